Context: an optimization exercise on an open-source flow, tuned for small area. The choices shown serve that exercise and are no tape-out recipe.
The RTL was checked by simulation tests, not by an equivalence proof against the original design.
The runs stand in the order in which they began. Some may have run side by side, so a run need not build on the results above it, and the first need not be the original design.
Not every run is shown, and edits may drop behaviour that the tests do not exercise.
In runs 5 to 11 and 13 to 16 the design's own scripts or RTL, not TritonCTS, make the clock network.
No driver is modelled on the clock port, so clock power and skew are understated where the tree is cut down; a real chip needs a root buffer or a tree.
Power is estimated from default activity; no workload was simulated.

===== design.v =====
module Decoder_7_segment(
    input [3:0] in,
    output reg [6:0] seg
    );
    always @(in)
    begin
        case(in)
            4'b0000: seg = 7'b0000001;  
            4'b0001: seg = 7'b1001111;  
            4'b0010: seg = 7'b0010010;  
            4'b0011: seg = 7'b0000110;  
            4'b0100: seg = 7'b1001100;  
            4'b0101: seg = 7'b0100100;  
            4'b0110: seg = 7'b0100000;  
            4'b0111: seg = 7'b0001111;  
            4'b1000: seg = 7'b0000000;  
            4'b1001: seg = 7'b0000100;  
            default: seg = 7'b1111111;  
        endcase
    end
endmodule
module binarytoBCD(
    input [11:0] binary,
    output reg [3:0] thos,
    output reg [3:0] hund,
    output reg [3:0] tens,
    output reg [3:0] ones
    );
    reg [11:0] bcd_data;
    always @(binary)
    begin
    bcd_data=binary;
    thos=bcd_data/1000;
    bcd_data=bcd_data%1000;
    hund=bcd_data/100;
    bcd_data=bcd_data%100;
    tens=bcd_data/10;
    ones=bcd_data%10;
    end
endmodule
module debounce(
    input clk_in, pb,    
    output reg pb_out,   
    input rst            
);
    reg [19:0] count;
    reg pb_sync_0, pb_sync_1, pb_stable;
    always @(posedge clk_in) begin
        if (rst) begin
        pb_sync_0 <= 1'b0;
        pb_sync_1 <= 1'b0;
        pb_stable <= 1'b0;
        count <= 0;
        end else begin
        pb_sync_0 <= pb;  
        pb_sync_1 <= pb_sync_0;
        if (pb_sync_1 == pb_stable)
            count <= 0;   
        else begin
            count <= count + 1;
            if (count > 100)  
                pb_stable <= pb_sync_1;
        end
        end
    end
    always @(posedge clk_in) begin
        if (rst)
        pb_out <= 1'b0;
        else
        pb_out <= (pb_sync_1 & ~pb_stable);  
    end
endmodule
 module sevenseg_driver(
        input clk,
        input clr,
        input [3:0] in1,
        input [3:0] in2,
        input [3:0] in3,
        input [3:0] in4,
        output reg [6:0] seg,
        output reg [3:0] an
        );
        wire[6:0] seg1,seg2,seg3,seg4;
        reg [9:0] segclk;  
        localparam LEFT=2'b00,MIDLEFT=2'b01,MIDRIGHT=2'b10,RIGHT=2'b11;
        reg [1:0] state;
        always @(posedge clk)
        begin
        if (clr==1)
        segclk<=0;
        else
        segclk<=segclk+1'b1;
        end
        always @(posedge clk)
        begin
        if (clr==1)
        begin
        seg<=7'b0000000;
        an<=4'b0000;
        state<=LEFT;
        end
        else if (segclk==10'h1FF)
        begin
        case(state)
        LEFT:
        begin
        seg<=seg1;
        an<=4'b0111;
        state<=MIDLEFT;
        end
        MIDLEFT:
        begin
        seg<=seg2;
        an<=4'b1011;
        state<=MIDRIGHT;
        end
        MIDRIGHT:
        begin
        seg<=seg3;
        an<=4'b1101;
        state<=RIGHT;
        end
        RIGHT:
        begin
        seg<=seg4;
        an<=4'b1110;
        state<=LEFT;
        end
        endcase
        end
        end
        Decoder_7_segment disp1(in1,seg1);
        Decoder_7_segment disp2(in2,seg2);
        Decoder_7_segment disp3(in3,seg3);
        Decoder_7_segment disp4(in4,seg4);
    endmodule
module digital_clock(
    input clk,
    input en,
    input rst,
    input srst,
    input hrup,
    input minup,
    output [3:0] s1,
    output [3:0] s2,
    output [3:0] m1,
    output [3:0] m2,
    output [3:0] h1,
    output [3:0] h2
    );
    reg [5:0] hour,min,sec;  
    integer clkc;
    localparam onesec=1_000;  
     always @(posedge clk)
     begin
     if (srst==1'b1)
     begin
     hour<=0;
     min<=0;
     sec<=0;
     clkc<=0;
     end
     else if (rst==1'b1)
     begin
     hour<=0;
     min<=0;
     sec<=0;
     end
     else if (minup==1'b1)
     begin
     if (min==6'd59)
     begin
     min<=0;
     end
     else
     begin
     min<=min+1'd1;
     end
     end
     else if (hrup==1'b1)
     begin
     if (hour==23)
     begin
     hour<=0;
     end
     else
     begin
     hour<=hour+1'd1;
     end
     end
     else if (en==1'b1)
        if (clkc==onesec)
        begin 
        clkc<=0;
        if (sec==6'd59)
        begin
    sec<=0;
    if (min==6'd59)
    begin min<=0;
    if (hour==6'd23)
    hour<=0;
     else
        hour<=hour+1'd1;
    end
    else
    min<=min+1'd1;
    end
    else
    sec<=sec+1'd1;
    end
    else
    clkc<=clkc+1;
    end
binarytoBCD secs(.binary(sec),.thos(),.hund(),.tens(s2),.ones(s1));
binarytoBCD mins(.binary(min),.thos(),.hund(),.tens(m2),.ones(m1));
binarytoBCD hours(.binary(hour),.thos(),.hund(),.tens(h2),.ones(h1));
endmodule
module Top_Module(
    input clk,  
    input rst,  
    input sw,  
    input btnC,  
    input btnU,  
    input btnR,  
    output [6:0] seg,
    output [3:0] an,
    output [7:0] led  
);
wire [3:0] s1, s2, m1, m2, h1, h2;
reg hrup, minup;
wire btnCclr, btnUclr, btnRclr;
reg btnCclr_prev, btnUclr_prev, btnRclr_prev;
debounce dbC(clk, btnC, btnCclr, rst);
debounce dbU(clk, btnU, btnUclr, rst);  
debounce dbR(clk, btnR, btnRclr, rst);  
sevenseg_driver seg7(clk, rst, h2, h1, m2, m1, seg, an);  
digital_clock clock(clk, sw, btnCclr, rst, hrup, minup, s1, s2, m1, m2, h1, h2);
always @(posedge clk)
begin
if (rst) begin
    btnUclr_prev <= 1'b0;
    btnRclr_prev <= 1'b0;
    hrup <= 1'b0;
    minup <= 1'b0;
end else begin
    btnUclr_prev <= btnUclr;  
    btnRclr_prev <= btnRclr;  
    if (btnUclr_prev == 1'b0 && btnUclr == 1'b1) 
        hrup <= 1'b1; 
    else 
        hrup <= 1'b0;
    if (btnRclr_prev == 1'b0 && btnRclr == 1'b1) 
        minup <= 1'b1; 
    else 
        minup <= 1'b0;
end
end
assign led[7:0] = {s2, s1};
endmodule

===== run.sh =====
#!/bin/bash
# synth_recipe.tcl (not shown) runs the flow's synth.tcl, then flattens the netlist and writes it again
# the make line also repeats each setting of config.mk as NAME=value (left out here)
make -C /OpenROAD-flow-scripts/flow DESIGN_CONFIG=/design/flow/config.mk WORK_HOME=/design/flow/orfs CLKGATE_MAP_FILE= SYNTH_SCRIPT=/design/flow/synth_recipe.tcl finish

===== config.mk =====
export PLATFORM = sky130hd
export DESIGN_NAME = Top_Module
export DESIGN_NICKNAME = Top_Module
export VERILOG_FILES = /design/flow/design.v
export SDC_FILE = /design/flow/constraint.sdc
export NUM_CORES = 4
export LEC_CHECK = 0
export CAP_MARGIN = 20
export CORE_MARGIN = 2
export CORE_UTILIZATION = 40
export SLEW_MARGIN = 20

===== constraint.sdc =====
create_clock -name core_clock -period 10.0 [get_ports {clk}]
set_input_delay 2.0000 -clock core_clock [delete_from_list [all_inputs] [get_ports {clk}]]
set_output_delay 2.0000 -clock core_clock [all_outputs]
set_load 0.01 [all_outputs]

==> results.cfg, run 1 <==
[yosys]
async_flop_share = 0
netlist_area_mm2 = 0.00880
yosysSeqAreaShare = 0.339
synth_top_area_frac = 0.339
ys_types = 90
syn_avg_cell_area_um2 = 8.24
yosys_warnings = 9
synth_edf_count = 0
ys.flop_type = dfxtp_1
syn-num-nets = 1133
synth_common_cells = 150 x nor2_1, 149 x dfxtp_1, 66 x nand2_1, 63 x inv_1, 59 x ha_1
synth_cells = 1068
ys_seq_elements = 149
yosysMostFrequentCell = nor2_1
ys_top_cells_by_area = dfxtp_1 34%, ha_1 8.4%, nor2_1 6.4%
yosys.area.top_type = dfxtp_1

[floorplanning]
die_x_um = 152
coreArea_mm2 = 0.0217
dieArea_mm2 = 0.0232
rows = 54
start_util = 0.406
fp.dieH_um = 152
io_pins = 25

[route]
ant_nets = 0
drt_pass1_iterations = 5
drc_errors = 0
vias = 7111
drt-vias-per-instance = 5.23
first_iter_violations = 327
routedWlPerCell_um = 12.9
finalWirelength_um = 17600

[power]
switchingPower_mw = 0.272
intPower_mw = 1.01
leakagePower_nw = 3.51
ir_drop_uv = 105
clkPwrFrac = 0.512
power_density_mw_per_mm2 = 131
power_frac_comb = 0.018
p_seq_frac = 0.470
sw_frac_of_total = 0.213

[worst_setup_path]
r2r_start = clock.min[4]
criticalPathCategory = reg2out
cp_data_arrival_time_ns = 4.07
startpoint = clock.sec[4]
cp_common_cell = ha_1
path_max_fanout = 8
cp_cell_sequence = inv_1 > ha_1 > or2_2 > ha_1 > and3b_1 > o21ai_0 > o311ai_1 > o21a_1 > xnor2_1 > ha_1 > o311a_1 > a22oi_1 > clkdlybuf4s50_1
cpPeakStageDelay_ns = 0.57
start_kind = flip-flop
slowest_stage = clkdlybuf4s50_1
cp.required_ns = 8.00
crit_path_end_kind = primary output

[sta]
timing.final.crit_period_ns = 6.07
drv_slew = 0
fin_worst_skew_ns = 0.0110
timing.setup.tns_ns = 0
hold_violations = 0
final-setup-viol-count = 0
worst_pin_slew_ns = 0.985
finalCritPeriodShare = 0.607
rsz0062_at_grt = false
maxSlewHeadroom = 0.343
fmax_mhz = 165

[clocking]
clockBufferDepth = 2
cts_sinks = 149
cts_buffers = 17
htreeDepth = 4
ctsResizeCount = 0
hold_buffers = 0
cts_setup_buffers = 0
root_buffer = clkbuf_16
path_clk_slew_ns = 0.06
clk_latency_ns = 0.42
cts_tree = yes

[hold_path]
hp-class = reg2reg
hp-start = btnUclr_prev

[flow_run]
maxCapViolations = 0

[global_routing]
antenna_found_initial = 0
grt_max_degree = 46
grt_pass1_vias = 6511
grt_pass1_wl_um = 30200
overflow = 0
grt.total_usage = 0.151

[final_layout]
num_antenna_cells = 0
fin_area_mm2 = 0.00977
area_growth_pct = 11.1
drive_gt1_frac = 0.0547
fin_nets = 1131

[placed_design]
place_congestion = 0.795
io_buffers = 23
place_area_mm2 = 0.00917
place_hpwl_um = 12200

[status]
status = timing/DRC/antenna clean
kinds of logic (layout without fill, tap and decap cells):
logic type                 count (synthesis)  count (layout)  share of synthesized area
AOI/OAI and AO/OA                        189             189                      0.148
xor gates and xnor gates                  93              93                     0.0947
adders and majority gates                 62              62                     0.0875
buffers and inverters                    113             124                     0.0530
DFF                                      149             149                      0.339
muxes                                     15              15                     0.0178
other                                      1               1                   0.000426
and+or+nand+nor                          446             446                      0.260
per-layer routing:
layer	GRT usage	wire (um)	up-vias
met1	0.213	9210	3295
met2	0.236	7740	75
met3	0.0282	426	20
met4	0.0432	221	0
met5	0	0	-
li1	-	-	3721
worst paths after layout:
check / end / cells after the start / slack [ns]
worst min register to register: hrup / 1 / 0.39
worst max-delay path: led[3] / 13 / 3.93
worst max register to register: seg7.seg[2] / 14 / 5.66
worst min-delay path: hrup / 1 / 0.39
power by group through the flow:
stage	Combinational (mW)	Clock [mW]	Sequential, mW
after floorplan	0.0178	0	0.613
after global placement	0.0237	0	0.614
after detailed placement	0.0237	0	0.614
after CTS	0.0239	0.669	0.601
after global routing	0.0268	0.693	0.601
final	0.0233	0.654	0.601
worst max-delay path: cells and delay by family, from the launching register on:
family                   cells  cell delay (ns)
buffers and inverters        2             0.70
adder cells (fa/ha/maj)      3             0.81
flip-flops                   1             0.44
XOR/XNOR                     1             0.16
AND/OR/NAND/NOR              2             0.46
AO/OA/AOI/OAI                5             1.07
area by class of cell:
type                            count  area [um2]
Timing Repair Buffer               25         240
Clock buffer                       21         450
Tap cell                          280         350
Multi-Input combinational cell    806        5350
Clock inverter                     11         149
Sequential cell                   149        2980
Fill cell                        2149       11900
Inverter                           67         251
layout by cell type, fill, tap and decap left out, drive strengths merged, types with 4 or more instances in the layout:
cell / n
a211oi: 8
a21o: 5
a21oi: 46
a221oi: 8
a22oi: 4
a311oi: 7
a31oi: 8
a41oi: 5
and2: 7
and3: 25
and4: 7
clkbuf: 21
clkdlybuf4s50: 22
dfxtp: 149
ha: 59
inv: 70
mux2i: 13
nand2: 66
nand2b: 11
nand3: 43
nand4: 26
nor2: 152
nor2b: 28
nor3: 16
nor4: 12
nor4b: 4
o211ai: 4
o21a: 6
o21ai: 43
o311ai: 7
or2: 11
or3: 19
or4: 8
xnor2: 42
xor2: 51
flip-flops by register name, indices dropped and copies added, names as in the netlist, 2 cells and up:
name and cells:
clock.clkc 32, clock.hour 6, clock.min 6, clock.sec 6
dbC.count 20, dbR.count 20, dbU.count 20, seg7.an 4
seg7.seg 7, seg7.segclk 10, seg7.state 2
metrics by stage:
stage          worst slack (ns)  instances  hold slack [ns]  utilization  power [mW]
3_3_place_gp               4.49       1327            0.373        0.423       0.638
2_1_floorplan              5.11       1068            0.367            -       0.631
3_5_place_dp               4.40       1327            0.376        0.423       0.638
5_1_grt                    3.67       1359            0.403        0.451        1.32
6_report                   3.93       1359            0.385        0.451        1.28
4_1_cts                    3.94       1359            0.384        0.451        1.29
==> inputs of run 2 (changes only) <==
==> design.v (replaced) <==
module Decoder_7_segment(
    input [3:0] in,
    output [6:0] seg
    );
    wire d3 = in[3], d2 = in[2], d1 = in[1], d0 = in[0];
    assign seg[6] = (~d3 & ~d2 & ~d1 & d0) | (d2 & ~d1 & ~d0);
    assign seg[5] = d2 & (d1 ^ d0);
    assign seg[4] = ~d2 & d1 & ~d0;
    assign seg[3] = (~d3 & ~d2 & ~d1 & d0) | (d2 & ~(d1 ^ d0));
    assign seg[2] = d0 | (d2 & ~d1);
    assign seg[1] = (~d2 & d1) | (d1 & d0) | (~d3 & ~d2 & d0);
    assign seg[0] = (~d3 & ~d2 & ~d1) | (d2 & d1 & d0);
endmodule
module debounce(
    input clk_in, pb,
    output reg pb_out,
    input rst
);
    reg [19:0] count;
    reg pb_sync_0, pb_sync_1, pb_stable;
    wire eq = (pb_sync_1 == pb_stable);
    wire gt = (|count[19:7]) |
              (count[6] & count[5] & (count[4] | count[3] | (count[2] & (count[1] | count[0]))));
    always @(posedge clk_in) begin
        count <= eq ? 20'd0 : count + 20'd1;
        if (rst) begin
            pb_sync_0 <= 1'b0;
            pb_sync_1 <= 1'b0;
            pb_stable <= 1'b0;
            pb_out <= 1'b0;
        end else begin
            pb_sync_0 <= pb;
            pb_sync_1 <= pb_sync_0;
            if (!eq && gt)
                pb_stable <= pb_sync_1;
            pb_out <= pb_sync_1 & ~pb_stable;
        end
    end
endmodule
module sevenseg_driver(
        input clk,
        input clr,
        input [3:0] in1,
        input [3:0] in2,
        input [3:0] in3,
        input [3:0] in4,
        output [6:0] seg,
        output [3:0] an
        );
        reg [11:0] cnt;
        reg started;
        reg [3:0] digit;
        wire load = &cnt[9:0];
        wire [1:0] st = cnt[11:10];
        reg [3:0] sel;
        always @(*) begin
            case (st)
                2'd0: sel = in1;
                2'd1: sel = in2;
                2'd2: sel = in3;
                default: sel = in4;
            endcase
        end
        always @(posedge clk) begin
            if (clr) begin
                cnt <= 12'h200;
                started <= 1'b0;
                digit <= 4'd8;
            end else begin
                cnt <= cnt + 12'd1;
                if (load) begin
                    started <= 1'b1;
                    digit <= sel;
                end
            end
        end
        assign an[3] = started & (st != 2'd1);
        assign an[2] = started & (st != 2'd2);
        assign an[1] = started & (st != 2'd3);
        assign an[0] = started & (st != 2'd0);
        Decoder_7_segment dec(digit, seg);
endmodule
module digital_clock(
    input clk,
    input en,         
    input srst,       
    input clr,        
    input hrup,
    input minup,
    output reg [3:0] s1,
    output reg [2:0] s2,
    output reg [3:0] m1,
    output reg [2:0] m2,
    output reg [3:0] h1,
    output reg [1:0] h2
    );
    reg [9:0] clkc;
    wire pre_end = &{clkc[9:5], clkc[3]};
    wire adv  = en & ~clr & ~minup & ~hrup;
    wire tick = adv & pre_end;
    wire s1_9 = s1[3] & s1[0];
    wire s2_5 = s2[2] & s2[0];
    wire m1_9 = m1[3] & m1[0];
    wire m2_5 = m2[2] & m2[0];
    wire h1_9 = h1[3] & h1[0];
    wire h_23 = h2[1] & h1[1] & h1[0];
    wire inc_s1 = tick;
    wire inc_s2 = tick & s1_9;
    wire inc_m1 = minup | (inc_s2 & s2_5);
    wire inc_m2 = inc_m1 & m1_9;
    wire inc_h  = (hrup & ~minup) | (inc_s2 & s2_5 & m1_9 & m2_5);
    wire clear = srst | clr;
    always @(posedge clk) begin
        if (srst)
            clkc <= 10'd0;
        else if (adv)
            clkc <= pre_end ? 10'd0 : clkc + 10'd1;
        if (clear) begin
            s1 <= 0; s2 <= 0; m1 <= 0; m2 <= 0; h1 <= 0; h2 <= 0;
        end else begin
            if (inc_s1) s1 <= s1_9 ? 4'd0 : s1 + 4'd1;
            if (inc_s2) s2 <= s2_5 ? 3'd0 : s2 + 3'd1;
            if (inc_m1) m1 <= m1_9 ? 4'd0 : m1 + 4'd1;
            if (inc_m2) m2 <= m2_5 ? 3'd0 : m2 + 3'd1;
            if (inc_h) begin
                if (h_23) begin
                    h1 <= 4'd0; h2 <= 2'd0;
                end else if (h1_9) begin
                    h1 <= 4'd0; h2 <= h2 + 2'd1;
                end else
                    h1 <= h1 + 4'd1;
            end
        end
    end
endmodule
module Top_Module(
    input clk,  
    input rst,  
    input sw,  
    input btnC,  
    input btnU,  
    input btnR,  
    output [6:0] seg,
    output [3:0] an,
    output [7:0] led  
);
wire [3:0] s1, m1, h1;
wire [2:0] s2, m2;
wire [1:0] h2;
reg hrup, minup;
wire btnCclr, btnUclr, btnRclr;
reg btnUclr_prev, btnRclr_prev;
debounce dbC(clk, btnC, btnCclr, rst);
debounce dbU(clk, btnU, btnUclr, rst);  
debounce dbR(clk, btnR, btnRclr, rst);  
sevenseg_driver seg7(clk, rst, {2'b00, h2}, h1, {1'b0, m2}, m1, seg, an);
digital_clock clock(clk, sw, rst, btnCclr, hrup, minup, s1, s2, m1, m2, h1, h2);
always @(posedge clk) begin
    btnUclr_prev <= btnUclr;
    btnRclr_prev <= btnRclr;
    if (rst) begin
        hrup <= 1'b0;
        minup <= 1'b0;
    end else begin
        hrup <= btnUclr & ~btnUclr_prev;
        minup <= btnRclr & ~btnRclr_prev;
    end
end
assign led[7:0] = {1'b0, s2, s1};
endmodule
==> run 2 against run 1 <==
  * Cell area fell by 31%
  * Register-to-register slack improved by 2.1 ns
  * Synthesized area fell by 34%
  * Synthesized cell count fell by 39%
  * First-iteration DRC count fell by 8.9%
  * Non-clock buffer count did not move
  * Critical path type unchanged
  * Critical endpoint is now seg[6]
  * Largest cell class unchanged
==> results.cfg, run 2 <==
[status]
status = timing/DRC/antenna clean

[route]
drc_errors = 0
drt-vias-per-instance = 5.40
routedWlPerCell_um = 12.8
ant_nets = 0
vias = 4636
drt_pass1_iterations = 6
first_iter_violations = 298
finalWirelength_um = 11000

[sta]
drv_slew = 0
worst_pin_slew_ns = 0.878
rsz0062_at_grt = false
hold_ws_ns = 0.343
maxSlewHeadroom = 0.413
final-setup-viol-count = 0
timing.final.crit_period_ns = 3.92
hold_violations = 0
fmax_mhz = 255
finalCritPeriodShare = 0.392
fin_worst_skew_ns = 0.00404
timing.setup.tns_ns = 0

[hold_path]
hp-class = reg2reg

[global_routing]
grt_max_degree = 41
overflow = 0
grt_pass1_vias = 4243
grt.busiest_layer = met2
use_met1 = 0.195
grt_pass1_wl_um = 19100
antenna_found_initial = 0
use_met3 = 0.0472
grt.total_usage = 0.157
gr-usage-met2 = 0.244

[floorplanning]
rows = 43
start_util = 0.413
die_x_um = 124
coreArea_mm2 = 0.0140
dieArea_mm2 = 0.0154
io_pins = 25
fp.dieH_um = 124

[placed_design]
place_hpwl_um = 7460
io_buffers = 23
dp.cells = 827
place_congestion = 0.816

[yosys]
yosys.area.top_type = dfxtp_1
netlist_area_mm2 = 0.00578
syn_avg_cell_area_um2 = 8.90
synth_edf_count = 0
yosysSeqAreaShare = 0.426
syn-num-nets = 672
synth_common_cells = 123 x dfxtp_1, 70 x nor2_1, 46 x nand2_1, 35 x nand3_1, 34 x xor2_1
async_flop_share = 0
synth_cells = 649
yosysMostFrequentCell = dfxtp_1
ys_seq_elements = 123
ys.flop_type = dfxtp_1
synth_top_area_frac = 0.426
ys_top_cells_by_area = dfxtp_1 43%, xor2_1 5.2%, nor2_1 4.5%
ys_types = 63
yosys_warnings = 4

[clocking]
root_buffer = clkbuf_16
path_clk_slew_ns = 0.05
cts_setup_buffers = 0
hold_buffers = 0
ctsResizeCount = 0
htreeDepth = 4
cts_buffers = 17
clockBufferDepth = 2
cts_tree = yes
clk_latency_ns = 0.41
cts_sinks = 123

[power]
ir_drop_uv = 121
leakagePower_nw = 2.19
power_density_mw_per_mm2 = 165

[worst_setup_path]
cp.required_ns = 8.00
path_max_fanout = 10
cp_data_arrival_time_ns = 1.92
critical_path_buf_inv_count = 1
criticalPathCategory = reg2out
cp_cell_sequence = mux2_2 > nor2_1 > clkdlybuf4s50_1
crit_family = buffers and inverters
crit_path_end_kind = primary output
slowest_stage = clkdlybuf4s50_1
cpPeakStageDelay_ns = 0.55
start_kind = flip-flop

[final_layout]
fin_nets = 689
drive_gt1_frac = 0.0692
final_cell_mix = 123 x dfxtp_1, 70 x nor2_1, 46 x nand2_1
largest_registers = dbC.count x20, dbR.count x20, dbU.count x20
fin_cells = 859
num_antenna_cells = 0
area_growth_pct = 15.9
finalCoreUtilization = 0.479
layout_commonest_cell = dfxtp_1

[flow_run]
maxCapViolations = 0
-- run 2: cell types whose count changed after synthesis, sizes merged, moves of 13 or more --
cell / previous run / this run
dfxtp: 149 / 123
a21oi: 46 / 33
inv: 67 / 17
ha: 59 / 17
xnor2: 42 / 19
nor2: 152 / 70
o21ai: 43 / 16
xor2: 51 / 34
nand2: 66 / 46
buf: 19 / 4
and3: 25 / 4
-- run 2: cells by family (layout without fill, tap and decap cells) --
group | Yosys count | in the layout | share of synthesized area
xor+xnor | 53 | 53 | 0.0804
flops | 123 | 123 | 0.426
buf+inv | 44 | 74 | 0.0308
other cells | 1 | 1 | 0.000649
mux | 14 | 14 | 0.0292
compound gates | 93 | 93 | 0.107
simple gates | 304 | 304 | 0.289
fa+ha+maj | 17 | 17 | 0.0368
-- run 2: final cells by class --
class,count,area (um2)
tap,180,225
multi-input combinational,482,3140
timing repair buffer,25,245
inverter,17,63.8
clock buffer,23,468
sequential,123,2460
clock inverter,9,95.1
fill,1315,7290
-- run 2: power breakdown --
part	internal [mW]	switching [mW]	total (mW)
clock	0.376	0.208	0.584
combinational	0.00881	0.0137	0.0225
sequential	0.495	0.00372	0.499
total	0.880	0.225	1.11
-- run 2: path summary, 6_finish.rpt --
check,from,endpoint,slack [ns],depth (start not counted)
worst min register to register,dbR.pb_out,btnRclr_prev,0.34,0
worst max-delay path,seg7.digit[2],seg[6],6.08,3
worst min-delay path,dbR.pb_out,btnRclr_prev,0.34,0
worst max register to register,minup,clock.h1[2],7.81,4
-- run 2: metrics by stage --
step | cell area, um2 | power [mW] | setup WS, ns
global placement | 6130 | 0.531 | 5.87
floorplan | 5780 | 0.526 | 6.42
detailed placement | 6130 | 0.532 | 5.84
CTS | 6700 | 1.12 | 6.06
global route | 6700 | 1.15 | 5.98
finish | 6700 | 1.11 | 6.08
-- run 2: layer usage --
metal  vias to the layer above  part of all wire
met5                         -                 0
met4                         0             0.018
met3                        22             0.044
met2                        96              0.45
met1                      2140              0.49
li1                       2378                 -
==> inputs of run 3 (changes only) <==
--- a/config.mk
+++ b/config.mk
@@ -9,3 +9,6 @@
 export CORE_MARGIN = 2
-export CORE_UTILIZATION = 40
+export CORE_UTILIZATION = 60
+export CTS_BUF_LIST = sky130_fd_sc_hd__clkbuf_8
+export CTS_CLUSTER_DIAMETER = 200
+export CTS_CLUSTER_SIZE = 40
 export SLEW_MARGIN = 20
==> run 3 against run 2 <==
  * Still clean
  * Synthesized cell count unchanged
  * Synthesized area unchanged
  * Register-to-register slack got worse by 0.02 ns
  * Sequential share of layout area is 1.6 points higher
  * Worst hold slack improved by 0.0033 ns
  * Via count about the same
  * Count of clock-buffer cells in the layout down 5
  * Largest cell class unchanged
  * Largest power group is now sequential cells
==> results.cfg, run 3 <==
[sta]
final-setup-viol-count = 0
timing.final.crit_period_ns = 3.93
hold_violations = 0
maxSlewHeadroom = 0.389
rsz0062_at_grt = false
worst_pin_slew_ns = 0.913
fmax_mhz = 254
fin_worst_skew_ns = 0.00916
drv_slew = 0
finalCritPeriodShare = 0.393
timing.setup.tns_ns = 0

[power]
leakagePower_nw = 2.08
ir_drop_uv = 112
power_density_mw_per_mm2 = 140

[global_routing]
grt_max_degree = 41
overflow = 0
grt_pass1_wl_um = 18300
antenna_found_initial = 0
grt_pass1_vias = 4099
grt.total_usage = 0.219

[clocking]
clockBufferDepth = 2
path_clk_slew_ns = 0.07
cts_setup_buffers = 0
clk_latency_ns = 0.43
cts_sinks = 123
root_buffer = clkbuf_8
ctsResizeCount = 0
hold_buffers = 0
cts_tree = yes
cts_buffers = 17
htreeDepth = 4

[worst_setup_path]
cp.required_ns = 8.00
timing.rr.end = clock.h1[2]
r2r_start = minup
path_max_fanout = 7
cpPeakStageDelay_ns = 0.57
slowest_stage = clkdlybuf4s50_1
critical_path_buf_inv_count = 1
rr_worst_depth = 4
criticalPathCategory = reg2out
r2r_slack_ns = 7.79
cp_cell_sequence = ha_1 > nand2b_1 > o31ai_1 > clkdlybuf4s50_1
start_kind = flip-flop
crit_family = buffers and inverters
crit_path_end_kind = primary output
cp_data_arrival_time_ns = 1.93

[final_layout]
drive_gt1_frac = 0.0722
fin_nets = 689
fill_cells = 792
final_cell_mix = 123 x dfxtp_1, 70 x nor2_1, 46 x nand2_1
fin_cells = 808
area_growth_pct = 11.1
layout_commonest_cell = dfxtp_1
largest_registers = dbC.count x20, dbR.count x20, dbU.count x20
num_antenna_cells = 0

[yosys]
ys_seq_elements = 123
synth_cells = 649
synth_top_area_frac = 0.426
yosys.area.top_type = dfxtp_1
syn_avg_cell_area_um2 = 8.90
synth_common_cells = 123 x dfxtp_1, 70 x nor2_1, 46 x nand2_1, 35 x nand3_1, 34 x xor2_1
synth_edf_count = 0
ys.flop_type = dfxtp_1
yosysMostFrequentCell = dfxtp_1
syn-num-nets = 672
yosysSeqAreaShare = 0.426
ys_types = 63
ys_top_cells_by_area = dfxtp_1 43%, xor2_1 5.2%, nor2_1 4.5%
netlist_area_mm2 = 0.00578
yosys_warnings = 4
async_flop_share = 0

[floorplanning]
coreArea_mm2 = 0.00928
fp.dieH_um = 102
io_pins = 25
rows = 35
start_util = 0.622
die_x_um = 102
dieArea_mm2 = 0.0104

[route]
vias = 4640
routedWlPerCell_um = 13.3
first_iter_violations = 181
ant_nets = 0
drc_errors = 0
finalWirelength_um = 10700
drt-vias-per-instance = 5.74
drt_pass1_iterations = 5

[placed_design]
place_congestion = 0.855
dp.cells = 776
io_buffers = 23
place_hpwl_um = 7270

[status]
status = timing/DRC/antenna clean

[hold_path]
hp-class = reg2reg
hp-start = dbU.pb_out
holdPathEnd = btnUclr_prev
worstHoldPathCells = 0

[flow_run]
maxCapViolations = 0
run 3: through the flow:
stage / hold slack [ns] / power, mW / instance area (um2) / worst slack, ns / util
6_report: 0.346 / 0.898 / 6420 / 6.07 / 0.691
5_1_grt: 0.353 / 0.934 / 6420 / 5.93 / 0.691
4_1_cts: 0.348 / 0.907 / 6420 / 6.04 / 0.691
3_5_place_dp: 0.328 / 0.532 / 6070 / 5.83 / 0.654
3_3_place_gp: 0.329 / 0.531 / 6070 / 5.87 / 0.654
2_1_floorplan: 0.323 / 0.526 / 5780 / 6.42 / -
run 3: cells by family (layout without fill, tap and decap cells):
group           count (synthesis)  in the layout  share of synthesized area
compound gates                 93             93                      0.107
fa+ha+maj                      17             17                     0.0368
buf+inv                        44             74                     0.0308
other cells                     1              1                   0.000649
flops                         123            123                      0.426
mux                            14             14                     0.0292
xor+xnor                       53             53                     0.0804
simple gates                  304            304                      0.289
run 3: worst max-delay path by stage:
| stage | from | endpoint | slack, ns | depth (start not counted) |
|---|---|---|---|---|
| final | seg7.digit[0] | seg[3] | 6.07 | 4 |
| after detailed placement | sw | clock.h1[2] | 5.83 | 5 |
| after global routing | seg7.digit[1] | seg[3] | 5.93 | 4 |
| after CTS | seg7.digit[1] | seg[3] | 6.04 | 4 |
| after floorplan | sw | clock.h1[3] | 6.42 | 5 |
| after global placement | sw | clock.h1[2] | 5.87 | 5 |
run 3: per-layer routing:
metal	part of all wire	global-route usage	wire length, um
met1	0.47	0.276	5050
met2	0.48	0.365	5120
met3	0.042	0.0581	448
met4	0.011	0.0759	116
met5	0	0	0
run 3: cell type report:
class | count | area, um2 | share of cell area
multi-input cells | 482 | 3140 | 0.489
clock inverters | 14 | 101 | 0.0158
flip-flops and latches | 123 | 2460 | 0.384
repair buffers | 25 | 245 | 0.0382
clock buffers | 18 | 248 | 0.0386
inverters | 17 | 63.8 | 0.00994
well taps | 129 | 161 | 0.0252
run 3: worst register-to-register path, cell delays in order, from the launching register on:
cell	delay (ns)
dfxtp_1	0.43
or4b_4	0.63
o41ai_1	0.57
a41oi_1	0.18
o221a_2	0.29
run 3: report_power, final:
group          internal, mW  switching [mW]  total (mW)
combinational       0.00879          0.0134      0.0222
clock                 0.177           0.200       0.378
sequential            0.494         0.00373       0.498
==> inputs of run 4 (changes only) <==
--- a/design.v
+++ b/design.v
@@ -18,9 +18,14 @@
 );
+    localparam [19:0] P = 20'hAAAAA;
     reg [19:0] count;
+    reg past;
     reg pb_sync_0, pb_sync_1, pb_stable;
     wire eq = (pb_sync_1 == pb_stable);
-    wire gt = (|count[19:7]) |
-              (count[6] & count[5] & (count[4] | count[3] | (count[2] & (count[1] | count[0]))));
+    wire [19:0] s = count ^ P;
+    wire z = ~|s[18:0];
+    wire fb = s[19] ^ s[16] ^ z;
+    wire hit = s[19] & s[14];
     always @(posedge clk_in) begin
-        count <= eq ? 20'd0 : count + 20'd1;
+        count <= eq ? P : ({s[18:0], fb} ^ P);
+        past <= ~eq & (past ? ~z : hit);
         if (rst) begin
@@ -33,3 +38,3 @@
             pb_sync_1 <= pb_sync_0;
-            if (!eq && gt)
+            if (!eq && past)
                 pb_stable <= pb_sync_1;
--- a/config.mk
+++ b/config.mk
@@ -9,6 +9,3 @@
 export CORE_MARGIN = 2
-export CORE_UTILIZATION = 60
-export CTS_BUF_LIST = sky130_fd_sc_hd__clkbuf_8
-export CTS_CLUSTER_DIAMETER = 200
-export CTS_CLUSTER_SIZE = 40
+export CORE_UTILIZATION = 40
 export SLEW_MARGIN = 20
==> run 4 against run 3 <==
  * Critical endpoint is now clock.m1[3]
  * Utilization is 20 points lower
  * Final cell count down 18%
  * Sequential share of layout area up 6.5 points
  * Synthesized area is 19% lower
  * Clock power grew 72%
  * Critical path depth is 1 higher
  * Clock skew decreased by 0.0038 ns
  * Non-clock buffer count is 1 lower
  * Worst setup slack lost 0.048 ns
  * Sequential cell count increased by 3
==> results.cfg, run 4 <==
[status]
status = timing/DRC/antenna clean

[route]
drt_pass1_iterations = 5
first_iter_violations = 188
drc_errors = 0
vias = 3396
routedWlPerCell_um = 12.2
ant_nets = 0
finalWirelength_um = 8160
drt-vias-per-instance = 5.10

[yosys]
ys_types = 52
ys.flop_type = dfxtp_1
synth_edf_count = 0
yosysMostFrequentCell = dfxtp_1
syn_avg_cell_area_um2 = 9.46
synth_top_area_frac = 0.541
netlist_area_mm2 = 0.00466
synth_cells = 493
ys_top_cells_by_area = dfxtp_1 54%, nor2_1 4.7%, nand2_1 4.0%
ys_seq_elements = 126
async_flop_share = 0
yosys.area.top_type = dfxtp_1
syn-num-nets = 510
synth_common_cells = 126 x dfxtp_1, 58 x nor2_1, 50 x nand2_1, 29 x a21oi_1, 19 x clkbuf_1
yosysSeqAreaShare = 0.541
yosys_warnings = 4

[sta]
worst_pin_slew_ns = 0.753
final-setup-viol-count = 0
fmax_mhz = 251
finalCritPeriodShare = 0.398
timing.setup.tns_ns = 0
timing.final.crit_period_ns = 3.98
rsz0062_at_grt = false
fin_worst_skew_ns = 0.00537
drv_slew = 0
hold_violations = 0
maxSlewHeadroom = 0.491

[placed_design]
io_buffers = 23
place_hpwl_um = 5550
place_congestion = 0.821

[global_routing]
antenna_found_initial = 0
grt_pass1_vias = 3137
grt_pass1_wl_um = 14100
grt_max_degree = 36
grt.total_usage = 0.139
overflow = 0

[clocking]
clockBufferDepth = 2
cts_buffers = 17
htreeDepth = 4
clk_latency_ns = 0.40
path_clk_slew_ns = 0.05
cts_tree = yes
ctsResizeCount = 0
cts_sinks = 126
cts_setup_buffers = 0
hold_buffers = 0
root_buffer = clkbuf_16

[worst_setup_path]
cpPeakStageDelay_ns = 0.60
path_max_fanout = 10
cp.required_ns = 10.33
slowest_stage = or4b_1
start_kind = input port
critical_path_buf_inv_count = 1
crit_path_end_kind = flip-flop
cp_cell_sequence = clkdlybuf4s50_1 > or4b_1 > o41a_1 > or4_1 > a21oi_1
crit_family = simple AND/OR/NAND/NOR gates
criticalPathCategory = in2reg
cp_data_arrival_time_ns = 4.30

[power]
power_frac_comb = 0.020
p_seq_frac = 0.432
switchingPower_mw = 0.213
power.total_mw = 1.18
leakagePower_nw = 2.11
sw_frac_of_total = 0.180
clkPwrFrac = 0.548
intPower_mw = 0.971
power_density_mw_per_mm2 = 211
ir_drop_uv = 151

[final_layout]
largest_registers = dbC.count x20, dbR.count x20, dbU.count x20
fin_nets = 532
layout_commonest_cell = dfxtp_1
drive_gt1_frac = 0.0765
final_cell_mix = 126 x dfxtp_1, 58 x nor2_1, 50 x nand2_1
multiInputGateArea_mm2 = 0.00200
num_antenna_cells = 0
area_growth_pct = 20.6
final-seq-area_mm2 = 0.00252
fill_cells = 1082

[floorplanning]
coreArea_mm2 = 0.0114
fp.dieH_um = 112
start_util = 0.408
dieArea_mm2 = 0.0125
rows = 39
die_x_um = 112
io_pins = 25

[hold_path]
hp-class = reg2reg

[flow_run]
maxCapViolations = 0
run 4: changes by cell type after synthesis, sizes merged, moves of 7 or more:
| cell | change |
|---|---|
| nand4 | -12 |
| nand3 | -20 |
| xor2 | -25 |
| nor4 | -8 |
| nor2 | -12 |
| nor2b | -7 |
| xnor2 | -8 |
| and4 | -11 |
| o31ai | -11 |
run 4: through the flow:
step                      instance area (um2)  setup WS [ns]  hold WS [ns]   util  cells
final                                    5630           6.02         0.343  0.493    666
after global routing                     5630           5.96         0.358  0.493    666
after CTS                                5630           6.04         0.347  0.493    666
after detailed placement                 5000           5.61         0.333  0.438    639
after global placement                   5000           5.65         0.329  0.438    639
after floorplan                          4660           6.27         0.323      -    493
run 4: logic make-up after synthesis:
family,share of synthesized area
xor gates and xnor gates,0.0376
other,0.000804
adders and majority gates,0.0295
and+or+nand+nor,0.238
muxes,0.0292
DFF,0.541
AOI/OAI and AO/OA,0.0939
buffers and inverters,0.0301
run 4: power by group through the flow:
stage,sequential (mW),clock (mW),combinational [mW]
2_1_floorplan,0.521,0,0.0181
3_3_place_gp,0.522,0,0.0232
3_5_place_dp,0.522,0,0.0233
4_1_cts,0.512,0.665,0.0235
5_1_grt,0.512,0.687,0.0266
6_report,0.512,0.649,0.0232
run 4: cell type report:
| cell class | instances | share of cell area |
|---|---|---|
| repair buffers | 24 | 0.0423 |
| flip-flops and latches | 126 | 0.448 |
| clock buffers | 20 | 0.0830 |
| clock inverters | 7 | 0.0289 |
| multi-input cells | 331 | 0.356 |
| inverters | 15 | 0.0100 |
| well taps | 143 | 0.0318 |
run 4: metal layers:
metal / vias to the layer above / share of wire / wire (um) / GRT usage
met5: - / 0 / 0 / 0
met4: 0 / 0.014 / 115 / 0.0610
li1: 1756 / - / - / -
met2: 49 / 0.46 / 3710 / 0.215
met3: 10 / 0.036 / 291 / 0.0533
met1: 1581 / 0.49 / 4040 / 0.174
run 4: path summary, 6_finish.rpt:
kind	start	end	slack [ns]	depth (start not counted)
setup / recovery	sw	clock.m1[3]	6.02	5
hold / removal	dbU.pb_out	btnUclr_prev	0.34	0
setup reg to reg	minup	clock.m1[3]	7.68	4
hold reg to reg	dbU.pb_out	btnUclr_prev	0.34	0
==> inputs of run 5 (changes only) <==
==> flow/run.sh (new file) <==
#!/bin/bash
# Own layout flow:
#  1. the standard synthesis (kept as std_1_2_yosys.v for reference);
#  3. the standard ORFS layout from floorplan to finish, with a smaller clock
#     tree built by manual_cts.tcl and the smallest buffer on the ports.
# Each tool's output goes to a log file in this folder.
set -euo pipefail
W=$PWD
F=$W/flow
R=$W/orfs/results/$FLOW_PLATFORM/Top_Module/base
L=$W/orfs/logs/$FLOW_PLATFORM/Top_Module/base

bash standard.sh synth > $W/log_std_synth.txt 2>&1
cp $R/1_2_yosys.v $W/std_1_2_yosys.v
cp $L/1_2_yosys.log $W/log_std_yosys.txt

export OWN_ABC_SCRIPT=$F/area.abc
bash standard.sh SYNTH_SCRIPT=$F/own_synth.tcl ADDER_MAP_FILE= do-yosys > $W/log_own_synth.txt 2>&1 || true
cp $L/1_2_yosys.log $W/log_own_yosys.txt || true

regs() { grep -oE '^\s*sky130_fd_sc_hd__(df|sdf|edf)[a-z0-9_]* +[^ ]+' "$1" | sed -E 's/_[0-9]+ / /; s/^\s*//' | sort; }
if [[ -s $R/1_2_yosys.v ]] && diff <(regs $W/std_1_2_yosys.v) <(regs $R/1_2_yosys.v) > $W/log_reg_diff.txt; then
  echo "own synthesis: registers match ($(regs $R/1_2_yosys.v | wc -l))"
else
  echo "own synthesis: registers differ or synthesis failed; using the standard netlist"
  cp $W/std_1_2_yosys.v $R/1_2_yosys.v
fi
touch $R/1_2_yosys.v

export OWN_CTS_CELL=${OWN_CTS_CELL:-sky130_fd_sc_hd__clkbuf_8}
export OWN_CTS_ROOT=${OWN_CTS_ROOT:-sky130_fd_sc_hd__clkbuf_8}
export OWN_RESULTS=$R
export PLATFORM_DIR=$FLOW_HOME/platforms/$FLOW_PLATFORM
LIMIT=${OWN_SLEW_LIMIT_PS:-115}
ok=0
bash standard.sh "BUFFER_PORTS_ARGS=-buffer_cell sky130_fd_sc_hd__buf_1" place > $W/log_orfs_place.txt 2>&1
for fan in ${OWN_CTS_FANS:-18 14 11 8}; do
  export OWN_CTS_MAXFAN=$fan
  bash standard.sh clean_cts clean_route clean_finish > /dev/null 2>&1 || true
  bash standard.sh \
    "PRE_CTS_TCL=$F/manual_cts.tcl" \
    "BUFFER_PORTS_ARGS=-buffer_cell sky130_fd_sc_hd__buf_1" \
    finish > $W/log_orfs_layout_fan$fan.txt 2>&1 || continue
  openroad -no_init -exit $F/clk_slew.tcl > $W/log_clk_slew_fan$fan.txt 2>&1 || continue
  slew=$(awk '/^OWN_CLK_SLEW_PS/ {print $2}' $W/log_clk_slew_fan$fan.txt)
  echo "manual clock tree, at most $fan sinks per buffer: worst clock-pin slew $slew ps"
  if awk -v s="$slew" -v l="$LIMIT" 'BEGIN { exit !(s > 0 && s <= l) }'; then ok=1; break; fi
done
if [[ $ok == 0 ]]; then
  echo "manual clock trees too slow; using TritonCTS"
  bash standard.sh clean_cts clean_route clean_finish > /dev/null 2>&1 || true
  bash standard.sh \
    "BUFFER_PORTS_ARGS=-buffer_cell sky130_fd_sc_hd__buf_1" \
    finish > $W/log_orfs_layout_tritoncts.txt 2>&1
fi
==> flow/area.abc (new file) <==
strash
&get -n
&fraig -x
&put
scorr
dc2
strash
&get -n
&dch -f
&nf -R 1000
&put
==> flow/clk_slew.tcl (new file) <==
set P $::env(PLATFORM_DIR)
set R $::env(OWN_RESULTS)
read_lef $P/lef/sky130_fd_sc_hd.tlef
read_lef $P/lef/sky130_fd_sc_hd_merged.lef
read_liberty $P/lib/sky130_fd_sc_hd__tt_025C_1v80.lib
read_db $R/6_final.odb
read_sdc $R/6_final.sdc
source $P/setRC.tcl
read_spef $R/6_final.spef
set_propagated_clock [all_clocks]
set worst 0
foreach pin [all_registers -clock_pins -edge_triggered] {
  foreach edge {rise fall} {
    foreach a {min max} {
      set worst [expr { max($worst, [sta::time_ui_sta [get_property $pin slew_${a}_$edge]] * 1e12) }]
    }
  }
}
puts "OWN_CLK_SLEW_PS $worst"
puts "OWN_SETUP_WS [worst_slack -max]"
puts "OWN_HOLD_WS [worst_slack -min]"
==> flow/manual_cts.tcl (new file) <==
# Clock tree for a small design, used instead of TritonCTS (ORFS's PRE_CTS_TCL
# hook): the flip-flops are split into groups of at most OWN_CTS_MAXFAN by
# position (k-means with a size cap),
# each group is driven by one clock buffer of type OWN_CTS_CELL placed at the
# group's centre, and the clock port drives only those buffers. ORFS's own
# clock_tree_synthesis call is then skipped; the rest of its CTS step (detailed
# placement, timing repair) runs as usual.
set maxfan [expr { [info exists ::env(OWN_CTS_MAXFAN)] ? $::env(OWN_CTS_MAXFAN) : 16 }]
set cell [expr { [info exists ::env(OWN_CTS_CELL)] ? $::env(OWN_CTS_CELL) : "sky130_fd_sc_hd__clkbuf_8" }]

set block [ord::get_db_block]
set clknet [[$block findBTerm clk] getNet]

# sinks: every instance pin on the clock net
set sinks {}
foreach it [$clknet getITerms] {
  set inst [$it getInst]
  set bb [$inst getBBox]
  lappend sinks [list $it [expr { ([$bb xMin] + [$bb xMax]) / 2.0 }] [expr { ([$bb yMin] + [$bb yMax]) / 2.0 }]]
}
set n [llength $sinks]
set k [expr { ($n + $maxfan - 1) / $maxfan }]
set cap [expr { ($n + $k - 1) / $k }]
puts "manual CTS: $n sinks, $k buffers of $cell, at most $cap sinks each"

# k-means, started from sinks spread along x
set sorted [lsort -real -index 1 $sinks]
set cx {}; set cy {}
for { set j 0 } { $j < $k } { incr j } {
  set s [lindex $sorted [expr { int(($j + 0.5) * $n / $k) }]]
  lappend cx [lindex $s 1]; lappend cy [lindex $s 2]
}
for { set iter 0 } { $iter < 50 } { incr iter } {
  # nearest centre with room left, sinks with the most to lose placed first
  set order {}
  set idx 0
  foreach s $sinks {
    set ds {}
    for { set j 0 } { $j < $k } { incr j } {
      lappend ds [list $j [expr { abs([lindex $s 1] - [lindex $cx $j]) + abs([lindex $s 2] - [lindex $cy $j]) }]]
    }
    set ds [lsort -real -index 1 $ds]
    set regret [expr { $k > 1 ? [lindex $ds 1 1] - [lindex $ds 0 1] : 0 }]
    lappend order [list $idx $regret $ds]
    incr idx
  }
  set order [lsort -real -decreasing -index 1 $order]
  set assign [lrepeat $n 0]
  set load [lrepeat $k 0]
  foreach o $order {
    foreach d [lindex $o 2] {
      set j [lindex $d 0]
      if { [lindex $load $j] < $cap } {
        lset assign [lindex $o 0] $j
        lset load $j [expr { [lindex $load $j] + 1 }]
        break
      }
    }
  }
  set nx {}; set ny {}
  for { set j 0 } { $j < $k } { incr j } {
    set sx 0.0; set sy 0.0; set c 0
    foreach s $sinks a $assign {
      if { $a == $j } { set sx [expr { $sx + [lindex $s 1] }]; set sy [expr { $sy + [lindex $s 2] }]; incr c }
    }
    if { $c > 0 } { lappend nx [expr { $sx / $c }]; lappend ny [expr { $sy / $c }] } else { lappend nx [lindex $cx $j]; lappend ny [lindex $cy $j] }
  }
  set cx $nx; set cy $ny
}

set master [[ord::get_db] findMaster $cell]
set drv $clknet
if { $k > 4 } {
  set rcell [expr { [info exists ::env(OWN_CTS_ROOT)] ? $::env(OWN_CTS_ROOT) : "sky130_fd_sc_hd__clkbuf_8" }]
  set root [odb::dbInst_create $block [[ord::get_db] findMaster $rcell] "clkbuf_own_root"]
  set drv [odb::dbNet_create $block "clknet_own_root"]
  $drv setSigType CLOCK
  [$root findITerm A] connect $clknet
  [$root findITerm X] connect $drv
  set sx 0.0; set sy 0.0
  foreach x $cx y $cy { set sx [expr { $sx + $x }]; set sy [expr { $sy + $y }] }
  $root setLocation [expr { int($sx / $k) }] [expr { int($sy / $k) }]
  $root setPlacementStatus PLACED
}
for { set j 0 } { $j < $k } { incr j } {
  set buf [odb::dbInst_create $block $master "clkbuf_own_$j"]
  set net [odb::dbNet_create $block "clknet_own_$j"]
  $net setSigType CLOCK
  [$buf findITerm A] connect $drv
  [$buf findITerm X] connect $net
  set c 0
  foreach s $sinks a $assign {
    if { $a == $j } {
      set it [lindex $s 0]
      $it disconnect
      $it connect $net
      incr c
    }
  }
  $buf setLocation [expr { int([lindex $cx $j]) }] [expr { int([lindex $cy $j]) }]
  $buf setPlacementStatus PLACED
  puts "manual CTS: buffer $j drives $c sinks at [expr { int([lindex $cx $j]) }] [expr { int([lindex $cy $j]) }]"
}
$clknet setSigType CLOCK

set_propagated_clock [all_clocks]
proc clock_tree_synthesis { args } {
  puts "manual CTS: clock_tree_synthesis skipped"
}
proc repair_clock_inverters { args } {}
==> flow/own_synth.tcl (new file) <==
# The standard synthesis (synth_recipe.tcl, ORFS's synth.tcl) with only the ABC
# script of the combinational mapping replaced by an area-oriented one. The
# registers are mapped before ABC runs, so they keep the standard names and cells.
proc abc {args} {
  set i [lsearch -exact $args -script]
  if { $i >= 0 } {
    lset args [expr { $i + 1 }] $::env(OWN_ABC_SCRIPT)
  }
  yosys abc {*}$args
}
source [file join [file dirname [file dirname [file normalize [info script]]]] synth_recipe.tcl]
==> standard.sh (new file) <==
#!/bin/bash
# synth_recipe.tcl (not shown) runs the flow's synth.tcl, then flattens the netlist and writes it again
# the make line also repeats each setting of config.mk as NAME=value (left out here)
make -C /OpenROAD-flow-scripts/flow DESIGN_CONFIG=/design/flow/config.mk WORK_HOME=/design/flow/orfs CLKGATE_MAP_FILE= SYNTH_SCRIPT=/design/flow/synth_recipe.tcl "${@:-finish}"
--- a/config.mk
+++ b/config.mk
@@ -9,3 +9,3 @@
 export CORE_MARGIN = 2
-export CORE_UTILIZATION = 40
+export CORE_UTILIZATION = 70
 export SLEW_MARGIN = 20
removed: run.sh
==> run 5 against run 4 <==
  * Critical endpoint is now clock.m2[1]
  * Maximum frequency is 9.1% higher
  * Clock skew is 0.0021 ns higher
  * Combinational power is 24% lower
  * Critical path type unchanged
  * Clock power is 68% lower
  * Sequential cell count stayed put
==> results.cfg, run 5 <==
[floorplanning]
dieArea_mm2 = 0.00651
fp.dieH_um = 80.7
die_x_um = 80.7
rows = 27
coreArea_mm2 = 0.00561
start_util = 0.734
io_pins = 25

[worst_setup_path]
cp.required_ns = 10.25
crit_path_end_kind = flip-flop
criticalPathCategory = in2reg
start_kind = input port
path_max_fanout = 7
cp_data_arrival_time_ns = 3.90

[power]
switchingPower_mw = 0.148
power_density_mw_per_mm2 = 167
intPower_mw = 0.584
sw_frac_of_total = 0.203
p_seq_frac = 0.694
leakagePower_nw = 1.65
power_frac_comb = 0.024
clkPwrFrac = 0.281
ir_drop_uv = 142

[yosys]
netlist_area_mm2 = 0.00412
async_flop_share = 0
syn-num-nets = 434
yosys_warnings = 4
ys_seq_elements = 126
synth_edf_count = 0
yosysMostFrequentCell = dfxtp_1
yosys.area.top_type = dfxtp_1
ys_types = 34
synth_cells = 428
yosysSeqAreaShare = 0.613
ys.flop_type = dfxtp_1
syn_avg_cell_area_um2 = 9.61
synth_common_cells = 126 x dfxtp_1, 65 x nor2_1, 51 x nand2_1, 42 x a21oi_1, 28 x nor3_1
ys_top_cells_by_area = dfxtp_1 61%, nor2_1 5.9%, a21oi_1 5.1%
synth_top_area_frac = 0.613

[route]
routedWlPerCell_um = 12.8
drc_errors = 0
drt-vias-per-instance = 5.59
finalWirelength_um = 6810
ant_nets = 0
vias = 2969
first_iter_violations = 117
drt_pass1_iterations = 4

[final_layout]
fill_cells = 405
layout_commonest_cell = dfxtp_1
area_growth_pct = 6.96
fin_area_mm2 = 0.00440
drive_gt1_frac = 0.0218
num_antenna_cells = 0
fin_nets = 467
final-seq-area_mm2 = 0.00252
final_cell_mix = 126 x dfxtp_1, 65 x nor2_1, 51 x nand2_1
largest_registers = dbC.count x20, dbR.count x20, dbU.count x20
multiInputGateArea_mm2 = 0.00157

[clocking]
clk_latency_ns = 0.36
hold_buffers = 0
cts_setup_buffers = 0
ctsResizeCount = 0
path_clk_slew_ns = 0.10

[sta]
finalCritPeriodShare = 0.365
timing.final.ws_setup_ns = 6.35
drv_slew = 0
rsz0062_at_grt = false
timing.final.crit_period_ns = 3.65
timing.setup.tns_ns = 0
fmax_mhz = 274
final-setup-viol-count = 0
fin_worst_skew_ns = 0.00747
hold_violations = 0
worst_pin_slew_ns = 0.811
maxSlewHeadroom = 0.457

[global_routing]
overflow = 0
antenna_found_initial = 0
grt.total_usage = 0.213
grt_pass1_vias = 2725
grt_pass1_wl_um = 11500
grt_max_degree = 39

[placed_design]
pre_cts_ws_ns = 6.01
io_buffers = 23
place_area_mm2 = 0.00429
place_hpwl_um = 4790
place_congestion = 0.833

[hold_path]
hp-class = reg2reg

[status]
status = timing/DRC/antenna clean

[flow_run]
maxCapViolations = 0
run 5: cell types whose count changed in the layout (fill, tap and decap cells not counted), sizes merged, moves of 10 or more:
cell	previous run	this run
a21oi	29	42
and3	3	16
buf	1	24
clkbuf	20	8
clkdlybuf4s50	23	0
ha	11	0
inv	15	0
nor3	12	28
o21ai	17	7
run 5: worst max-delay path: stages:
cell and delay, ns:
buf_1 0.09, and3_1 0.23, and3_1 0.31, and3_1 0.29
a21oi_1 0.12, nor2b_1 0.38, and3_1 0.28, xnor2_1 0.13
nor2_1 0.06
run 5: worst paths after layout:
check | start | end | slack [ns] | cells past startpoint
worst max register to register | clock.clkc[3] | clock.m2[1] | 7.52 | 9
worst max-delay path | sw | clock.m2[1] | 6.35 | 9
worst min register to register | dbR.pb_out | btnRclr_prev | 0.36 | 0
worst min-delay path | dbR.pb_out | btnRclr_prev | 0.36 | 0
run 5: cell type report:
cell class              instances  area share
inverters                       4     0.00341
flip-flops and latches        126       0.573
multi-input cells             297       0.357
plain buffers                   8      0.0250
well taps                      72      0.0205
repair buffers                 24      0.0213
run 5: routing by layer:
layer / GRT usage / share of wire / vias up
met5: 0 / 0 / -
met4: 0.0305 / 0.010 / 0
met3: 0.0247 / 0.047 / 10
met2: 0.375 / 0.46 / 62
met1: 0.289 / 0.48 / 1365
li1: - / - / 1532
run 5: per-stage QoR:
step            util  hold slack, ns  total power [mW]  std cells
3_3_place_gp   0.765           0.335             0.537        523
4_1_cts        0.785           0.355             0.739        531
6_report       0.785           0.356             0.733        531
5_1_grt        0.785           0.369             0.762        531
3_5_place_dp   0.765           0.339             0.538        523
2_1_floorplan      -           0.323             0.532        428
run 5: cell families after synthesis:
family | Yosys count | synth area share
multiplexers | 4 | 0.0128
buffers and inverters | 5 | 0.00547
other | 1 | 0.000911
AO/OA/AOI/OAI | 69 | 0.0967
AND/OR/NAND/NOR | 206 | 0.235
flip-flops | 126 | 0.613
XOR/XNOR | 17 | 0.0362
run 5: power by group through the flow:
stage / Clock [mW] / Sequential, mW / Combinational (mW)
final: 0.206 / 0.509 / 0.0177
after global routing: 0.232 / 0.510 / 0.0202
after CTS: 0.213 / 0.509 / 0.0178
after detailed placement: 0 / 0.520 / 0.0178
after global placement: 0 / 0.520 / 0.0173
after floorplan: 0 / 0.520 / 0.0120
==> inputs of run 6 (changes only) <==
--- a/flow/run.sh
+++ b/flow/run.sh
@@ -33,6 +33,6 @@
 export PLATFORM_DIR=$FLOW_HOME/platforms/$FLOW_PLATFORM
-LIMIT=${OWN_SLEW_LIMIT_PS:-115}
+LIMIT=${OWN_SLEW_LIMIT_PS:-120}
 ok=0
 bash standard.sh "BUFFER_PORTS_ARGS=-buffer_cell sky130_fd_sc_hd__buf_1" place > $W/log_orfs_place.txt 2>&1
-for fan in ${OWN_CTS_FANS:-18 14 11 8}; do
+for fan in ${OWN_CTS_FANS:-20 18 16 14 12 10}; do
   export OWN_CTS_MAXFAN=$fan
==> flow/area.abc (replaced) <==
strash
&get -n
&fraig -x
&put
scorr
dc2
strash
&get -n
&deepsyn -T 60
&put
strash
&get -n
&dch -f
&nf -R 1000
&put
strash
&get -n
&dch -f
&nf -R 1000
&put
--- a/config.mk
+++ b/config.mk
@@ -9,3 +9,3 @@
 export CORE_MARGIN = 2
-export CORE_UTILIZATION = 70
+export CORE_UTILIZATION = 75
 export SLEW_MARGIN = 20
==> run 6 against run 5 <==
  * Still clean on timing, DRC and antenna
  * Synthesized cell count fell by 5.6%
  * Worst setup slack got worse by 1.4 ns
  * Power barely moved
  * Via count fell by 3.2%
  * Die area fell by 8.5%
  * Final cell count fell by 4.9%
  * Combinational power barely moved
  * Worst hold slack got worse by 0.0049 ns
  * Maximum frequency fell by 28%
  * Routed wire length fell by 1.0%
  * Highest routed layer unchanged
==> results.cfg, run 6 <==
[status]
status = timing/DRC/antenna clean

[clocking]
cts_setup_buffers = 0
clk_latency_ns = 0.36
ctsResizeCount = 0
hold_buffers = 0
path_clk_slew_ns = 0.11

[yosys]
ys_top_cells_by_area = dfxtp_1 63%, nor2_1 6.4%, a21oi_1 4.6%
yosys.area_share.adder = 0
synth-simple-area-share = 0.233
muxShareOfSynthArea = 0.0215
synth_compound_area_frac = 0.0960
synth_common_cells = 126 x dfxtp_1, 68 x nor2_1, 42 x nand2_1, 37 x a21oi_1, 24 x nor3_1
ys_seq_elements = 126
async_flop_share = 0
synth_cells = 404
yosys_warnings = 4
synthXorXnorAreaFrac = 0.0174
yosysSeqAreaShare = 0.628
syn-num-nets = 410
netlist_area_mm2 = 0.00402
yosysMostFrequentCell = dfxtp_1
synth_top_area_frac = 0.628
synth_edf_count = 0
synth_top_family_by_area = simple AND/OR/NAND/NOR gates
syn_avg_cell_area_um2 = 9.94
ys.flop_type = dfxtp_1
ys_types = 34
yosys.area.top_type = dfxtp_1

[power]
ir_drop_uv = 157
leakagePower_nw = 1.64
power.total_mw = 0.734
power_density_mw_per_mm2 = 171

[route]
drc_errors = 0
routedWlPerCell_um = 13.3
drt_pass1_iterations = 4
vias = 2873
first_iter_violations = 123
finalWirelength_um = 6740
ant_nets = 0
drt-vias-per-instance = 5.69

[final_layout]
final-seq-area_mm2 = 0.00252
largest_registers = dbC.count x20, dbR.count x20, dbU.count x20
final_cell_mix = 126 x dfxtp_1, 68 x nor2_1, 42 x nand2_1
layout_commonest_cell = dfxtp_1
fill_cells = 323
area_growth_pct = 7.07
num_antenna_cells = 0
drive_gt1_frac = 0.0253
fin_nets = 443
multiInputGateArea_mm2 = 0.00148

[worst_setup_path]
r2r_slack_ns = 6.27
crit_path_end_kind = flip-flop
slowest_stage = nor4b_1
cp.required_ns = 10.30
critical_path_buf_inv_count = 1
criticalPathCategory = in2reg
path_max_fanout = 7
cp.depth = 15
rr_worst_depth = 14
start_kind = input port
cp_cell_sequence = buf_1 > nor4b_1 > nand2_1 > nor2_1 > and3_1 > a21oi_1 > nor2b_1 > and3_1 > a21oi_1 > nor2_1 > and2_0 > nand2_1 > nor4_1 > nor2_1 > a21oi_1
timing.rr.end = clock.h1[2]
cpPeakStageDelay_ns = 0.64
cp_data_arrival_time_ns = 5.35
crit_family = simple AND/OR/NAND/NOR gates
r2r_start = minup

[floorplanning]
start_util = 0.781
coreArea_mm2 = 0.00514
dieArea_mm2 = 0.00596
die_x_um = 77.2
rows = 26
io_pins = 25
fp.dieH_um = 77.2

[hold_path]
holdPathEnd = btnRclr_prev
hp-start = dbR.pb_out
worstHoldPathCells = 0
hp-class = reg2reg

[sta]
timing.final.ws_setup_ns = 4.96
final-setup-viol-count = 0
fin_worst_skew_ns = 0.0101
fmax_mhz = 198
worst_pin_slew_ns = 0.842
timing.setup.tns_ns = 0
rsz0062_at_grt = false
drv_slew = 0
finalCritPeriodShare = 0.504
maxSlewHeadroom = 0.437
timing.final.crit_period_ns = 5.04
hold_violations = 0

[global_routing]
antenna_found_initial = 0
grt_pass1_vias = 2677
grt.total_usage = 0.225
grt_max_degree = 31
grt_pass1_wl_um = 11500
overflow = 0

[flow_run]
maxCapViolations = 0

[placed_design]
io_buffers = 23
place_hpwl_um = 4730
pre_cts_ws_ns = 4.65
place_congestion = 0.817
==> run 6: logic make-up after synthesis <==
group                     count (synthesis)
other                                     1
muxes                                     6
buffers and inverters                     2
DFF                                     126
xor gates and xnor gates                  8
and+or+nand+nor                         197
AOI/OAI and AO/OA                        64
==> run 6: stage by stage <==
| stage | hold WS [ns] | area, um2 | util | std cells |
|---|---|---|---|---|
| 2_1_floorplan | 0.323 | 4020 | - | 404 |
| 3_3_place_gp | 0.329 | 4190 | 0.815 | 497 |
| 3_5_place_dp | 0.328 | 4190 | 0.815 | 497 |
| 4_1_cts | 0.352 | 4300 | 0.837 | 505 |
| 5_1_grt | 0.365 | 4300 | 0.837 | 505 |
| 6_report | 0.351 | 4300 | 0.837 | 505 |
==> run 6: worst max-delay path by stage <==
stage	start	to	slack, ns
floorplan	sw	clock.h1[3]	5.22
global placement	sw	clock.h1[3]	4.89
detailed placement	sw	clock.h1[2]	4.65
CTS	sw	clock.h1[2]	5.03
global route	sw	clock.h1[3]	4.57
finish	sw	clock.h1[2]	4.96
==> run 6: final cells by class <==
class | count | share of cell area
Buffer | 8 | 0.0256
Inverter | 1 | 0.000873
Multi-Input combinational cell | 276 | 0.345
Sequential cell | 126 | 0.587
Tap cell | 70 | 0.0204
Timing Repair Buffer | 24 | 0.0218
==> run 6: report_power, final <==
part           total, mW  switching [mW]  internal (mW)
clock              0.207           0.134         0.0729
sequential         0.509         0.00299          0.506
combinational     0.0178          0.0115        0.00628
==> run 6: routing by layer <==
metal  GRT usage  vias up  wire, um
met1       0.298     1346      3060
met2       0.409       61      3380
met4      0.0304        0        64
li1            -     1458         -
met5           0        -         0
met3      0.0259        8       236
==> inputs of run 7 (changes only) <==
--- a/flow/run.sh
+++ b/flow/run.sh
@@ -29,4 +29,4 @@
 
-export OWN_CTS_CELL=${OWN_CTS_CELL:-sky130_fd_sc_hd__clkbuf_8}
-export OWN_CTS_ROOT=${OWN_CTS_ROOT:-sky130_fd_sc_hd__clkbuf_8}
+export OWN_CTS_CELL=${OWN_CTS_CELL:-sky130_fd_sc_hd__inv_8}
+export OWN_CTS_ROOT=${OWN_CTS_ROOT:-sky130_fd_sc_hd__inv_8}
 export OWN_RESULTS=$R
@@ -36,3 +36,3 @@
 bash standard.sh "BUFFER_PORTS_ARGS=-buffer_cell sky130_fd_sc_hd__buf_1" place > $W/log_orfs_place.txt 2>&1
-for fan in ${OWN_CTS_FANS:-20 18 16 14 12 10}; do
+for fan in ${OWN_CTS_FANS:-23 20 18 16 14 12}; do
   export OWN_CTS_MAXFAN=$fan
--- a/flow/manual_cts.tcl
+++ b/flow/manual_cts.tcl
@@ -71,4 +71,16 @@
 set master [[ord::get_db] findMaster $cell]
+# input and output pin of a buffer or inverter cell
+proc io_iterms { inst } {
+  set in ""; set out ""
+  foreach it [$inst getITerms] {
+    if { [$it getSigType] ne "SIGNAL" } { continue }
+    if { [$it getIoType] eq "INPUT" } { set in $it }
+    if { [$it getIoType] eq "OUTPUT" } { set out $it }
+  }
+  return [list $in $out]
+}
 set drv $clknet
-if { $k > 4 } {
+# (an inverting group cell always gets an inverting root, so the flip-flops see
+# the clock's own polarity)
+if { $k > 4 || [string match "*inv*" $cell] } {
   set rcell [expr { [info exists ::env(OWN_CTS_ROOT)] ? $::env(OWN_CTS_ROOT) : "sky130_fd_sc_hd__clkbuf_8" }]
@@ -77,4 +89,5 @@
   $drv setSigType CLOCK
-  [$root findITerm A] connect $clknet
-  [$root findITerm X] connect $drv
+  lassign [io_iterms $root] rin rout
+  $rin connect $clknet
+  $rout connect $drv
   set sx 0.0; set sy 0.0
@@ -88,4 +101,5 @@
   $net setSigType CLOCK
-  [$buf findITerm A] connect $drv
-  [$buf findITerm X] connect $net
+  lassign [io_iterms $buf] bin bout
+  $bin connect $drv
+  $bout connect $net
   set c 0
==> run 7 against run 6 <==
  * Worst hold slack about the same
  * Critical path depth stayed put
  * Sequential cell count did not move
  * Synthesized area is the same
  * Final cell count fell by 0.20%
  * Global-route usage fell by 0.23 points
  * Routed wire length fell by 1.8%
  * First-iteration DRC count is 15% higher
  * Clock skew grew 0.0044 ns
==> results.cfg, run 7 <==
[power]
sw_frac_of_total = 0.245
ir_drop_uv = 138
power_density_mw_per_mm2 = 167
intPower_mw = 0.538
p_seq_frac = 0.713
clkPwrFrac = 0.262
power_frac_comb = 0.025
switchingPower_mw = 0.175
leakagePower_nw = 1.62

[route]
dr_wl_met3_um = 157
top_layer_used = met4
wl_met1_um = 3120
drc_errors = 0
finalWirelength_um = 6620
vias = 2834
ant_nets = 0
first_iter_violations = 142
met2_wirelength_um = 3220
drt_pass1_iterations = 4
routedWlPerCell_um = 13.1
drt-vias-per-instance = 5.62

[sta]
fmax_mhz = 191
final-setup-viol-count = 0
drv_slew = 0
finalCritPeriodShare = 0.522
timing.setup.tns_ns = 0
rsz0062_at_grt = false
fin_worst_skew_ns = 0.0145
hold_violations = 0
worst_pin_slew_ns = 0.858
timing.final.ws_setup_ns = 4.78
timing.final.crit_period_ns = 5.22
maxSlewHeadroom = 0.426

[yosys]
yosysMostFrequentCell = dfxtp_1
ys_types = 34
synth_compound_area_frac = 0.0960
synthXorXnorAreaFrac = 0.0174
muxShareOfSynthArea = 0.0215
ys.flop_type = dfxtp_1
syn-num-nets = 410
synth_cells = 404
yosysSeqAreaShare = 0.628
async_flop_share = 0
synth_edf_count = 0
synth-simple-area-share = 0.233
netlist_area_mm2 = 0.00402
ys_seq_elements = 126
yosys.area.top_type = dfxtp_1
synth_top_area_frac = 0.628
synth_top_family_by_area = simple AND/OR/NAND/NOR gates
yosys.area_share.adder = 0
ys_top_cells_by_area = dfxtp_1 63%, nor2_1 6.4%, a21oi_1 4.6%
synth_common_cells = 126 x dfxtp_1, 68 x nor2_1, 42 x nand2_1, 37 x a21oi_1, 24 x nor3_1
yosys_warnings = 4
syn_avg_cell_area_um2 = 9.94

[final_layout]
largest_registers = dbC.count x20, dbR.count x20, dbU.count x20
drive_gt1_frac = 0.0230
fill_cells = 331
final_cell_mix = 126 x dfxtp_1, 68 x nor2_1, 42 x nand2_1
num_antenna_cells = 0
fin_nets = 442
area_growth_pct = 6.29
layout_commonest_cell = dfxtp_1

[status]
status = timing/DRC/antenna clean

[global_routing]
grt_pass1_vias = 2687
grt_max_degree = 31
grt_pass1_wl_um = 11400
overflow = 0
grt.total_usage = 0.223
antenna_found_initial = 0

[worst_setup_path]
criticalPathCategory = in2reg
crit_path_end_kind = flip-flop
r2r_start = hrup
worstSetupEndpoint = clock.h1[2]
r2r_slack_ns = 6.26
cp_data_arrival_time_ns = 5.34
timing.rr.end = clock.h1[2]
path_max_fanout = 7
startpoint = sw
cp.required_ns = 10.12
start_kind = input port
rr_worst_depth = 14

[floorplanning]
fp.dieH_um = 77.2
dieArea_mm2 = 0.00596
rows = 26
die_x_um = 77.2
coreArea_mm2 = 0.00514
start_util = 0.781
io_pins = 25

[placed_design]
pre_cts_ws_ns = 4.65
place_hpwl_um = 4730
place_congestion = 0.817
io_buffers = 23

[clocking]
cts_setup_buffers = 0
path_clk_slew_ns = 0.10
clk_latency_ns = 0.19
ctsResizeCount = 0
hold_buffers = 0

[hold_path]
hp-class = reg2reg

[flow_run]
maxCapViolations = 0
==> run 7: cell counts after synthesis <==
Identical to the previous run, type by type.
==> run 7: cells by family after synthesis <==
| logic type | Yosys count |
|---|---|
| DFF | 126 |
| buffers and inverters | 2 |
| xor gates and xnor gates | 8 |
| other | 1 |
| muxes | 6 |
| and+or+nand+nor | 197 |
| AOI/OAI and AO/OA | 64 |
==> run 7: how the worst min path moves through the flow <==
stage,from,end,slack (ns),cells past startpoint
final,dbR.pb_out,btnRclr_prev,0.35,0
after global routing,dbR.pb_out,btnRclr_prev,0.37,0
after CTS,dbR.pb_out,btnRclr_prev,0.35,0
after detailed placement,dbR.pb_out,btnRclr_prev,0.33,0
after global placement,dbR.pb_out,btnRclr_prev,0.33,0
after floorplan,dbR.pb_out,btnRclr_prev,0.32,0
==> run 7: power by group through the flow <==
stage | registers (mW) | clock network, mW | logic, mW
after floorplan | 0.520 | 0 | 0.0126
after global placement | 0.520 | 0 | 0.0169
after detailed placement | 0.520 | 0 | 0.0178
after CTS | 0.509 | 0.191 | 0.0178
after global routing | 0.510 | 0.208 | 0.0198
final | 0.509 | 0.187 | 0.0178
==> run 7: through the flow <==
step                power, mW   util  hold slack, ns  area [um2]  cells
floorplan               0.532      -           0.323        4020    404
global placement        0.537  0.815           0.329        4190    497
detailed placement      0.538  0.815           0.328        4190    497
CTS                     0.717  0.831           0.351        4270    504
global route            0.737  0.831           0.366        4270    504
finish                  0.713  0.831           0.352        4270    504
==> run 7: critical path: stages <==
cell and delay, ns:
buf_1 0.07, nor4b_1 0.64, nand2_1 0.15, nor2_1 0.36, and3_1 0.27, a21oi_1 0.09
nor2b_1 0.34, and3_1 0.31, a21oi_1 0.09, nor2_1 0.13, and2_0 0.30, nand2_1 0.12
nor4_1 0.26, nor2_1 0.08, a21oi_1 0.12
==> run 7: cell type report <==
type,count,area (um2),share of cell area
tap,70,87.6,0.0205
multi-input combinational,276,1480,0.347
sequential,126,2520,0.591
inverter,8,82.6,0.0193
timing repair buffer,24,93.8,0.0220
==> run 7: per-layer routing <==
layer / global-route usage / vias up
li1: - / 1459
met1: 0.293 / 1319
met2: 0.409 / 47
met3: 0.0153 / 9
met4: 0.0411 / 0
met5: 0 / -
==> inputs of run 8 (changes only) <==
--- a/design.v
+++ b/design.v
@@ -52,35 +52,24 @@
         output [6:0] seg,
-        output [3:0] an
+        output reg [3:0] an
         );
-        reg [11:0] cnt;
-        reg started;
+        localparam [9:0] P = 10'h2AA;
+        reg [9:0] segclk;
         reg [3:0] digit;
-        wire load = &cnt[9:0];
-        wire [1:0] st = cnt[11:10];
-        reg [3:0] sel;
-        always @(*) begin
-            case (st)
-                2'd0: sel = in1;
-                2'd1: sel = in2;
-                2'd2: sel = in3;
-                default: sel = in4;
-            endcase
-        end
+        wire [9:0] s = segclk ^ P;
+        wire z = ~|s[8:0];
+        wire fb = s[9] ^ s[6] ^ z;
+        wire load = (s == 10'h084);
+        wire first = ~(an[3] | an[2]);
+        wire [3:0] sel = ({4{~an[0] | first}} & in1) | ({4{~an[3] & ~first}} & in2) |
+                         ({4{~an[2] & ~first}} & in3) | ({4{~an[1] & ~first}} & in4);
         always @(posedge clk) begin
+            segclk <= clr ? P : ({s[8:0], fb} ^ P);
             if (clr) begin
-                cnt <= 12'h200;
-                started <= 1'b0;
+                an <= 4'b0000;
                 digit <= 4'd8;
-            end else begin
-                cnt <= cnt + 12'd1;
-                if (load) begin
-                    started <= 1'b1;
-                    digit <= sel;
-                end
+            end else if (load) begin
+                an <= first ? 4'b0111 : {an[0], an[3:1]};
+                digit <= sel;
             end
         end
-        assign an[3] = started & (st != 2'd1);
-        assign an[2] = started & (st != 2'd2);
-        assign an[1] = started & (st != 2'd3);
-        assign an[0] = started & (st != 2'd0);
         Decoder_7_segment dec(digit, seg);
--- a/flow/run.sh
+++ b/flow/run.sh
@@ -3,2 +3,6 @@
 #  1. the standard synthesis (kept as std_1_2_yosys.v for reference);
+#  2. the same synthesis again with an area-oriented ABC script for the
+#     combinational logic (own_synth.tcl, area.abc), once per ABC seed; the
+#     smallest netlist whose registers match the standard synthesis (names and
+#     cells) is used, or the standard netlist if none does;
 #  3. the standard ORFS layout from floorplan to finish, with a smaller clock
@@ -16,11 +20,33 @@
 
-export OWN_ABC_SCRIPT=$F/area.abc
-bash standard.sh SYNTH_SCRIPT=$F/own_synth.tcl ADDER_MAP_FILE= do-yosys > $W/log_own_synth.txt 2>&1 || true
-cp $L/1_2_yosys.log $W/log_own_yosys.txt || true
-
+# Own synthesis, once per ABC random seed (in parallel, each in its own ORFS
+# work folder); the smallest netlist whose registers match the standard
+# synthesis is used.
 regs() { grep -oE '^\s*sky130_fd_sc_hd__(df|sdf|edf)[a-z0-9_]* +[^ ]+' "$1" | sed -E 's/_[0-9]+ / /; s/^\s*//' | sort; }
-if [[ -s $R/1_2_yosys.v ]] && diff <(regs $W/std_1_2_yosys.v) <(regs $R/1_2_yosys.v) > $W/log_reg_diff.txt; then
-  echo "own synthesis: registers match ($(regs $R/1_2_yosys.v | wc -l))"
+for S in ${OWN_SYNTH_SEEDS:-1 2 3 4}; do
+  H=$W/syn_s$S
+  mkdir -p $H
+  sed "s/&deepsyn -T 60/\&deepsyn -T 60 -S $S/" $F/area.abc > $H/area.abc
+  OWN_ABC_SCRIPT=$H/area.abc bash standard.sh WORK_HOME=$H SYNTH_SCRIPT=$F/own_synth.tcl ADDER_MAP_FILE= \
+    $H/results/$FLOW_PLATFORM/Top_Module/base/1_2_yosys.v > $W/log_own_synth_s$S.txt 2>&1 &
+done
+wait || true
+best=""; best_area=""
+for S in ${OWN_SYNTH_SEEDS:-1 2 3 4}; do
+  H=$W/syn_s$S
+  v=$H/results/$FLOW_PLATFORM/Top_Module/base/1_2_yosys.v
+  st=$H/reports/$FLOW_PLATFORM/Top_Module/base/synth_stat.txt
+  cp $H/logs/$FLOW_PLATFORM/Top_Module/base/1_2_yosys.log $W/log_own_yosys_s$S.txt 2>/dev/null || true
+  [[ -s $v && -s $st ]] || { echo "own synthesis seed $S: failed"; continue; }
+  if ! diff <(regs $W/std_1_2_yosys.v) <(regs $v) > $W/log_reg_diff_s$S.txt; then
+    echo "own synthesis seed $S: registers differ from the standard synthesis"; continue
+  fi
+  a=$(awk '/Chip area for module/ {print $NF}' $st | tail -1)
+  echo "own synthesis seed $S: area $a, registers match ($(regs $v | wc -l))"
+  if [[ -z $best_area ]] || awk -v a="$a" -v b="$best_area" 'BEGIN { exit !(a < b) }'; then best=$v; best_area=$a; fi
+done
+if [[ -n $best ]]; then
+  echo "using $best ($best_area)"
+  cp $best $R/1_2_yosys.v
 else
-  echo "own synthesis: registers differ or synthesis failed; using the standard netlist"
+  echo "no own synthesis usable; using the standard netlist"
   cp $W/std_1_2_yosys.v $R/1_2_yosys.v
@@ -36,3 +62,3 @@
 bash standard.sh "BUFFER_PORTS_ARGS=-buffer_cell sky130_fd_sc_hd__buf_1" place > $W/log_orfs_place.txt 2>&1
-for fan in ${OWN_CTS_FANS:-23 20 18 16 14 12}; do
+for fan in ${OWN_CTS_FANS:-26 23 20 18 16 14}; do
   export OWN_CTS_MAXFAN=$fan
==> run 8 against run 7 <==
  * Still clean on timing, DRC and antenna
  * Sequential share of layout area up 0.98 points
  * Routed wire length down 2.0%
  * Worst setup slack improved by 0.033 ns
  * Sequential power rose by 0.8%
  * Sequential cell count up 1
  * Critical endpoint unchanged
==> results.cfg, run 8 <==
[status]
status = timing/DRC/antenna clean

[clocking]
hold_buffers = 0
ctsResizeCount = 0
cts_setup_buffers = 0
clk_latency_ns = 0.19
path_clk_slew_ns = 0.11

[floorplanning]
fp.dieH_um = 76.8
start_util = 0.779
die_x_um = 76.8
dieArea_mm2 = 0.00591
rows = 26
coreArea_mm2 = 0.00511
io_pins = 25

[sta]
timing.setup.tns_ns = 0
worst_pin_slew_ns = 0.833
hold_violations = 0
drv_slew = 0
fmax_mhz = 193
finalCritPeriodShare = 0.519
final-setup-viol-count = 0
fin_worst_skew_ns = 0.0146
timing.final.crit_period_ns = 5.19
maxSlewHeadroom = 0.443
rsz0062_at_grt = false

[worst_setup_path]
start_kind = input port
cp.required_ns = 10.09
path_max_fanout = 7
crit_family = simple AND/OR/NAND/NOR gates
cpPeakStageDelay_ns = 0.56
r2r_start = hrup
startpoint = sw
slowest_stage = nor4b_1
cp_data_arrival_time_ns = 5.28
criticalPathCategory = in2reg
critical_path_buf_inv_count = 1
cp_common_cell = nor2_1
crit_path_end_kind = flip-flop
cp_cell_sequence = buf_1 > nor4b_1 > nand3_1 > nor2_1 > nand3_1 > nor2_1 > a21oi_1 > nor2b_1 > and3_1 > a21oi_1 > nor2_1 > and2_0 > nand2_1 > nand2_1 > nor3_1

[hold_path]
hp-start = dbU.pb_out
hp-class = reg2reg

[route]
ant_nets = 0
drt-vias-per-instance = 5.46
finalWirelength_um = 6490
drc_errors = 0
first_iter_violations = 103
drt_pass1_iterations = 5
routedWlPerCell_um = 12.7
vias = 2784

[placed_design]
io_buffers = 23
dp.cells = 503
place_area_mm2 = 0.00415
place_hpwl_um = 4690
place_congestion = 0.802

[final_layout]
fin_nets = 448
num_antenna_cells = 0
finalCoreUtilization = 0.829
drive_gt1_frac = 0.0182
fin_cells = 510
fin_area_mm2 = 0.00423
final_cell_mix = 127 x dfxtp_1, 75 x nor2_1, 53 x nand2_1
area_growth_pct = 6.35
largest_registers = dbC.count x20, dbR.count x20, dbU.count x20
layout_commonest_cell = dfxtp_1
fill_cells = 320

[global_routing]
antenna_found_initial = 0
grt_pass1_wl_um = 11300
overflow = 0
grt_max_degree = 30
grt.total_usage = 0.221
grt_pass1_vias = 2654

[power]
leakagePower_nw = 1.57
ir_drop_uv = 153
power.total_mw = 0.718
power_density_mw_per_mm2 = 170

[yosys]
netlist_area_mm2 = 0.00398
syn-num-nets = 416
yosys_warnings = 4
syn_avg_cell_area_um2 = 9.71
synth_cells = 410

[flow_run]
maxCapViolations = 0
## run 8: worst register-to-register path: stages, from the launching register on
cell and delay [ns]:
dfxtp_1 0.33, nor4b_1 0.62, nand3_1 0.14, nor2_1 0.31, nand3_1 0.14, nor2_1 0.28
a21oi_1 0.14, nor2b_1 0.39, and3_1 0.34, a21oi_1 0.10, nor2_1 0.10, and2_0 0.34
nand2_1 0.16, nand2_1 0.14, nor3_1 0.07
## run 8: final timing paths
kind              depth (start not counted)  slack, ns      endpoint
setup / recovery                         15       4.81   clock.h1[2]
hold / removal                            0       0.36  btnUclr_prev
setup reg to reg                         14       6.31   clock.h1[2]
hold reg to reg                           0       0.36  btnUclr_prev
## run 8: report_power, final
part	total, mW	leakage [nW]	switching [mW]	internal, mW
Sequential	0.513	1.03	0.00291	0.510
Clock	0.186	0.0424	0.160	0.0260
Combinational	0.0181	0.502	0.0116	0.00649
## run 8: through the flow
step | setup WS [ns] | hold WS (ns)
after global routing | 4.22 | 0.364
after CTS | 4.85 | 0.356
after floorplan | 5.20 | 0.323
final | 4.81 | 0.357
after global placement | 4.86 | 0.332
after detailed placement | 4.66 | 0.335
## run 8: cell type report
cell class	count	area, um2	share of cell area
Sequential cell	127	2540	0.601
Timing Repair Buffer	24	93.8	0.0222
Multi-Input combinational cell	274	1400	0.331
Tap cell	70	87.6	0.0207
Inverter	15	109	0.0257
## run 8: per-layer routing
metal | part of all wire | GRT usage
met2 | 0.49 | 0.412
met5 | 0 | 0
met4 | 0.012 | 0.0218
met3 | 0.038 | 0.0212
met1 | 0.46 | 0.289
==> inputs of run 9 (changes only) <==
--- a/design.v
+++ b/design.v
@@ -91,3 +91,4 @@
     reg [9:0] clkc;
-    wire pre_end = &{clkc[9:5], clkc[3]};
+    localparam [9:0] OFS = 10'd23;
+    wire pre_end = &clkc;
     wire adv  = en & ~clr & ~minup & ~hrup;
@@ -108,5 +109,5 @@
         if (srst)
-            clkc <= 10'd0;
+            clkc <= OFS;
         else if (adv)
-            clkc <= pre_end ? 10'd0 : clkc + 10'd1;
+            clkc <= pre_end ? OFS : clkc + 10'd1;
         if (clear) begin
==> run 9 against run 8 <==
  * Power is 0.75% higher
  * Clock skew is 0.0086 ns lower
  * Utilization is 0.61 points lower
  * Synthesized cell count is 2.0% lower
  * Sequential cell count stayed put
  * Critical endpoint is now clock.h1[3]
  * Sequential power is 1% higher
  * Register-to-register slack worse by 1.2 ns
  * Global-route usage is 0.51 points lower
  * Die area is 0.47% lower
  * Critical path depth is 4 higher
  * Still clean on timing, DRC and antenna
==> results.cfg, run 9 <==
[worst_setup_path]
slowest_stage = a2111oi_0
critical_path_buf_inv_count = 1
start_kind = input port
cp.required_ns = 10.12
crit_family = simple AND/OR/NAND/NOR gates
cp_cell_sequence = buf_1 > and3_1 > and4_1 > and3_1 > and3_1 > and3_1 > and2_0 > and3_1 > a21oi_1 > nor2b_1 > and3_1 > a21oi_1 > nor2_1 > and2_0 > nand2b_1 > o31ai_1 > a2111oi_0 > nand2_1 > o21ai_0
cpPeakStageDelay_ns = 0.59
path_max_fanout = 7
cp_data_arrival_time_ns = 6.23
crit_path_end_kind = flip-flop
criticalPathCategory = in2reg
cp_common_cell = and3_1

[final_layout]
area_growth_pct = 6.10
largest_registers = dbC.count x20, dbR.count x20, dbU.count x20
fill_cells = 313
finalCoreUtilization = 0.823
final_cell_mix = 127 x dfxtp_1, 63 x nor2_1, 56 x nand2_1
fin_area_mm2 = 0.00420
layout_commonest_cell = dfxtp_1
fin_nets = 439
drive_gt1_frac = 0.0162
num_antenna_cells = 0

[yosys]
syn-num-nets = 408
yosys_warnings = 4
syn_avg_cell_area_um2 = 9.85
synth_cells = 402
netlist_area_mm2 = 0.00396

[route]
drc_errors = 0
ant_nets = 0
first_iter_violations = 161
routedWlPerCell_um = 12.7
drt_pass1_iterations = 4
finalWirelength_um = 6360
vias = 2779
drt-vias-per-instance = 5.55

[sta]
final-setup-viol-count = 0
finalCritPeriodShare = 0.611
drv_slew = 0
fmax_mhz = 164
rsz0062_at_grt = false
timing.final.crit_period_ns = 6.11
timing.setup.tns_ns = 0
hold_violations = 0
maxSlewHeadroom = 0.446
worst_pin_slew_ns = 0.828
timing.final.ws_setup_ns = 3.89
fin_worst_skew_ns = 0.00598

[floorplanning]
rows = 26
dieArea_mm2 = 0.00588
coreArea_mm2 = 0.00511
start_util = 0.775
fp.dieH_um = 76.7
die_x_um = 76.7
io_pins = 25

[flow_run]
maxCapViolations = 0

[hold_path]
hp-class = reg2reg

[placed_design]
place_hpwl_um = 4570
place_congestion = 0.810
io_buffers = 23
place_area_mm2 = 0.00413
pre_cts_ws_ns = 3.76

[status]
status = timing/DRC/antenna clean

[clocking]
ctsResizeCount = 0
path_clk_slew_ns = 0.11
cts_setup_buffers = 0
hold_buffers = 0
clk_latency_ns = 0.18

[power]
power_density_mw_per_mm2 = 172
ir_drop_uv = 155
power.total_mw = 0.723
leakagePower_nw = 1.57

[global_routing]
grt_pass1_vias = 2555
grt.total_usage = 0.216
grt_max_degree = 35
overflow = 0
antenna_found_initial = 0
grt_pass1_wl_um = 10900
==> run 9: cell types whose count changed in the layout (fill, tap and decap cells not counted), moves of 3 or more <==
cell	before	now
a21oi_1	25	28
and3_1	5	9
nand2_1	53	56
nand3_1	6	0
nor2_1	75	63
o21a_1	0	4
o21ai_0	11	14
==> run 9: area by class of cell <==
cell class | count | area, um2 | share of cell area
multi-input combinational | 267 | 1380 | 0.329
inverter | 13 | 93.8 | 0.0223
sequential | 127 | 2540 | 0.605
timing repair buffer | 24 | 93.8 | 0.0223
tap | 70 | 87.6 | 0.0208
==> run 9: final timing paths <==
check / start / endpoint / slack, ns / cells past startpoint
worst max-delay path: sw / clock.h1[3] / 3.89 / 19
worst min-delay path: dbR.pb_out / btnRclr_prev / 0.36 / 0
worst max register to register: minup / clock.h1[3] / 5.14 / 19
worst min register to register: dbR.pb_out / btnRclr_prev / 0.36 / 0
==> run 9: routing by layer <==
| metal | vias to the layer above | global-route usage | wire length [um] |
|---|---|---|---|
| li1 | 1428 | - | - |
| met1 | 1265 | 0.292 | 2950 |
| met2 | 69 | 0.378 | 2960 |
| met3 | 17 | 0.0165 | 254 |
| met4 | 0 | 0.0600 | 197 |
| met5 | - | 0 | 0 |
==> run 9: where the power goes <==
| group | switching, mW | internal (mW) |
|---|---|---|
| logic | 0.0154 | 0.0104 |
| clock network | 0.154 | 0.0232 |
| registers | 0.00602 | 0.514 |
==> run 9: worst register-to-register path, cell delays in order, from the launching register on <==
cell and delay, ns:
dfxtp_1 0.35, nor3_1 0.26, and3_1 0.29, and4_1 0.29, and3_1 0.25, and3_1 0.22
and3_1 0.21, and2_0 0.25, and3_1 0.28, a21oi_1 0.12, nor2b_1 0.36, and3_1 0.32
a21oi_1 0.09, nor2_1 0.11, and2_0 0.23, nand2b_1 0.22, o31ai_1 0.14, a2111oi_0 0.59
nand2_1 0.13, o21ai_0 0.09
==> run 9: stage by stage <==
stage                     hold WS [ns]  cells
after floorplan                  0.323    402
after global placement           0.330    495
after detailed placement         0.348    495
after CTS                        0.361    501
after global routing             0.364    501
final                            0.362    501
==> inputs of run 10 (changes only) <==
--- a/flow/run.sh
+++ b/flow/run.sh
@@ -24,3 +24,5 @@
 regs() { grep -oE '^\s*sky130_fd_sc_hd__(df|sdf|edf)[a-z0-9_]* +[^ ]+' "$1" | sed -E 's/_[0-9]+ / /; s/^\s*//' | sort; }
-for S in ${OWN_SYNTH_SEEDS:-1 2 3 4}; do
+SEEDS=${OWN_SYNTH_SEEDS:-1 2 3 4 5 6 7 8}
+n=0
+for S in $SEEDS; do
   H=$W/syn_s$S
@@ -30,2 +32,4 @@
     $H/results/$FLOW_PLATFORM/Top_Module/base/1_2_yosys.v > $W/log_own_synth_s$S.txt 2>&1 &
+  n=$((n + 1))
+  if (( n % ${NUM_CORES:-4} == 0 )); then wait || true; fi
 done
@@ -33,3 +37,3 @@
 best=""; best_area=""
-for S in ${OWN_SYNTH_SEEDS:-1 2 3 4}; do
+for S in $SEEDS; do
   H=$W/syn_s$S
==> run 10 against run 9 <==
  * Still clean
  * Sequential power shrank 0.8%
  * Worst setup slack improved by 0.37 ns
  * Combinational power is 15% lower
  * Cell area about the same
  * Clock skew increased by 0.0025 ns
  * Worst hold slack got worse by 0.0069 ns
  * Clock power is 3% lower
  * Power shrank 1.9%
  * Routed wire length fell by 1.5%
  * Utilization barely moved
  * Largest cell class unchanged
  * Highest routed layer unchanged
==> results.cfg, run 10 <==
[status]
status = timing/DRC/antenna clean

[yosys]
syn_avg_cell_area_um2 = 9.87
yosys_warnings = 4
netlist_area_mm2 = 0.00396
syn-num-nets = 407
synth_cells = 401

[floorplanning]
die_x_um = 76.7
io_pins = 25
start_util = 0.775
rows = 26
dieArea_mm2 = 0.00588
fp.dieH_um = 76.7
coreArea_mm2 = 0.00511

[sta]
finalCritPeriodShare = 0.574
final-setup-viol-count = 0
timing.final.ws_setup_ns = 4.26
fmax_mhz = 174
rsz0062_at_grt = false
worst_pin_slew_ns = 0.877
maxSlewHeadroom = 0.413
timing.setup.tns_ns = 0
fin_worst_skew_ns = 0.00848
hold_violations = 0
hold_ws_ns = 0.355
drv_slew = 0
timing.final.crit_period_ns = 5.74

[worst_setup_path]
crit_path_end_kind = flip-flop
path_max_fanout = 7
cpPeakStageDelay_ns = 0.34
criticalPathCategory = in2reg
start_kind = input port
slowest_stage = nor2b_1
crit_family = simple AND/OR/NAND/NOR gates
cp_common_cell = and3_1
critical_path_buf_inv_count = 1
cp_cell_sequence = buf_1 > and3_1 > and4_1 > and3_1 > and3_1 > and3_1 > and2_0 > and3_1 > a21oi_1 > nor2b_1 > and3_1 > a21oi_1 > nor2_1 > nand2_1 > nor2_1 > and2_0 > o21ai_0 > o21ai_0 > nor2_1
cp_data_arrival_time_ns = 5.80
cp.required_ns = 10.05

[power]
switchingPower_mw = 0.165
ir_drop_uv = 148
sw_frac_of_total = 0.233
power_density_mw_per_mm2 = 169
power_frac_comb = 0.031
leakagePower_nw = 1.58
clkPwrFrac = 0.241
p_seq_frac = 0.728
intPower_mw = 0.544

[clocking]
path_clk_slew_ns = 0.11
ctsResizeCount = 0
clk_latency_ns = 0.18
hold_buffers = 0
cts_setup_buffers = 0

[global_routing]
grt.total_usage = 0.218
grt_pass1_wl_um = 11000
overflow = 0
antenna_found_initial = 0
grt_max_degree = 34
grt_pass1_vias = 2662

[route]
finalWirelength_um = 6260
drc_errors = 0
ant_nets = 0
first_iter_violations = 121
vias = 2775
drt_pass1_iterations = 4
routedWlPerCell_um = 12.5
drt-vias-per-instance = 5.55

[final_layout]
num_antenna_cells = 0
area_growth_pct = 6.10
fin_nets = 438
drive_gt1_frac = 0.0163
largest_registers = dbC.count x20, dbR.count x20, dbU.count x20
layout_commonest_cell = dfxtp_1
final_cell_mix = 127 x dfxtp_1, 67 x nor2_1, 48 x nand2_1
fin_cells = 500

[flow_run]
maxCapViolations = 0

[placed_design]
place_hpwl_um = 4510
place_congestion = 0.848
pre_cts_ws_ns = 4.15
io_buffers = 23
dp.cells = 494

[hold_path]
hp-class = reg2reg
-- run 10: power by group through the flow --
stage	registers, mW	logic (mW)	clock network (mW)
final	0.516	0.0220	0.171
after global routing	0.517	0.0250	0.195
after CTS	0.516	0.0221	0.178
after detailed placement	0.528	0.0220	0
after global placement	0.528	0.0212	0
after floorplan	0.527	0.0162	0
-- run 10: per-layer routing --
layer,track usage,vias up,routed length [um]
li1,-,1419,-
met1,0.279,1294,2860
met2,0.412,52,3110
met3,0.0129,10,181
met4,0.0382,0,114
met5,0,-,0
-- run 10: cell type report --
| type | count | area (um2) |
|---|---|---|
| Timing Repair Buffer | 24 | 93.8 |
| Multi-Input combinational cell | 267 | 1390 |
| Tap cell | 70 | 87.6 |
| Fill cell | 328 | 907 |
| Inverter | 12 | 90.1 |
| Sequential cell | 127 | 2540 |
-- run 10: worst paths after layout --
check,end,slack [ns],from,cells after the start
max,clock.h2[1],4.26,sw,19
min,btnUclr_prev,0.36,dbU.pb_out,0
max reg2reg,clock.h2[1],5.51,minup,19
min reg2reg,btnUclr_prev,0.36,dbU.pb_out,0
-- run 10: per-stage QoR --
stage	power [mW]	instance area, um2	util
3_3_place_gp	0.549	4130	0.809
3_5_place_dp	0.550	4130	0.809
6_report	0.709	4200	0.822
5_1_grt	0.737	4200	0.822
2_1_floorplan	0.543	3960	-
4_1_cts	0.717	4200	0.822
==> inputs of run 11 (changes only) <==
--- a/flow/run.sh
+++ b/flow/run.sh
@@ -60,3 +60,3 @@
 export OWN_CTS_CELL=${OWN_CTS_CELL:-sky130_fd_sc_hd__inv_8}
-export OWN_CTS_ROOT=${OWN_CTS_ROOT:-sky130_fd_sc_hd__inv_8}
+export OWN_CTS_ROOT=${OWN_CTS_ROOT:-sky130_fd_sc_hd__inv_4}
 export OWN_RESULTS=$R
==> run 11 against run 10 <==
  * Clock power decreased by 2%
  * Sequential power about the same
  * Sequential share of layout area increased by 0.072 points
  * Final cell count unchanged
  * Utilization decreased by 0.098 points
  * Still clean on timing, DRC and antenna
  * Clock skew about the same
  * Cell area decreased by 0.12%
  * Combinational power about the same
  * Worst hold slack improved by 0.0011 ns
==> results.cfg, run 11 <==
[flow_run]
maxCapViolations = 0

[final_layout]
layout_commonest_cell = dfxtp_1
largest_registers = dbC.count x20, dbR.count x20, dbU.count x20
finalCoreUtilization = 0.821
num_antenna_cells = 0
final_cell_mix = 127 x dfxtp_1, 67 x nor2_1, 48 x nand2_1
fin_nets = 438
area_growth_pct = 5.97
fin_cells = 500
fin_area_mm2 = 0.00420
drive_gt1_frac = 0.0163
fill_cells = 329

[route]
finalWirelength_um = 6280
vias = 2777
routedWlPerCell_um = 12.6
first_iter_violations = 159
drc_errors = 0
ant_nets = 0
drt_pass1_iterations = 4
drt-vias-per-instance = 5.55

[power]
power_density_mw_per_mm2 = 168
leakagePower_nw = 1.58
ir_drop_uv = 147

[sta]
maxSlewHeadroom = 0.432
worst_pin_slew_ns = 0.849
rsz0062_at_grt = false
final-setup-viol-count = 0
finalCritPeriodShare = 0.567
fin_worst_skew_ns = 0.00880
timing.final.crit_period_ns = 5.67
drv_slew = 0
hold_violations = 0
timing.setup.tns_ns = 0
timing.final.ws_setup_ns = 4.33
fmax_mhz = 176

[floorplanning]
start_util = 0.775
dieArea_mm2 = 0.00588
coreArea_mm2 = 0.00511
fp.dieH_um = 76.7
die_x_um = 76.7
rows = 26
io_pins = 25

[placed_design]
dp.cells = 494
place_area_mm2 = 0.00413
io_buffers = 23
place_hpwl_um = 4510
pre_cts_ws_ns = 4.15
place_congestion = 0.848

[yosys]
netlist_area_mm2 = 0.00396
synth_cells = 401
syn-num-nets = 407
yosys_warnings = 4
syn_avg_cell_area_um2 = 9.87

[global_routing]
grt_max_degree = 34
overflow = 0
antenna_found_initial = 0
grt.total_usage = 0.218
grt_pass1_vias = 2661
grt_pass1_wl_um = 11000

[worst_setup_path]
crit_path_end_kind = flip-flop
cpPeakStageDelay_ns = 0.35
start_kind = input port
cp_data_arrival_time_ns = 5.79
cp_common_cell = and3_1
cp_cell_sequence = buf_1 > and3_1 > and4_1 > and3_1 > and3_1 > and3_1 > and2_0 > and3_1 > a21oi_1 > nor2b_1 > and3_1 > a21oi_1 > nor2_1 > nand2_1 > nor2_1 > and2_0 > o21ai_0 > o21ai_0 > nor2_1
path_max_fanout = 7
slowest_stage = nor2b_1
cp.required_ns = 10.12
criticalPathCategory = in2reg

[clocking]
ctsResizeCount = 0
clk_latency_ns = 0.24
path_clk_slew_ns = 0.11
cts_setup_buffers = 0
hold_buffers = 0

[hold_path]
hp-class = reg2reg

[status]
status = timing/DRC/antenna clean
## run 11: cell type report
cell class	count	area, um2	area share
repair buffers	24	93.8	0.0224
inverters	12	85.1	0.0203
multi-input cells	267	1390	0.330
flip-flops and latches	127	2540	0.606
well taps	70	87.6	0.0209
## run 11: critical path: cells and delay by family
kind                   cells  cell delay, ns
AND/OR/NAND/NOR           14            3.30
buffers and inverters      1            0.08
AO/OA/AOI/OAI              4            0.41
## run 11: layer usage
metal | vias to the layer above | global-route usage | wire length (um)
met1 | 1294 | 0.279 | 2880
li1 | 1422 | - | -
met4 | 0 | 0.0382 | 97
met5 | - | 0 | 0
met3 | 8 | 0.0141 | 178
met2 | 53 | 0.413 | 3120
## run 11: per-stage QoR
| step | power (mW) | hold WS [ns] |
|---|---|---|
| floorplan | 0.543 | 0.323 |
| global placement | 0.549 | 0.331 |
| detailed placement | 0.550 | 0.336 |
| CTS | 0.714 | 0.360 |
| global route | 0.734 | 0.374 |
| finish | 0.706 | 0.357 |
## run 11: path summary, 6_finish.rpt
kind,from,end,depth (start not counted),slack (ns)
worst max register to register,minup,clock.h2[1],19,5.52
worst min-delay path,dbU.pb_out,btnUclr_prev,0,0.36
worst max-delay path,sw,clock.h2[1],19,4.33
worst min register to register,dbU.pb_out,btnUclr_prev,0,0.36
## run 11: power breakdown
group / total, mW / internal (mW) / switching [mW]
combinational: 0.0220 / 0.00866 / 0.0134
clock: 0.167 / 0.0193 / 0.148
sequential: 0.517 / 0.513 / 0.00434
total: 0.706 / 0.540 / 0.165
==> inputs of run 12 (changes only) <==
==> run.sh (new file) <==
#!/bin/bash
# synth_recipe.tcl (not shown) runs the flow's synth.tcl, then flattens the netlist and writes it again
# the make line also repeats each setting of config.mk as NAME=value (left out here)
make -C /OpenROAD-flow-scripts/flow DESIGN_CONFIG=/design/flow/config.mk WORK_HOME=/design/flow/orfs CLKGATE_MAP_FILE= SYNTH_SCRIPT=/design/flow/synth_recipe.tcl finish
--- a/config.mk
+++ b/config.mk
@@ -10,2 +10,5 @@
 export CORE_UTILIZATION = 75
+export CTS_BUF_LIST = sky130_fd_sc_hd__clkbuf_8
+export CTS_CLUSTER_DIAMETER = 100
+export CTS_CLUSTER_SIZE = 30
 export SLEW_MARGIN = 20
removed: flow/run.sh
removed: flow/area.abc
removed: flow/clk_slew.tcl
removed: flow/manual_cts.tcl
removed: flow/own_synth.tcl
removed: standard.sh
==> run 12 against run 11 <==
  * Sequential power hardly changed
  * Synthesized area is 20% higher
  * Critical path type is now reg2out
  * Routed wire length is 88% higher
  * Clock power grew to 2.9 times the previous value
  * Die area is 18% higher
  * Largest power group unchanged
  * Sequential share of layout area is 14 points lower
==> results.cfg, run 12 <==
[final_layout]
drive_gt1_frac = 0.0819
fill_cells = 266
final_cell_mix = 127 x dfxtp_1, 65 x nand2_1, 57 x nor2_1
largest_registers = dbC.count x20, dbR.count x20, dbU.count x20
layout_commonest_cell = dfxtp_1
fin_cells = 612
num_antenna_cells = 0
area_growth_pct = 14.3
fin_nets = 540
fin_area_mm2 = 0.00541
final-seq-area_mm2 = 0.00254
multiInputGateArea_mm2 = 0.00206

[clocking]
path_clk_slew_ns = 0.08
cts_buffers = 17
hold_buffers = 0
ctsResizeCount = 0
cts_setup_buffers = 0
root_buffer = clkbuf_8
clockBufferDepth = 2
htreeDepth = 4
cts_tree = yes
clk_latency_ns = 0.43
cts_sinks = 127

[worst_setup_path]
criticalPathCategory = reg2out
cp.required_ns = 8.00
cp.depth = 4
r2r_start = minup
cp_data_arrival_time_ns = 1.94
crit_path_end_kind = primary output
crit_family = buffers and inverters
start_kind = flip-flop
path_max_fanout = 7
critical_path_buf_inv_count = 1
r2r_slack_ns = 7.64
rr_worst_depth = 4
timing.rr.end = clock.m2[1]
slowest_stage = clkdlybuf4s50_1
cp_cell_sequence = ha_1 > nand2b_1 > o31ai_1 > clkdlybuf4s50_1
cpPeakStageDelay_ns = 0.57

[placed_design]
pre_cts_ws_ns = 5.80
place_hpwl_um = 6240
place_area_mm2 = 0.00498
place_congestion = 0.880
io_buffers = 23
dp.cells = 580

[route]
finalWirelength_um = 11800
routedWlPerCell_um = 19.3
first_iter_violations = 399
drt-vias-per-instance = 6.55
drc_errors = 0
vias = 4006
drt_pass1_iterations = 8
ant_nets = 0

[yosys]
async_flop_share = 0
yosysSeqAreaShare = 0.537
syn_avg_cell_area_um2 = 9.46
ys_types = 55
ys_top_cells_by_area = dfxtp_1 54%, nand2_1 5.2%, nor2_1 4.6%
synth_cells = 500
yosys.area.top_type = dfxtp_1
yosysMostFrequentCell = dfxtp_1
synth_edf_count = 0
synth_common_cells = 127 x dfxtp_1, 65 x nand2_1, 58 x nor2_1, 24 x a21oi_1, 17 x nand4_1
syn-num-nets = 516
synth_top_area_frac = 0.537
ys_seq_elements = 127
netlist_area_mm2 = 0.00473
ys.flop_type = dfxtp_1
yosys_warnings = 4

[floorplanning]
dieArea_mm2 = 0.00696
coreArea_mm2 = 0.00603
die_x_um = 83.4
rows = 28
io_pins = 25
fp.dieH_um = 83.4
start_util = 0.785

[hold_path]
hp-start = dbR.pb_out
holdPathEnd = btnRclr_prev
worstHoldPathCells = 0
hp-class = reg2reg

[sta]
finalCritPeriodShare = 0.394
timing.setup.tns_ns = 0
timing.final.ws_setup_ns = 6.06
maxSlewHeadroom = 0.297
rsz0062_at_grt = false
hold_violations = 0
final-setup-viol-count = 0
fmax_mhz = 254
fin_worst_skew_ns = 0.00954
timing.final.crit_period_ns = 3.94
worst_pin_slew_ns = 1.05
drv_slew = 0

[power]
power.total_mw = 1.03
intPower_mw = 0.780
clkPwrFrac = 0.463
switchingPower_mw = 0.254
power_frac_comb = 0.035
power_density_mw_per_mm2 = 191
leakagePower_nw = 2.11
p_seq_frac = 0.502
ir_drop_uv = 244
sw_frac_of_total = 0.246

[flow_run]
maxCapViolations = 0

[global_routing]
overflow = 0
grt_pass1_vias = 3915
grt_pass1_wl_um = 19500
antenna_found_initial = 0
grt_max_degree = 35
grt.total_usage = 0.357

[status]
status = timing/DRC/antenna clean
[run 12: layout make-up]
cell class              count  area share
repair buffers             24      0.0440
flip-flops and latches    127       0.470
well taps                  75      0.0173
clock inverters            15      0.0359
multi-input cells         341       0.381
clock buffers              17      0.0433
inverters                  13     0.00902
[run 12: how the worst max path moves through the flow]
stage	end	start
after floorplan	clock.s2[0]	sw
after global placement	clock.m2[1]	sw
after detailed placement	clock.m2[1]	sw
after CTS	seg[3]	seg7.digit[1]
after global routing	seg[3]	seg7.digit[1]
final	seg[3]	seg7.digit[1]
[run 12: power by group through the flow]
stage	registers [mW]	logic, mW	clock network, mW
floorplan	0.528	0.0276	0
global placement	0.530	0.0328	0
detailed placement	0.530	0.0338	0
CTS	0.519	0.0355	0.480
global route	0.520	0.0397	0.501
finish	0.519	0.0361	0.479
[run 12: cells by family after synthesis]
logic type	count (synthesis)	share of synthesized area
compound gates	73	0.0989
xor+xnor	14	0.0259
fa+ha+maj	10	0.0264
buf+inv	32	0.0283
flops	127	0.537
mux	10	0.0214
other cells	1	0.000792
simple gates	233	0.261
[run 12: layer usage]
layer,vias up,track usage,share of wire
met5,-,0,0
met4,0,0.194,0.048
met3,68,0.0795,0.075
met2,243,0.609,0.49
met1,1877,0.419,0.39
li1,1818,-,-
[run 12: stage by stage]
stage	utilization	hold WS, ns
4_1_cts	0.897	0.368
3_5_place_dp	0.826	0.346
3_3_place_gp	0.826	0.328
2_1_floorplan	-	0.323
5_1_grt	0.898	0.376
6_report	0.898	0.368
==> inputs of run 13 (changes only) <==
==> flow/run.sh (new file) <==
#!/bin/bash
# Own layout flow:
#  1. the standard synthesis (kept as std_1_2_yosys.v for reference);
#  2. the same synthesis again with an area-oriented ABC script for the
#     combinational logic (own_synth.tcl, area.abc), once per ABC seed; the
#     smallest netlist whose registers match the standard synthesis (names and
#     cells) is used, or the standard netlist if none does;
#  3. the standard ORFS layout from floorplan to finish, with a smaller clock
#     tree built by manual_cts.tcl and the smallest buffer on the ports.
# Each tool's output goes to a log file in this folder.
set -euo pipefail
W=$PWD
F=$W/flow
R=$W/orfs/results/$FLOW_PLATFORM/Top_Module/base
L=$W/orfs/logs/$FLOW_PLATFORM/Top_Module/base

bash standard.sh synth > $W/log_std_synth.txt 2>&1
cp $R/1_2_yosys.v $W/std_1_2_yosys.v
cp $L/1_2_yosys.log $W/log_std_yosys.txt

# Own synthesis, once per ABC random seed (in parallel, each in its own ORFS
# work folder); the smallest netlist whose registers match the standard
# synthesis is used.
regs() { grep -oE '^\s*sky130_fd_sc_hd__(df|sdf|edf)[a-z0-9_]* +[^ ]+' "$1" | sed -E 's/_[0-9]+ / /; s/^\s*//' | sort; }
SEEDS=${OWN_SYNTH_SEEDS:-1 2 3 4 5 6 7 8}
n=0
for S in $SEEDS; do
  H=$W/syn_s$S
  mkdir -p $H
  sed "s/&deepsyn -T 120/\&deepsyn -T 120 -S $S/" $F/area.abc > $H/area.abc
  OWN_ABC_SCRIPT=$H/area.abc bash standard.sh WORK_HOME=$H SYNTH_SCRIPT=$F/own_synth.tcl ADDER_MAP_FILE= \
    $H/results/$FLOW_PLATFORM/Top_Module/base/1_2_yosys.v > $W/log_own_synth_s$S.txt 2>&1 &
  n=$((n + 1))
  if (( n % ${NUM_CORES:-4} == 0 )); then wait || true; fi
done
wait || true
best=""; best_area=""
for S in $SEEDS; do
  H=$W/syn_s$S
  v=$H/results/$FLOW_PLATFORM/Top_Module/base/1_2_yosys.v
  st=$H/reports/$FLOW_PLATFORM/Top_Module/base/synth_stat.txt
  cp $H/logs/$FLOW_PLATFORM/Top_Module/base/1_2_yosys.log $W/log_own_yosys_s$S.txt 2>/dev/null || true
  [[ -s $v && -s $st ]] || { echo "own synthesis seed $S: failed"; continue; }
  if ! diff <(regs $W/std_1_2_yosys.v) <(regs $v) > $W/log_reg_diff_s$S.txt; then
    echo "own synthesis seed $S: registers differ from the standard synthesis"; continue
  fi
  a=$(awk '/Chip area for module/ {print $NF}' $st | tail -1)
  echo "own synthesis seed $S: area $a, registers match ($(regs $v | wc -l))"
  if [[ -z $best_area ]] || awk -v a="$a" -v b="$best_area" 'BEGIN { exit !(a < b) }'; then best=$v; best_area=$a; fi
done
if [[ -n $best ]]; then
  echo "using $best ($best_area)"
  cp $best $R/1_2_yosys.v
else
  echo "no own synthesis usable; using the standard netlist"
  cp $W/std_1_2_yosys.v $R/1_2_yosys.v
fi
touch $R/1_2_yosys.v

export OWN_CTS_CELL=${OWN_CTS_CELL:-sky130_fd_sc_hd__inv_8}
export OWN_CTS_ROOT=${OWN_CTS_ROOT:-sky130_fd_sc_hd__inv_4}
export OWN_RESULTS=$R
export PLATFORM_DIR=$FLOW_HOME/platforms/$FLOW_PLATFORM
LIMIT=${OWN_SLEW_LIMIT_PS:-120}
ok=0
bash standard.sh "BUFFER_PORTS_ARGS=-buffer_cell sky130_fd_sc_hd__buf_1" place > $W/log_orfs_place.txt 2>&1
for fan in ${OWN_CTS_FANS:-26 23 20 18 16 14}; do
  export OWN_CTS_MAXFAN=$fan
  bash standard.sh clean_cts clean_route clean_finish > /dev/null 2>&1 || true
  bash standard.sh \
    "PRE_CTS_TCL=$F/manual_cts.tcl" \
    "BUFFER_PORTS_ARGS=-buffer_cell sky130_fd_sc_hd__buf_1" \
    finish > $W/log_orfs_layout_fan$fan.txt 2>&1 || continue
  openroad -no_init -exit $F/clk_slew.tcl > $W/log_clk_slew_fan$fan.txt 2>&1 || continue
  slew=$(awk '/^OWN_CLK_SLEW_PS/ {print $2}' $W/log_clk_slew_fan$fan.txt)
  echo "manual clock tree, at most $fan sinks per buffer: worst clock-pin slew $slew ps"
  if awk -v s="$slew" -v l="$LIMIT" 'BEGIN { exit !(s > 0 && s <= l) }'; then ok=1; break; fi
done
if [[ $ok == 0 ]]; then
  echo "manual clock trees too slow; using TritonCTS"
  bash standard.sh clean_cts clean_route clean_finish > /dev/null 2>&1 || true
  bash standard.sh \
    "BUFFER_PORTS_ARGS=-buffer_cell sky130_fd_sc_hd__buf_1" \
    finish > $W/log_orfs_layout_tritoncts.txt 2>&1
fi
==> flow/area.abc (new file) <==
strash
&get -n
&fraig -x
&put
scorr
dc2
strash
&get -n
&deepsyn -T 120
&put
strash
&get -n
&dch -f
&nf -R 1000
&put
strash
&get -n
&dch -f
&nf -R 1000
&put
==> flow/clk_slew.tcl (new file) <==
set P $::env(PLATFORM_DIR)
set R $::env(OWN_RESULTS)
read_lef $P/lef/sky130_fd_sc_hd.tlef
read_lef $P/lef/sky130_fd_sc_hd_merged.lef
read_liberty $P/lib/sky130_fd_sc_hd__tt_025C_1v80.lib
read_db $R/6_final.odb
read_sdc $R/6_final.sdc
source $P/setRC.tcl
read_spef $R/6_final.spef
set_propagated_clock [all_clocks]
set worst 0
foreach pin [all_registers -clock_pins -edge_triggered] {
  foreach edge {rise fall} {
    foreach a {min max} {
      set worst [expr { max($worst, [sta::time_ui_sta [get_property $pin slew_${a}_$edge]] * 1e12) }]
    }
  }
}
puts "OWN_CLK_SLEW_PS $worst"
puts "OWN_SETUP_WS [worst_slack -max]"
puts "OWN_HOLD_WS [worst_slack -min]"
==> flow/manual_cts.tcl: back to that of run 7 <==
==> flow/own_synth.tcl (new file) <==
# The standard synthesis (synth_recipe.tcl, ORFS's synth.tcl) with only the ABC
# script of the combinational mapping replaced by an area-oriented one. The
# registers are mapped before ABC runs, so they keep the standard names and cells.
proc abc {args} {
  set i [lsearch -exact $args -script]
  if { $i >= 0 } {
    lset args [expr { $i + 1 }] $::env(OWN_ABC_SCRIPT)
  }
  yosys abc {*}$args
}
source [file join [file dirname [file dirname [file normalize [info script]]]] synth_recipe.tcl]
==> standard.sh (new file) <==
#!/bin/bash
# synth_recipe.tcl (not shown) runs the flow's synth.tcl, then flattens the netlist and writes it again
# the make line also repeats each setting of config.mk as NAME=value (left out here)
make -C /OpenROAD-flow-scripts/flow DESIGN_CONFIG=/design/flow/config.mk WORK_HOME=/design/flow/orfs CLKGATE_MAP_FILE= SYNTH_SCRIPT=/design/flow/synth_recipe.tcl "${@:-finish}"
--- a/config.mk
+++ b/config.mk
@@ -10,5 +10,2 @@
 export CORE_UTILIZATION = 75
-export CTS_BUF_LIST = sky130_fd_sc_hd__clkbuf_8
-export CTS_CLUSTER_DIAMETER = 100
-export CTS_CLUSTER_SIZE = 30
 export SLEW_MARGIN = 20
removed: run.sh
==> run 13 against run 12 <==
  * Worst setup slack worse by 1.7 ns
  * First-iteration DRC count is 60% lower
  * Maximum frequency is 31% lower
  * Cell area is 22% lower
  * Critical endpoint is now clock.h2[1]
  * Highest routed layer unchanged
==> results.cfg, run 13 <==
[status]
status = timing/DRC/antenna clean

[final_layout]
largest_registers = dbC.count x20, dbR.count x20, dbU.count x20
fin_nets = 438
num_antenna_cells = 0
finalCoreUtilization = 0.821
drive_gt1_frac = 0.0163
layout_commonest_cell = dfxtp_1
area_growth_pct = 5.97
final_cell_mix = 127 x dfxtp_1, 67 x nor2_1, 48 x nand2_1
fin_area_mm2 = 0.00420

[power]
sw_frac_of_total = 0.234
ir_drop_uv = 147
intPower_mw = 0.540
p_seq_frac = 0.732
power.total_mw = 0.706
leakagePower_nw = 1.58
clkPwrFrac = 0.236
power_density_mw_per_mm2 = 168
switchingPower_mw = 0.165
power_frac_comb = 0.031

[yosys]
yosys_warnings = 4
syn_avg_cell_area_um2 = 9.87
syn-num-nets = 407
netlist_area_mm2 = 0.00396
synth_cells = 401

[worst_setup_path]
timing.rr.end = clock.h2[1]
start_kind = input port
criticalPathCategory = in2reg
crit_path_end_kind = flip-flop
cp_data_arrival_time_ns = 5.79
r2r_slack_ns = 5.52
cp.required_ns = 10.12
r2r_start = minup
cp_common_cell = and3_1
rr_worst_depth = 19
cpPeakStageDelay_ns = 0.35
slowest_stage = nor2b_1
cp_cell_sequence = buf_1 > and3_1 > and4_1 > and3_1 > and3_1 > and3_1 > and2_0 > and3_1 > a21oi_1 > nor2b_1 > and3_1 > a21oi_1 > nor2_1 > nand2_1 > nor2_1 > and2_0 > o21ai_0 > o21ai_0 > nor2_1
path_max_fanout = 7

[global_routing]
grt.total_usage = 0.218
overflow = 0
antenna_found_initial = 0
grt_pass1_vias = 2661
grt_max_degree = 34
grt_pass1_wl_um = 11000

[hold_path]
hp-class = reg2reg
holdPathEnd = btnUclr_prev
hp-start = dbU.pb_out
worstHoldPathCells = 0

[placed_design]
place_congestion = 0.848
io_buffers = 23
place_hpwl_um = 4510
place_area_mm2 = 0.00413

[sta]
maxSlewHeadroom = 0.432
drv_slew = 0
finalCritPeriodShare = 0.567
worst_pin_slew_ns = 0.849
timing.setup.tns_ns = 0
rsz0062_at_grt = false
hold_violations = 0
fmax_mhz = 176
timing.final.crit_period_ns = 5.67
final-setup-viol-count = 0
fin_worst_skew_ns = 0.00880

[route]
drt-vias-per-instance = 5.55
ant_nets = 0
vias = 2777
routedWlPerCell_um = 12.6
first_iter_violations = 159
finalWirelength_um = 6280
drt_pass1_iterations = 4
drc_errors = 0

[floorplanning]
die_x_um = 76.7
dieArea_mm2 = 0.00588
io_pins = 25
fp.dieH_um = 76.7
rows = 26
coreArea_mm2 = 0.00511
start_util = 0.775

[clocking]
hold_buffers = 0
ctsResizeCount = 0
clk_latency_ns = 0.24
cts_setup_buffers = 0
path_clk_slew_ns = 0.11

[flow_run]
maxCapViolations = 0
==> run 13: worst max-delay path: cells and delay by family <==
kind	cells	cell delay (ns)
AO/OA/AOI/OAI	4	0.41
AND/OR/NAND/NOR	14	3.30
buffers and inverters	1	0.08
==> run 13: area by class of cell <==
| type | count | area (um2) |
|---|---|---|
| tap | 70 | 87.6 |
| inverter | 12 | 85.1 |
| fill | 329 | 912 |
| sequential | 127 | 2540 |
| multi-input combinational | 267 | 1390 |
| timing repair buffer | 24 | 93.8 |
==> run 13: worst max path at each step <==
stage | start | end | slack, ns | cells after the start
global route | sw | clock.h2[1] | 3.91 | 19
finish | sw | clock.h2[1] | 4.33 | 19
CTS | sw | clock.h2[1] | 4.42 | 19
global placement | sw | clock.h2[1] | 4.36 | 19
detailed placement | sw | clock.h2[1] | 4.15 | 19
floorplan | sw | clock.h2[1] | 4.71 | 18
==> run 13: per-stage QoR <==
| step | worst slack (ns) | hold slack (ns) | std cells |
|---|---|---|---|
| 2_1_floorplan | 4.71 | 0.323 | 401 |
| 3_3_place_gp | 4.36 | 0.331 | 494 |
| 3_5_place_dp | 4.15 | 0.336 | 494 |
| 4_1_cts | 4.42 | 0.360 | 500 |
| 5_1_grt | 3.91 | 0.374 | 500 |
| 6_report | 4.33 | 0.357 | 500 |
==> run 13: routing by layer <==
layer / routed length (um) / GRT usage / vias up
met5: 0 / 0 / -
met4: 97 / 0.0382 / 0
met3: 178 / 0.0141 / 8
met2: 3120 / 0.413 / 53
met1: 2880 / 0.279 / 1294
li1: - / - / 1422
==> run 13: power by group through the flow <==
stage	sequential (mW)	combinational, mW	clock (mW)
floorplan	0.527	0.0162	0
global placement	0.528	0.0212	0
detailed placement	0.528	0.0220	0
CTS	0.517	0.0221	0.175
global route	0.518	0.0249	0.191
finish	0.517	0.0220	0.167
==> inputs of run 14 (changes only) <==
--- a/design.v
+++ b/design.v
@@ -55,2 +55,3 @@
         localparam [9:0] P = 10'h2AA;
+        localparam [9:0] X = 10'h210;
         reg [9:0] segclk;
@@ -60,3 +61,3 @@
         wire fb = s[9] ^ s[6] ^ z;
-        wire load = (s == 10'h084);
+        wire load = z & ~s[9];
         wire first = ~(an[3] | an[2]);
@@ -65,3 +66,3 @@
         always @(posedge clk) begin
-            segclk <= clr ? P : ({s[8:0], fb} ^ P);
+            segclk <= clr ? (X ^ P) : ({s[8:0], fb} ^ P);
             if (clr) begin
--- a/flow/run.sh
+++ b/flow/run.sh
@@ -29,3 +29,3 @@
   mkdir -p $H
-  sed "s/&deepsyn -T 120/\&deepsyn -T 120 -S $S/" $F/area.abc > $H/area.abc
+  sed "s/&deepsyn -T 60/\&deepsyn -T 60 -S $S/" $F/area.abc > $H/area.abc
   OWN_ABC_SCRIPT=$H/area.abc bash standard.sh WORK_HOME=$H SYNTH_SCRIPT=$F/own_synth.tcl ADDER_MAP_FILE= \
--- a/flow/area.abc
+++ b/flow/area.abc
@@ -8,3 +8,3 @@
 &get -n
-&deepsyn -T 120
+&deepsyn -T 60
 &put
==> run 14 against run 13 <==
  * Still clean on timing, DRC and antenna
  * Clock power barely moved
  * Register-to-register slack improved by 0.40 ns
  * Utilization fell by 0.074 points
  * Sequential cell count did not move
  * Synthesized cell count rose by 0.50%
  * Global-route usage rose by 0.96 points
  * Power rose by 1.3%
  * Routed wire length rose by 5.0%
==> results.cfg, run 14 <==
[yosys]
synth_cells = 403
syn-num-nets = 409
syn_avg_cell_area_um2 = 9.81
netlist_area_mm2 = 0.00396
yosys_warnings = 4

[worst_setup_path]
cpPeakStageDelay_ns = 0.39
rr_worst_depth = 16
slowest_stage = nor2b_1
cp_data_arrival_time_ns = 5.43
crit_family = simple AND/OR/NAND/NOR gates
cp.required_ns = 10.15
path_max_fanout = 7
start_kind = input port
r2r_start = minup
cp_cell_sequence = buf_1 > and3_1 > and4_1 > and3_1 > and3_1 > and3_1 > and2_0 > a41oi_1 > nor2b_1 > and3_1 > a21oi_1 > nor2_1 > nand2_1 > nor2_1 > nor2_1 > a22o_1
cp_common_cell = and3_1
critical_path_buf_inv_count = 1
criticalPathCategory = in2reg
r2r_slack_ns = 5.92
timing.rr.end = clock.h2[1]
startpoint = sw
crit_path_end_kind = flip-flop

[route]
first_iter_violations = 199
finalWirelength_um = 6600
routedWlPerCell_um = 13.1
drc_errors = 0
vias = 2824
drt_pass1_iterations = 4
drt-vias-per-instance = 5.63
ant_nets = 0

[floorplanning]
io_pins = 25
fp.dieH_um = 76.6
dieArea_mm2 = 0.00587
coreArea_mm2 = 0.00511
start_util = 0.774
die_x_um = 76.6
rows = 26

[sta]
maxSlewHeadroom = 0.447
timing.setup.tns_ns = 0
worst_pin_slew_ns = 0.826
fin_worst_skew_ns = 0.00589
rsz0062_at_grt = false
finalCritPeriodShare = 0.528
final-setup-viol-count = 0
timing.final.crit_period_ns = 5.28
fmax_mhz = 189
timing.final.ws_setup_ns = 4.72
drv_slew = 0
hold_violations = 0

[final_layout]
drive_gt1_frac = 0.0162
finalCoreUtilization = 0.821
largest_registers = dbC.count x20, dbR.count x20, dbU.count x20
layout_commonest_cell = dfxtp_1
fin_nets = 440
final_cell_mix = 127 x dfxtp_1, 68 x nor2_1, 58 x nand2_1
fill_cells = 317
num_antenna_cells = 0
fin_area_mm2 = 0.00419
multiInputGateArea_mm2 = 0.00140
area_growth_pct = 5.98
final-seq-area_mm2 = 0.00254

[power]
power.total_mw = 0.715
ir_drop_uv = 165
power_density_mw_per_mm2 = 171
leakagePower_nw = 1.59

[clocking]
ctsResizeCount = 0
path_clk_slew_ns = 0.11
clk_latency_ns = 0.25
hold_buffers = 0
cts_setup_buffers = 0

[global_routing]
grt_pass1_vias = 2677
grt_max_degree = 35
overflow = 0
grt_pass1_wl_um = 11500
antenna_found_initial = 0
grt.total_usage = 0.228

[hold_path]
hp-start = dbR.pb_out
hp-class = reg2reg
worstHoldPathCells = 0
holdPathEnd = btnRclr_prev

[placed_design]
io_buffers = 23
pre_cts_ws_ns = 4.49
place_area_mm2 = 0.00413
place_hpwl_um = 4860
place_congestion = 0.796

[status]
status = timing/DRC/antenna clean

[flow_run]
maxCapViolations = 0
-- run 14: metrics by stage --
stage	hold WS, ns	std cells
6_report	0.364	502
5_1_grt	0.372	502
4_1_cts	0.365	502
3_5_place_dp	0.343	496
3_3_place_gp	0.331	496
2_1_floorplan	0.323	403
-- run 14: report_power, final --
group	total (mW)	leakage, nW	switching [mW]	internal, mW
clock	0.170	0.0347	0.150	0.0193
combinational	0.0256	0.525	0.0161	0.00951
sequential	0.520	1.03	0.00557	0.514
total	0.715	1.59	0.172	0.543
-- run 14: layout make-up --
class | count | share of cell area
timing repair buffer | 24 | 0.0224
multi-input combinational | 274 | 0.334
tap | 70 | 0.0209
inverter | 7 | 0.0158
sequential | 127 | 0.607
-- run 14: worst max-delay path by stage --
stage                       end  cells after the start  slack (ns)
floorplan           clock.h2[1]                     15        5.01
global placement    clock.h2[1]                     16        4.71
detailed placement  clock.h2[1]                     16        4.49
CTS                 clock.h2[1]                     16        4.76
global route        clock.h2[1]                     16        4.35
finish              clock.h2[1]                     16        4.72
-- run 14: layer usage --
layer	vias to the layer above	track usage	part of all wire
met1	1320	0.294	0.46
li1	1441	-	-
met3	2	0.0225	0.038
met5	-	0	0
met2	61	0.427	0.50
met4	0	0.0291	0.0026
==> inputs of run 15 (changes only) <==
--- a/flow/run.sh
+++ b/flow/run.sh
@@ -4,5 +4,6 @@
 #  2. the same synthesis again with an area-oriented ABC script for the
-#     combinational logic (own_synth.tcl, area.abc), once per ABC seed; the
-#     smallest netlist whose registers match the standard synthesis (names and
-#     cells) is used, or the standard netlist if none does;
+#     combinational logic (own_synth.tcl, area_a.abc, area_b.abc), once per
+#     ABC script and seed; the smallest netlist whose registers match the
+#     standard synthesis (names and cells) is used, or the standard netlist if
+#     none does;
 #  3. the standard ORFS layout from floorplan to finish, with a smaller clock
@@ -20,14 +21,15 @@
 
-# Own synthesis, once per ABC random seed (in parallel, each in its own ORFS
-# work folder); the smallest netlist whose registers match the standard
-# synthesis is used.
+# Own synthesis, once per ABC script and random seed (in parallel, each in its
+# own ORFS work folder); the smallest netlist whose registers match the
+# standard synthesis is used.
 regs() { grep -oE '^\s*sky130_fd_sc_hd__(df|sdf|edf)[a-z0-9_]* +[^ ]+' "$1" | sed -E 's/_[0-9]+ / /; s/^\s*//' | sort; }
-SEEDS=${OWN_SYNTH_SEEDS:-1 2 3 4 5 6 7 8}
+# each run is an ABC script (area_a.abc or area_b.abc) and a deepsyn seed
+RUNS=${OWN_SYNTH_RUNS:-a1 a2 a3 a4 b1 b2 b3 b4}
 n=0
-for S in $SEEDS; do
-  H=$W/syn_s$S
+for S in $RUNS; do
+  H=$W/syn_$S
   mkdir -p $H
-  sed "s/&deepsyn -T 60/\&deepsyn -T 60 -S $S/" $F/area.abc > $H/area.abc
+  sed "s/&deepsyn -T 60/\&deepsyn -T 60 -S ${S:1}/" $F/area_${S:0:1}.abc > $H/area.abc
   OWN_ABC_SCRIPT=$H/area.abc bash standard.sh WORK_HOME=$H SYNTH_SCRIPT=$F/own_synth.tcl ADDER_MAP_FILE= \
-    $H/results/$FLOW_PLATFORM/Top_Module/base/1_2_yosys.v > $W/log_own_synth_s$S.txt 2>&1 &
+    $H/results/$FLOW_PLATFORM/Top_Module/base/1_2_yosys.v > $W/log_own_synth_$S.txt 2>&1 &
   n=$((n + 1))
@@ -37,13 +39,13 @@
 best=""; best_area=""
-for S in $SEEDS; do
-  H=$W/syn_s$S
+for S in $RUNS; do
+  H=$W/syn_$S
   v=$H/results/$FLOW_PLATFORM/Top_Module/base/1_2_yosys.v
   st=$H/reports/$FLOW_PLATFORM/Top_Module/base/synth_stat.txt
-  cp $H/logs/$FLOW_PLATFORM/Top_Module/base/1_2_yosys.log $W/log_own_yosys_s$S.txt 2>/dev/null || true
-  [[ -s $v && -s $st ]] || { echo "own synthesis seed $S: failed"; continue; }
-  if ! diff <(regs $W/std_1_2_yosys.v) <(regs $v) > $W/log_reg_diff_s$S.txt; then
-    echo "own synthesis seed $S: registers differ from the standard synthesis"; continue
+  cp $H/logs/$FLOW_PLATFORM/Top_Module/base/1_2_yosys.log $W/log_own_yosys_$S.txt 2>/dev/null || true
+  [[ -s $v && -s $st ]] || { echo "own synthesis run $S: failed"; continue; }
+  if ! diff <(regs $W/std_1_2_yosys.v) <(regs $v) > $W/log_reg_diff_$S.txt; then
+    echo "own synthesis run $S: registers differ from the standard synthesis"; continue
   fi
   a=$(awk '/Chip area for module/ {print $NF}' $st | tail -1)
-  echo "own synthesis seed $S: area $a, registers match ($(regs $v | wc -l))"
+  echo "own synthesis run $S: area $a, registers match ($(regs $v | wc -l))"
   if [[ -z $best_area ]] || awk -v a="$a" -v b="$best_area" 'BEGIN { exit !(a < b) }'; then best=$v; best_area=$a; fi
==> flow/area_a.abc (new file) <==
strash
&get -n
&fraig -x
&put
scorr
dc2
strash
&get -n
&deepsyn -T 60
&put
strash
&get -n
&dch -f
&nf -R 1000
&put
strash
&get -n
&dch -f
&nf -R 1000
&put
==> flow/area_b.abc (new file) <==
strash
&get -n
&deepsyn -T 60
&put
strash
&get -n
&dch -f
&nf -R 1000
&put
strash
&get -n
&dch -f
&nf -R 1000
&put
removed: flow/area.abc
==> run 15 against run 14 <==
  * Sequential share of layout area decreased by 0.22 points
  * Synthesized area about the same
  * Sequential cell count unchanged
  * Global-route usage increased by 0.069 points
  * Utilization increased by 0.29 points
  * Clock power increased by 6%
  * Power increased by 1.4%
  * Via count increased by 1.1%
  * Largest cell class unchanged
  * Clock skew increased by 0.0097 ns
  * Still clean
  * Die area about the same
  * Synthesized cell count increased by 0.50%
==> results.cfg, run 15 <==
[status]
status = timing/DRC/antenna clean

[worst_setup_path]
cp_cell_sequence = buf_1 > and3_1 > and4_1 > and3_1 > and3_1 > and3_1 > and2_0 > and3_1 > a21oi_1 > nor2b_1 > a41oi_1 > nor2_1 > and2_0 > nand2_1 > or4_1 > o32ai_1
criticalPathCategory = in2reg
cp_data_arrival_time_ns = 5.62
start_kind = input port
crit_path_end_kind = flip-flop
cpPeakStageDelay_ns = 0.43
path_max_fanout = 7
slowest_stage = or4_1
cp.required_ns = 10.17
cp_common_cell = and3_1

[floorplanning]
rows = 26
dieArea_mm2 = 0.00588
fp.dieH_um = 76.7
coreArea_mm2 = 0.00511
start_util = 0.775
die_x_um = 76.7
io_pins = 25

[sta]
fmax_mhz = 183
timing.setup.tns_ns = 0
final-setup-viol-count = 0
fin_worst_skew_ns = 0.0156
maxSlewHeadroom = 0.455
drv_slew = 0
hold_violations = 0
timing.final.crit_period_ns = 5.46
rsz0062_at_grt = false
finalCritPeriodShare = 0.546
worst_pin_slew_ns = 0.815

[global_routing]
grt_max_degree = 35
overflow = 0
grt_pass1_wl_um = 11500
grt.total_usage = 0.229
grt_pass1_vias = 2689
antenna_found_initial = 0

[clocking]
path_clk_slew_ns = 0.11
hold_buffers = 0
cts_setup_buffers = 0
ctsResizeCount = 0
clk_latency_ns = 0.27

[placed_design]
place_congestion = 0.811
place_hpwl_um = 4770
io_buffers = 23

[route]
ant_nets = 0
routedWlPerCell_um = 12.9
vias = 2854
drc_errors = 0
drt-vias-per-instance = 5.65
finalWirelength_um = 6510
drt_pass1_iterations = 4
first_iter_violations = 118

[power]
clkPwrFrac = 0.248
power_density_mw_per_mm2 = 172
power.total_mw = 0.725
sw_frac_of_total = 0.246
power_frac_comb = 0.035
leakagePower_nw = 1.57
intPower_mw = 0.547
p_seq_frac = 0.717
switchingPower_mw = 0.179
ir_drop_uv = 136

[final_layout]
drive_gt1_frac = 0.0184
layout_commonest_cell = dfxtp_1
multiInputGateArea_mm2 = 0.00139
fill_cells = 333
area_growth_pct = 6.26
fin_nets = 443
final_cell_mix = 127 x dfxtp_1, 65 x nor2_1, 58 x nand2_1
largest_registers = dbC.count x20, dbR.count x20, dbU.count x20
num_antenna_cells = 0
final-seq-area_mm2 = 0.00254

[yosys]
netlist_area_mm2 = 0.00396
synth_cells = 405
yosys_warnings = 4
syn_avg_cell_area_um2 = 9.77
syn-num-nets = 411

[flow_run]
maxCapViolations = 0

[hold_path]
hp-class = reg2reg
==> run 15: per-layer routing <==
layer  track usage  vias to the layer above  routed length, um
met3        0.0176                        7                226
met2         0.423                       58               3220
met4        0.0436                        0                 90
met1         0.297                     1354               2970
met5             0                        -                  0
li1              -                     1435                  -
==> run 15: area by class of cell <==
class                      instances  area share
sequential                       127       0.604
multi-input combinational        273       0.331
timing repair buffer              24      0.0223
inverter                          11      0.0211
tap                               70      0.0208
==> run 15: worst paths after layout <==
check	cells past startpoint	start	to	slack, ns
max	16	sw	clock.h1[3]	4.54
min	0	dbR.pb_out	btnRclr_prev	0.35
max reg2reg	16	minup	clock.h1[3]	5.70
min reg2reg	0	dbR.pb_out	btnRclr_prev	0.35
==> run 15: stage by stage <==
| stage | instance area (um2) | instances | utilization | setup slack, ns | hold WS, ns |
|---|---|---|---|---|---|
| after floorplan | 3960 | 405 | - | 4.81 | 0.323 |
| after global placement | 4130 | 498 | 0.809 | 4.52 | 0.332 |
| after detailed placement | 4130 | 498 | 0.809 | 4.32 | 0.337 |
| after CTS | 4210 | 505 | 0.824 | 4.59 | 0.348 |
| after global routing | 4210 | 505 | 0.824 | 4.18 | 0.362 |
| final | 4210 | 505 | 0.824 | 4.54 | 0.346 |
==> run 15: critical path: cells and delay by family <==
family / cells / cell delay [ns]
buf+inv: 1 / 0.08
simple gates: 12 / 3.11
compound gates: 3 / 0.42
==> run 15: power by group through the flow <==
| stage | clock, mW | sequential [mW] | combinational [mW] |
|---|---|---|---|
| 5_1_grt | 0.204 | 0.521 | 0.0297 |
| 3_5_place_dp | 0 | 0.531 | 0.0257 |
| 6_report | 0.180 | 0.520 | 0.0257 |
| 2_1_floorplan | 0 | 0.530 | 0.0183 |
| 3_3_place_gp | 0 | 0.530 | 0.0249 |
| 4_1_cts | 0.186 | 0.520 | 0.0258 |
==> inputs of run 16 (changes only) <==
--- a/flow/run.sh
+++ b/flow/run.sh
@@ -26,3 +26,3 @@
 # each run is an ABC script (area_a.abc or area_b.abc) and a deepsyn seed
-RUNS=${OWN_SYNTH_RUNS:-a1 a2 a3 a4 b1 b2 b3 b4}
+RUNS=${OWN_SYNTH_RUNS:-a1 a2 a3 a4 a5 a6 a7 a8 b11 b12 b13 b14 b15 b16 b17 b18}
 n=0
==> run 16 against run 15 <==
  * Synthesized cell count down 0.74%
  * Largest power group unchanged
  * Die area down 0.30%
  * Utilization down 0.47 points
  * Clock skew down 0.0053 ns
  * Global-route usage down 0.89 points
  * Cell area down 0.57%
  * Via count down 2.8%
  * Critical path type unchanged
==> results.cfg, run 16 <==
[status]
status = timing/DRC/antenna clean

[sta]
fin_worst_skew_ns = 0.0103
finalCritPeriodShare = 0.551
fmax_mhz = 182
rsz0062_at_grt = false
timing.final.ws_setup_ns = 4.49
final-setup-viol-count = 0
worst_pin_slew_ns = 0.825
hold_violations = 0
timing.setup.tns_ns = 0
timing.final.crit_period_ns = 5.51
drv_slew = 0
maxSlewHeadroom = 0.448

[hold_path]
holdPathEnd = btnUclr_prev
hp-class = reg2reg
hp-start = dbU.pb_out
worstHoldPathCells = 0

[final_layout]
layout_commonest_cell = dfxtp_1
num_antenna_cells = 0
largest_registers = dbC.count x20, dbR.count x20, dbU.count x20
drive_gt1_frac = 0.0162
fin_nets = 439
final_cell_mix = 127 x dfxtp_1, 63 x nor2_1, 54 x nand2_1
area_growth_pct = 5.99
fill_cells = 333

[clocking]
ctsResizeCount = 0
path_clk_slew_ns = 0.11
hold_buffers = 0
cts_setup_buffers = 0
clk_latency_ns = 0.25

[worst_setup_path]
cp_common_cell = and3_1
criticalPathCategory = in2reg
crit_path_end_kind = flip-flop
r2r_start = minup
slowest_stage = nor2b_1
cp.required_ns = 10.19
cp_cell_sequence = buf_1 > and3_1 > and4_1 > and3_1 > and3_1 > and3_1 > and2_0 > and3_1 > a21oi_1 > nor2b_1 > and3_1 > a21oi_1 > nor2_1 > and2_0 > nor2b_1 > o21ai_0 > a21oi_1
path_max_fanout = 7
timing.rr.end = clock.h2[1]
cp_data_arrival_time_ns = 5.70
start_kind = input port
cpPeakStageDelay_ns = 0.34
rr_worst_depth = 17
r2r_slack_ns = 5.62

[global_routing]
grt_max_degree = 35
overflow = 0
antenna_found_initial = 0
grt_pass1_vias = 2627
grt.total_usage = 0.220
grt_pass1_wl_um = 11100

[yosys]
syn-num-nets = 408
netlist_area_mm2 = 0.00395
yosys_warnings = 4
syn_avg_cell_area_um2 = 9.82
synth_cells = 402

[floorplanning]
start_util = 0.773
fp.dieH_um = 76.5
dieArea_mm2 = 0.00586
io_pins = 25
coreArea_mm2 = 0.00511
die_x_um = 76.5
rows = 26

[placed_design]
place_congestion = 0.826
io_buffers = 23
place_hpwl_um = 4520
pre_cts_ws_ns = 4.36

[route]
vias = 2775
drc_errors = 0
routedWlPerCell_um = 12.6
ant_nets = 0
first_iter_violations = 130
drt-vias-per-instance = 5.54
finalWirelength_um = 6310
drt_pass1_iterations = 4

[power]
power_density_mw_per_mm2 = 171
power_frac_comb = 0.036
sw_frac_of_total = 0.241
switchingPower_mw = 0.173
leakagePower_nw = 1.57
p_seq_frac = 0.726
clkPwrFrac = 0.238
intPower_mw = 0.543
ir_drop_uv = 140

[flow_run]
maxCapViolations = 0
[run 16: area by class of cell]
| cell class | count | area [um2] | share of cell area |
|---|---|---|---|
| inverter | 11 | 81.3 | 0.0194 |
| multi-input combinational | 269 | 1380 | 0.329 |
| sequential | 127 | 2540 | 0.608 |
| tap | 70 | 87.6 | 0.0209 |
| timing repair buffer | 24 | 93.8 | 0.0224 |
[run 16: critical path, delay by kind of cell]
kind / cells / cell delay, ns
AO/OA/AOI/OAI: 4 / 0.46
buffers and inverters: 1 / 0.09
AND/OR/NAND/NOR: 12 / 3.13
[run 16: routing by layer]
metal,global-route usage,up-vias,share of wire
li1,-,1426,-
met2,0.412,47,0.49
met3,0.0201,10,0.029
met5,0,-,0
met1,0.282,1292,0.47
met4,0.0309,0,0.016
[run 16: power by group through the flow]
stage               Clock [mW]  Sequential [mW]  Combinational (mW)
global placement             0            0.530              0.0250
detailed placement           0            0.531              0.0260
CTS                      0.176            0.520              0.0262
finish                   0.171            0.520              0.0259
global route             0.194            0.521              0.0297
floorplan                    0            0.530              0.0183
[run 16: how the worst max path moves through the flow]
stage / to / depth (start not counted) / start
finish: clock.h2[1] / 17 / sw
global placement: clock.h2[1] / 17 / sw
detailed placement: clock.h2[1] / 17 / sw
global route: clock.h2[1] / 17 / sw
floorplan: clock.h2[1] / 16 / sw
CTS: clock.h2[1] / 17 / sw
[run 16: metrics by stage]
step	utilization	hold WS, ns	total power [mW]	cells	area (um2)
after floorplan	-	0.323	0.548	402	3950
after global placement	0.807	0.329	0.555	495	4120
after detailed placement	0.807	0.333	0.557	495	4120
after CTS	0.819	0.354	0.722	501	4180
after global routing	0.819	0.361	0.745	501	4180
final	0.819	0.350	0.716	501	4180

[re-timing with driven ports]
How much do the figures lean on ideal ports? The routed layouts below were timed once more, with nothing changed but the port constraints.
Step 1, drivers: a clkbuf_16 drives clk and a buf_2 each remaining input, both assumed.
Step 2, shift: input delay + t, output delay - t, t = (earliest + latest rising clock arrival at the registers) / 2. This alone moves slack from input paths to output paths.
Three values: no drivers, after step 1, after step 2; two values: the first two.
| run | shift t [ns] | setup WS [ns] | clock arrival spread, ns |
|---|---|---|---|
| run 1 | 0.460 | 3.926 / 3.884 / 4.343 | 0.014 / 0.015 |
| run 2 | 0.455 | 6.076 / 6.034 / 5.780 | 0.007 / 0.007 |
| run 3 | 0.462 | 6.068 / 6.035 / 5.788 | 0.009 / 0.009 |
| run 4 | 0.431 | 6.021 / 6.034 / 5.603 | 0.006 / 0.006 |
| run 5 | 0.382 | 6.353 / 6.353 / 5.972 | 0.008 / 0.009 |
| run 6 | 0.384 | 4.956 / 4.951 / 4.567 | 0.010 / 0.010 |
| run 7 | 0.227 | 4.778 / 4.793 / 4.566 | 0.015 / 0.015 |
| run 8 | 0.228 | 4.811 / 4.831 / 4.603 | 0.017 / 0.017 |
| run 9 | 0.226 | 3.890 / 3.912 / 3.686 | 0.006 / 0.007 |
| run 10 | 0.217 | 4.255 / 4.278 / 4.061 | 0.010 / 0.009 |
| run 11 | 0.272 | 4.330 / 4.338 / 4.067 | 0.009 / 0.009 |
| run 12 | 0.461 | 6.059 / 6.026 / 5.732 | 0.013 / 0.013 |
| run 13 | 0.272 | 4.330 / 4.338 / 4.067 | 0.009 / 0.009 |
| run 14 | 0.275 | 4.721 / 4.728 / 4.454 | 0.007 / 0.007 |
| run 15 | 0.298 | 4.541 / 4.553 / 4.255 | 0.016 / 0.016 |
| run 16 | 0.284 | 4.493 / 4.503 / 4.219 | 0.011 / 0.010 |
After both steps every run listed still meets setup and hold. The setup slack of run 4, which loses most, moves by +0.013 ns with the drivers and by -0.418 ns with both steps.
